This design comes from an exercise in tuning for a short achievable clock period and few clock cycles on the open sky130 flow, not from production work. At most, simulation tests tie the RTL to the original design; equivalence was not proved. Runs are listed by start time; runs that overlapped did not see each other's results, and the first one shown may already differ from the original design. Not every run is shown, and edits may drop behaviour that the tests do not exercise. Function not checked in run 2: the RTL went through the layout flow alone. Power is estimated from default activity; no workload was simulated.

$ cat flow/config.mk
export PLATFORM = sky130hd
export DESIGN_NAME = RiscV_pipeline
export DESIGN_NICKNAME = RiscV_pipeline
export VERILOG_FILES = /design/flow/design.v
export SDC_FILE = /design/flow/constraint.sdc
export NUM_CORES = 4
export LEC_CHECK = 0
export CAP_MARGIN = 20
export CORE_MARGIN = 2
export CORE_UTILIZATION = 30
export PLACE_DENSITY = 0.45
export SLEW_MARGIN = 20
$ cat flow/constraint.sdc
create_clock -name core_clock -period 8.5 [get_ports {clk}]
set_input_delay 1.7000 -clock core_clock [delete_from_list [all_inputs] [get_ports {clk}]]
set_output_delay 1.7000 -clock core_clock [all_outputs]
set_load 0.01 [all_outputs]
$ cat flow/design.v
module MUX_2_1 (
    input  wire [31:0] I1,
    input  wire [31:0] I2,
    input  wire        S,
    output wire [31:0] out
);
assign out = (S == 1'b0) ? I1 : I2;
endmodule
module MUX_3_1 (
    input  wire [31:0] I1,
    input  wire [31:0] I2,
    input  wire [31:0] I3,
    input  wire [1:0]  S,
    output wire [31:0] out
);
assign out = (S == 2'b00) ? I1 :
             (S == 2'b01) ? I2 : I3;
endmodule
module ALU (
  input   wire [31:0] op_1,
  input   wire [31:0] op_2,
  input   wire [3:0]  alu_op,
  output  reg  [31:0] alu_out
);
  localparam OP_ADD = 4'b0000;
  localparam OP_SUB = 4'b0001;
  localparam OP_SLL = 4'b0010;
  localparam OP_SLT = 4'b0100;
  localparam OP_ULT = 4'b0110;
  localparam OP_XOR = 4'b1000;
  localparam OP_LSR = 4'b1010;
  localparam OP_ASR = 4'b1011;
  localparam OP_OR  = 4'b1100;
  localparam OP_AND = 4'b1110;
  localparam OP_BP  = 4'b0111;
  localparam OP_EQL = 4'b0011;
  localparam OP_UGT = 4'b0101;
  localparam OP_SGT = 4'b1001;
  reg signed [31:0] signed_op_1;
  reg signed [31:0] signed_op_2;
  always@(*) begin
    signed_op_1 = op_1;
    signed_op_2 = op_2;
    case (alu_op)
      OP_ADD : alu_out = op_1 + op_2;
      OP_SUB : alu_out = op_1 - op_2;
      OP_SLL : alu_out = op_1 << op_2[4:0];
      OP_SGT : alu_out = {31'h0, signed_op_1 >= signed_op_2};
      OP_UGT:  alu_out = {31'h0, op_1 >= op_2};
      OP_LSR:  alu_out = op_1>> op_2[4:0];
      OP_ASR:  alu_out = signed_op_1 >>> op_2[4:0];
      OP_OR :  alu_out = op_1 | op_2;
      OP_AND:  alu_out = op_1 & op_2;
      OP_XOR:  alu_out = op_1 ^ op_2;
      OP_EQL:  alu_out = {31'h0, op_1 == op_2};
      OP_ULT:  alu_out = {31'h0, op_1 < op_2};
      OP_SLT:  alu_out = {31'h0, signed_op_1 < signed_op_2};
      OP_BP :  alu_out = op_2;
      default: alu_out = 32'h0;
    endcase
  end
endmodule
module inst_decoder (
  input   wire [31:0]  instr,
  output  wire [4:0]   rs1,
  output  wire [4:0]   rs2,
  output  wire [4:0]   rd,
  output  wire [6:0]   opcode,
  output  wire [2:0]   funct3,
  output  wire [6:0]   funct7,
  output  reg  [31:0]  immediate 
);
  assign rd = instr[11:7];
  assign opcode = instr[6:0];
  assign funct3 = instr[14:12];
  assign funct7 = instr[31:25];
  assign rs1 = instr[19:15];
  assign rs2 = instr[24:20];
  assign rd = instr[11:7];
  always @(instr) begin
    case (opcode)
      7'b011_0011: 
      begin
          immediate = 32'hdeadbeef;
      end 
      7'b110_0111,
      7'b000_0011,
      7'b001_0011:
      begin
          immediate = {{20{instr[31]}},instr[31:20]}; 
      end
      7'b011_0111,
      7'b001_0111:
      begin 
        immediate = {instr[31:12],12'h0}; 
      end
      7'b110_1111:
      begin
        immediate = {{11{instr[31]}},instr[31], instr[19:12],instr[20], instr[30:21],1'b0};
      end	
      7'b110_0011:
      begin
            immediate = {{19{instr[31]}},instr[31],instr[7],instr[30:25],instr[11:8],1'b0};
      end	
      7'b010_0011:
      begin 
            immediate = {{20{instr[31]}},instr[31:25],instr[11:7]};
      end
      default:    immediate = 32'hdeadbeef;   
    endcase
  end
endmodule
module controller(
    input  wire       clk,
    input  wire       rst_n,
    input  wire [6:0] opcode,
    input  wire [2:0] funct3,
    input  wire [6:0] funct7,
    output reg         jump,
    output reg         branch,
    output reg         ALU_OP1_mux,
    output reg         ALU_OP2_mux,
    output reg  [3:0]  ALU_OP,
    output reg  [1:0]  reg_data_mux,
    output reg         reg_wr_en, 
    output reg         mem_wr_en,
    output reg  [2:0]  mem_control,
    output reg         mem_read
);
    localparam OP_ADD = 4'b0000;
    localparam OP_BP  = 4'b0111;
    always @(opcode or funct3 or funct7) begin
        jump         = 0;
        branch       = 0;
        mem_read     = 0;
        ALU_OP1_mux  = 0;
        ALU_OP2_mux  = 0;
        reg_wr_en    = 0;
        mem_wr_en    = 0;
        reg_data_mux = 0;
        ALU_OP       = 4'hf;
        mem_control  = 3'b010;
        case (opcode)
            7'b011_0011:  
            begin
                ALU_OP2_mux  = 1;
                reg_wr_en = 1; 
                reg_data_mux = 2'b01;
                ALU_OP = {funct3,funct7[5]};
            end
            7'b001_0011:  
            begin
                reg_data_mux = 2'b01;
                reg_wr_en = 1; 
                ALU_OP = (funct3 == 3'b101) ? {funct3,funct7[5]}:{funct3,1'b0};
            end
            7'b010_0011:  
            begin
                mem_wr_en = 1;
                reg_data_mux = 2'b01;
                mem_control = funct3;
                ALU_OP = OP_ADD;
            end
            7'b000_0011:  
            begin
                mem_control = funct3;
                reg_wr_en = 1;
                ALU_OP = OP_ADD;
                mem_read = 1;
            end 
            7'b110_0011:  
            begin 
                branch = 1;
                ALU_OP1_mux = 1; 
                ALU_OP = OP_ADD;
            end
            7'b110_0111:  
            begin
                reg_wr_en = 1;
                reg_data_mux = 2'b11;
                ALU_OP = OP_ADD;
                jump = 1;
            end
            7'b110_1111:  
            begin
                jump = 1;
                reg_wr_en = 1;
                ALU_OP1_mux = 1; 
                reg_data_mux = 2'b11;
                ALU_OP = OP_ADD;
            end
            7'b011_0111:  
            begin 
                reg_wr_en = 1;
                reg_data_mux = 2'b01;
                ALU_OP = OP_BP;
            end
            7'b001_0111:  
            begin 
                reg_wr_en = 1;
                ALU_OP1_mux = 1; 
                reg_data_mux = 2'b01;
                ALU_OP = OP_ADD;
            end
        endcase
    end
endmodule
module fwd_unit (
    input  [4:0] rs1_addr,
    input  [4:0] rs2_addr,
    input  [4:0] rd_addr_stg_4,
    input  [4:0] rd_addr_stg_5,
    input         rw_stg_4,
    input         rw_stg_5,
    output [1:0]  fwd_mux_1,
    output [1:0]  fwd_mux_2 
);
assign fwd_mux_1 = (rw_stg_4 && (rd_addr_stg_4 != 5'd0) && (rs1_addr == rd_addr_stg_4)) ? 2'b01 :  
                   (rw_stg_5 && (rd_addr_stg_5 != 5'd0) && (rs1_addr == rd_addr_stg_5)) ? 2'b10 : 
                   2'b00 ;
assign fwd_mux_2 = (rw_stg_4 && (rd_addr_stg_4 != 5'd0) && (rs2_addr == rd_addr_stg_4)) ? 2'b01 :  
                   (rw_stg_5 && (rd_addr_stg_5 != 5'd0) && (rs2_addr == rd_addr_stg_5)) ? 2'b10 : 
                   2'b00 ;
endmodule
module hazard_unit (
    input  [4:0] reg_wr_addr,
    input  [4:0] rs1_addr,
    input  [4:0] rs2_addr,
    input         mem_rd,
    output wire   load_hazard      
);
    assign load_hazard = mem_rd &&((reg_wr_addr == rs1_addr) || (reg_wr_addr == rs2_addr)); 
endmodule
module PC_counter (
    input  wire        clk,
    input  wire        rst_n,
    input  wire        PC_en,
    input  wire [31:0] PC_in,
    input  wire        input_sel,   
    output reg  [31:0] PC,
    output wire [31:0] PC_next
);
    assign PC_next = PC + 4;
    always @(posedge clk or negedge rst_n) 
    begin
        if (~ rst_n)
            PC <= 32'd4294967292; 
        else if(PC_en)
            PC <= input_sel ? PC_in :PC_next ;
    end
endmodule
module IF_reg (
    input         clk,
    input         clear,
    input         rst_n,
    input         wr_en,
    input  [31:0] PC_next_in,
    input  [31:0] instr_in,
    input  [31:0] instr_addr_in,
    output [31:0] PC_next_out,
    output [31:0] instr_out,
    output [31:0] instr_addr_out
);
    reg [95:0] IF_data;
    assign {PC_next_out,instr_out,instr_addr_out} = IF_data;
    always @(posedge clk or negedge rst_n) begin
        if (~rst_n)
            IF_data <= 96'h0;
        else if (clear)
            IF_data <= 96'h0;
        else if (wr_en)
            IF_data <= {PC_next_in,instr_in,instr_addr_in};
    end
endmodule
module ID_reg (
    input         clk,
    input         clear,
    input         rst_n,
    input         wr_en,
    input         jump_in,
    input         branch_in,
    input         mem_read_in,
    input         ALU_OP1_mux_in,
    input         ALU_OP2_mux_in,
    input  [3:0]  ALU_OP_in,
    input  [1:0]  reg_data_mux_in,
    input         reg_wr_en_in, 
    input         mem_wr_en_in,
    input  [2:0]  mem_control_in,
    input  [31:0] PC_next_in,
    input  [31:0] instr_addr_in,
    input  [31:0] rs1_in,
    input  [31:0] rs2_in,
    input  [31:0] immediate_in,
    input  [4:0]  reg_wr_addr_in,
    input  [4:0]  rs1_addr_in,
    input  [4:0]  rs2_addr_in,
    input  [6:0]  OPCODE_in,
    input  [2:0]  funct3_in,
    output         jump_out,
    output         branch_out,
    output         mem_read_out,
    output         ALU_OP1_mux_out,
    output         ALU_OP2_mux_out,
    output  [3:0]  ALU_OP_out,
    output  [1:0]  reg_data_mux_out,
    output         reg_wr_en_out, 
    output         mem_wr_en_out,
    output  [2:0]  mem_control_out,
    output  [31:0] PC_next_out,
    output  [31:0] instr_addr_out,
    output  [31:0] rs1_out,
    output  [31:0] rs2_out,
    output  [31:0] immediate_out,
    output  [4:0]  reg_wr_addr_out,
    output  [4:0]  rs1_addr_out,
    output  [4:0]  rs2_addr_out,
    output  [6:0]  OPCODE_out,
    output  [2:0]  funct3_out
);
    reg [200:0] ID_data;
    assign {jump_out,
            branch_out,
            mem_read_out,
            ALU_OP1_mux_out,
            ALU_OP2_mux_out,
            ALU_OP_out,
            reg_data_mux_out,
            reg_wr_en_out,
            mem_wr_en_out,
            mem_control_out,
            PC_next_out,
            instr_addr_out,
            rs1_out,
            rs2_out,
            immediate_out,
            reg_wr_addr_out,
            rs1_addr_out,
            rs2_addr_out,
            OPCODE_out,
            funct3_out
            } = ID_data;
    always @(posedge clk or negedge rst_n) begin
        if (~rst_n)
            ID_data <= 201'h0;
        else if (clear)
            ID_data <= 201'h0;
        else if (wr_en)
            ID_data <= { jump_in,
                        branch_in,
                        mem_read_in,
                        ALU_OP1_mux_in,
                        ALU_OP2_mux_in,
                        ALU_OP_in,
                        reg_data_mux_in,
                        reg_wr_en_in,
                        mem_wr_en_in,
                        mem_control_in,
                        PC_next_in,
                        instr_addr_in,
                        rs1_in,
                        rs2_in,
                        immediate_in,
                        reg_wr_addr_in,
                        rs1_addr_in,
                        rs2_addr_in,
                        OPCODE_in,
                        funct3_in
                        };
    end
endmodule
module EX_reg (
    input         clk,
    input         clear,
    input         rst_n,
    input         wr_en,
    input  [1:0]  reg_data_mux_in,
    input         reg_wr_en_in, 
    input         mem_wr_en_in,
    input  [2:0]  mem_control_in,
    input  [31:0] PC_next_in,
    input  [31:0] ALU_result_in,
    input  [31:0] rs_OP2_in,
    input  [4:0]  reg_wr_addr_in,
    output [1:0]  reg_data_mux_out,
    output        reg_wr_en_out, 
    output        mem_wr_en_out,
    output [2:0]  mem_control_out,
    output [31:0] PC_next_out,
    output [31:0] ALU_result_out,
    output [31:0] rs_OP2_out,
    output [4:0]  reg_wr_addr_out
);
    reg [107:0] EX_data;
    assign {reg_data_mux_out,
            reg_wr_en_out, 
            mem_wr_en_out,
            mem_control_out,
            PC_next_out,
            ALU_result_out,
            rs_OP2_out,
            reg_wr_addr_out
            } = EX_data;
    always @(posedge clk or negedge rst_n) begin
        if (~rst_n)
            EX_data <= 108'h0;
        else if (clear)
            EX_data <= 108'h0;
        else if (wr_en)
        EX_data <= { reg_data_mux_in,
                    reg_wr_en_in, 
                    mem_wr_en_in,
                    mem_control_in,
                    PC_next_in,
                    ALU_result_in,
                    rs_OP2_in,
                    reg_wr_addr_in
                    };
    end
endmodule
module WB_reg (
    input         clk,
    input         clear,
    input         rst_n,
    input         wr_en, 
    input  [1:0]  reg_data_mux_in,
    input         reg_wr_en_in, 
    input  [31:0] PC_next_in,
    input  [31:0] ALU_result_in,
    input  [4:0]  reg_wr_addr_in,
    input  [31:0] mem_data_read_in,
    output [1:0]  reg_data_mux_out,
    output        reg_wr_en_out, 
    output [31:0] PC_next_out,
    output [31:0] ALU_result_out,
    output [4:0]  reg_wr_addr_out,
    output [31:0] mem_data_read_out
);
reg [103:0] WB_data;
assign           { reg_data_mux_out,
                   reg_wr_en_out, 
                   PC_next_out,
                   ALU_result_out,
                   reg_wr_addr_out,
                   mem_data_read_out
                 } = WB_data;
    always @(posedge clk or negedge rst_n) begin
        if (~rst_n)
            WB_data <= 104'h0;
        else if (clear)
            WB_data <= 104'h0;
        else if (wr_en)
            WB_data <= { reg_data_mux_in,
                        reg_wr_en_in, 
                        PC_next_in,
                        ALU_result_in,
                        reg_wr_addr_in,
                        mem_data_read_in
                      };
    end
endmodule
module branch_comp (
    input wire  [31:0] branch_OP1,
    input wire  [31:0] branch_OP2,
    input wire  [2:0]  branch_OPCODE,
    output wire        branch_taken
);
    localparam OP_EQL = 3'b000;
    localparam OP_NEQ = 3'b001;
    localparam OP_UGT = 3'b111;  
    localparam OP_SGT = 3'b101;  
    localparam OP_SLT = 3'b100;
    localparam OP_ULT = 3'b110;
    reg signed [31:0] signed_op_1;
    reg signed [31:0] signed_op_2;
    always @(*) 
    begin
        signed_op_1 = branch_OP1;
        signed_op_2 = branch_OP2;
    end
    assign branch_taken =  
                          (branch_OPCODE == OP_EQL) ? (branch_OP1 == branch_OP2):
                          (branch_OPCODE == OP_NEQ) ? (branch_OP1 != branch_OP2):
                          (branch_OPCODE == OP_UGT) ? (branch_OP1 >= branch_OP2):
                          (branch_OPCODE == OP_ULT) ? (branch_OP1 <  branch_OP2):
                          (branch_OPCODE == OP_SGT) ? (signed_op_1 >= signed_op_2):
                          (branch_OPCODE == OP_SLT) ? (signed_op_1 < signed_op_2):
                          1'b0; 
endmodule
module reg_file (
  input   wire          clk,
  input   wire          rst_n,
  input   wire [4:0]    rs1_addr,
  input   wire [4:0]    rs2_addr,
  input   wire [4:0]    rd_addr,
  input   wire          wr_en,
  input   wire [31:0]   data_in,
  output  wire [31:0]   rs1_out,
  output  wire [31:0]   rs2_out
);  
  reg [31:0] regfile [31:0];	
  assign rs1_out = rs1_addr ? ((rs1_addr == rd_addr) && wr_en) ? data_in :regfile[rs1_addr] : 32'h0;
  assign rs2_out = rs2_addr ? ((rs2_addr == rd_addr) && wr_en) ? data_in :regfile[rs2_addr] : 32'h0;
  integer i;
  always @(posedge clk or negedge rst_n)
    begin
      if(~rst_n)
        for (i = 0; i < 32; i = i + 1) 
          regfile [i] <= 32'h0; 
      else
        if (wr_en)
            regfile[rd_addr] <=  data_in;
    end
endmodule
module data_mem_if (
    input   wire [2:0]    mem_control,
    input   wire          mem_wr_en,
    input   wire [31:0]   mem_addr,
    input   wire [31:0]   mem_data_in,
    input   wire [31:0]   bus_rdata,
    output  wire [31:0]   bus_addr,
    output  wire          bus_we,
    output  wire [3:0]    bus_wstrb,
    output  wire [31:0]   bus_wdata,
    output  wire [31:0]   mem_data_out
);
    wire [1:0]  ofs   = mem_addr[1:0];
    wire [31:0] shft  = bus_rdata >> {ofs, 3'b000};
    assign bus_addr = mem_addr;
    assign bus_we   = mem_wr_en;
    assign mem_data_out = (mem_control == 3'b010) ? bus_rdata :
                          (mem_control == 3'b001) ? {{16{shft[15]}}, shft[15:0]} :
                          (mem_control == 3'b000) ? {{24{shft[7]}}, shft[7:0]} :
                          (mem_control == 3'b101) ? {16'h0, shft[15:0]} :
                          (mem_control == 3'b100) ? {24'h0, shft[7:0]} : bus_rdata;
    assign bus_wstrb = (mem_control[1:0] == 2'b00) ? (4'b0001 << ofs) :
                       (mem_control[1:0] == 2'b01) ? (ofs[1] ? 4'b1100 : 4'b0011) :
                                                     4'b1111;
    assign bus_wdata = (mem_control[1:0] == 2'b00) ? {4{mem_data_in[7:0]}} :
                       (mem_control[1:0] == 2'b01) ? {2{mem_data_in[15:0]}} :
                                                     mem_data_in;
endmodule
module RiscV_pipeline (
    input  wire        clk,
    input  wire        rst_n,
    output wire [31:0] imem_addr,
    input  wire [31:0] imem_rdata,
    output wire [31:0] dmem_addr,
    output wire        dmem_we,
    output wire [3:0]  dmem_wstrb,
    output wire [31:0] dmem_wdata,
    input  wire [31:0] dmem_rdata
);
    wire [31:0] instr_0, instr_1, rs1_out_0, rs1_out_1, rs2_out_0, rs2_out_1,
                rs1_w_fwd, rs2_w_fwd_0, rs2_w_fwd_1,
                PC_next_0, PC_next_1, PC_next_2, PC_next_3, PC_next_4,
                ALU_OP1, ALU_OP2, immediate_0, immediate_1,
                ALU_result_0, ALU_result_1, ALU_result_2, reg_data_in,
                mem_data_out_0, mem_data_out_1,
                instr_mem_addr_0, instr_mem_addr_1, instr_mem_addr_2;
    wire        PC_mux, branch_0, branch_1, jump_0, jump_1,
                ALU_OP1_mux_0, ALU_OP1_mux_1, ALU_OP2_mux_0, ALU_OP2_mux_1,
                reg_wr_en_0, reg_wr_en_1, reg_wr_en_2, reg_wr_en_3,
                mem_wr_en_0, mem_wr_en_1, mem_wr_en_2,
                branch_taken, if_clear, if_en, id_clear, PC_en;
    wire [4:0]  rs1_addr_0, rs1_addr_1, rs2_addr_0, rs2_addr_1,
                rd_addr_0, rd_addr_1, rd_addr_2, rd_addr_3;
    wire        mem_read_0, mem_read_1, load_hazard;
    wire [6:0]  opcode_0, opcode_1;
    wire [2:0]  funct3_0, funct3_1;
    wire [6:0]  funct7;
    wire [2:0]  mem_control_0, mem_control_1, mem_control_2;
    wire [1:0]  reg_data_mux_0, reg_data_mux_1, reg_data_mux_2, reg_data_mux_3;
    wire [3:0]  ALU_OP_0, ALU_OP_1;
    wire [1:0]  fwd_mux_2_ctrl, fwd_mux_1_ctrl;
    assign imem_addr = instr_mem_addr_0;
    assign instr_0   = imem_rdata;
    assign PC_mux = jump_1 | (branch_1 & branch_taken );
    assign if_en = ~load_hazard;
    assign if_clear = PC_mux; 
    assign PC_en = if_en;
    assign id_clear = load_hazard | PC_mux;
    PC_counter    PC (
                    .clk(clk),
                    .rst_n(rst_n),
                    .PC_en(PC_en),
                    .PC_in({ALU_result_0[31:1], 1'b0}),
                    .input_sel(PC_mux),
                    .PC(instr_mem_addr_0),
                    .PC_next(PC_next_0)
                    );
    IF_reg      IFR ( 
                    .clk(clk),
                    .rst_n(rst_n),
                    .clear(if_clear),
                    .wr_en(if_en),
                    .PC_next_in(PC_next_0),
                    .instr_in(instr_0),    
                    .instr_addr_in(instr_mem_addr_0),
                    .PC_next_out(PC_next_1),
                    .instr_out(instr_1),
                    .instr_addr_out(instr_mem_addr_1)
                    );
    inst_decoder ID ( 
                    .instr(instr_1),
                    .rs1(rs1_addr_0),
                    .rs2(rs2_addr_0),
                    .rd(rd_addr_0),
                    .opcode(opcode_0),
                    .funct3(funct3_0),
                    .funct7(funct7),
                    .immediate(immediate_0)
                    );
    reg_file     RF ( 
                    .clk(clk),
                    .rst_n(rst_n),
                    .rs1_addr(rs1_addr_0),
                    .rs2_addr(rs2_addr_0),
                    .rd_addr(rd_addr_3),
                    .data_in(reg_data_in),
                    .wr_en(reg_wr_en_3),
                    .rs1_out(rs1_out_0),
                    .rs2_out(rs2_out_0)
                    );
    controller   CU ( 
                    .clk(clk),
                    .rst_n(rst_n),
                    .opcode(opcode_0),
                    .funct3(funct3_0),
                    .funct7(funct7),
                    .jump(jump_0),
                    .branch(branch_0),
                    .ALU_OP1_mux(ALU_OP1_mux_0),
                    .ALU_OP2_mux(ALU_OP2_mux_0),
                    .ALU_OP(ALU_OP_0),
                    .reg_data_mux(reg_data_mux_0),
                    .reg_wr_en(reg_wr_en_0),
                    .mem_wr_en(mem_wr_en_0),
                    .mem_control(mem_control_0),
                    .mem_read(mem_read_0)
                    );
    ID_reg      IDR (
                    .clk(clk),
                    .rst_n(rst_n),
                    .clear(id_clear),
                    .wr_en(1'b1),
                    .jump_in(jump_0),
                    .branch_in(branch_0),
                    .mem_read_in(mem_read_0),
                    .ALU_OP1_mux_in(ALU_OP1_mux_0),
                    .ALU_OP2_mux_in(ALU_OP2_mux_0),
                    .ALU_OP_in(ALU_OP_0),
                    .reg_data_mux_in(reg_data_mux_0),
                    .reg_wr_en_in(reg_wr_en_0),
                    .mem_wr_en_in(mem_wr_en_0),
                    .mem_control_in(mem_control_0),
                    .PC_next_in(PC_next_1),
                    .instr_addr_in(instr_mem_addr_1),
                    .rs1_in(rs1_out_0),
                    .rs2_in(rs2_out_0),
                    .immediate_in(immediate_0),
                    .reg_wr_addr_in(rd_addr_0),
                    .rs1_addr_in(rs1_addr_0),
                    .rs2_addr_in(rs2_addr_0),
                    .OPCODE_in(opcode_0),
                    .funct3_in(funct3_0),
                    .jump_out(jump_1),
                    .branch_out(branch_1),
                    .mem_read_out(mem_read_1),
                    .ALU_OP1_mux_out(ALU_OP1_mux_1),
                    .ALU_OP2_mux_out(ALU_OP2_mux_1),
                    .ALU_OP_out(ALU_OP_1),
                    .reg_data_mux_out(reg_data_mux_1),
                    .reg_wr_en_out(reg_wr_en_1),
                    .mem_wr_en_out(mem_wr_en_1),
                    .mem_control_out(mem_control_1),
                    .PC_next_out(PC_next_2),
                    .instr_addr_out(instr_mem_addr_2),
                    .rs1_out(rs1_out_1),
                    .rs2_out(rs2_out_1),
                    .immediate_out(immediate_1),
                    .reg_wr_addr_out(rd_addr_1),
                    .rs1_addr_out(rs1_addr_1),
                    .rs2_addr_out(rs2_addr_1),
                    .OPCODE_out(opcode_1),
                    .funct3_out(funct3_1)
                     ); 
    MUX_3_1      M4 (
                    .I1(rs1_out_1),  
                    .I2(ALU_result_1), 
                    .I3(reg_data_in),  
                    .S(fwd_mux_1_ctrl),
                    .out(rs1_w_fwd)
                    );
    MUX_3_1      M5 (
                    .I1(rs2_out_1), 
                    .I2(ALU_result_1), 
                    .I3(reg_data_in), 
                    .S(fwd_mux_2_ctrl),
                    .out(rs2_w_fwd_0)
                    );
    MUX_2_1      M1 (
                    .I1(rs1_w_fwd),
                    .I2(instr_mem_addr_2),
                    .S(ALU_OP1_mux_1),
                    .out(ALU_OP1)
                    );
    MUX_2_1      M2 (
                    .I1(immediate_1),
                    .I2(rs2_w_fwd_0),
                    .S(ALU_OP2_mux_1),
                    .out(ALU_OP2)
                    );
    ALU          A1 (
                    .op_1(ALU_OP1),
                    .op_2(ALU_OP2),
                    .alu_op(ALU_OP_1),
                    .alu_out(ALU_result_0)
                    );
    fwd_unit     FU (
                    .rs1_addr(rs1_addr_1),
                    .rs2_addr(rs2_addr_1),
                    .rd_addr_stg_4(rd_addr_2),
                    .rd_addr_stg_5(rd_addr_3),
                    .rw_stg_4(reg_wr_en_2),
                    .rw_stg_5(reg_wr_en_3),
                    .fwd_mux_1(fwd_mux_1_ctrl),
                    .fwd_mux_2(fwd_mux_2_ctrl)
                    );
    hazard_unit  HU (
                    .reg_wr_addr(rd_addr_1),
                    .rs1_addr(rs1_addr_0),
                    .rs2_addr(rs2_addr_0),
                    .mem_rd(mem_read_1),
                    .load_hazard(load_hazard)
                    );
    EX_reg      EXR (
                    .clk(clk),
                    .rst_n(rst_n),
                    .clear(1'b0),
                    .wr_en(1'b1),
                    .reg_data_mux_in(reg_data_mux_1),
                    .reg_wr_en_in(reg_wr_en_1), 
                    .mem_wr_en_in(mem_wr_en_1),
                    .mem_control_in(mem_control_1),
                    .PC_next_in(PC_next_2),
                    .ALU_result_in(ALU_result_0),
                    .rs_OP2_in(rs2_w_fwd_0),
                    .reg_wr_addr_in(rd_addr_1),
                    .reg_data_mux_out(reg_data_mux_2),
                    .reg_wr_en_out(reg_wr_en_2), 
                    .mem_wr_en_out(mem_wr_en_2),
                    .mem_control_out(mem_control_2),
                    .PC_next_out(PC_next_3),
                    .ALU_result_out(ALU_result_1),
                    .rs_OP2_out(rs2_w_fwd_1),
                    .reg_wr_addr_out(rd_addr_2)
                    );
    branch_comp  BC (
                    .branch_OP1(rs1_w_fwd),
                    .branch_OP2(rs2_w_fwd_0),
                    .branch_OPCODE(funct3_1),
                    .branch_taken(branch_taken)
    );
    data_mem_if  Mem (
                    .mem_control(mem_control_2),
                    .mem_wr_en(mem_wr_en_2),
                    .mem_addr(ALU_result_1),
                    .mem_data_in(rs2_w_fwd_1),
                    .bus_rdata(dmem_rdata),
                    .bus_addr(dmem_addr),
                    .bus_we(dmem_we),
                    .bus_wstrb(dmem_wstrb),
                    .bus_wdata(dmem_wdata),
                    .mem_data_out(mem_data_out_0)
                    );                      
    WB_reg      WBR (
                    .clk(clk),
                    .rst_n(rst_n),
                    .clear(1'b0),
                    .wr_en(1'b1),
                    .reg_data_mux_in(reg_data_mux_2),
                    .reg_wr_en_in(reg_wr_en_2), 
                    .PC_next_in(PC_next_3),
                    .ALU_result_in(ALU_result_1),
                    .reg_wr_addr_in(rd_addr_2),
                    .mem_data_read_in(mem_data_out_0),
                    .reg_data_mux_out(reg_data_mux_3),
                    .reg_wr_en_out(reg_wr_en_3), 
                    .PC_next_out(PC_next_4),
                    .ALU_result_out(ALU_result_2),
                    .reg_wr_addr_out(rd_addr_3),
                    .mem_data_read_out(mem_data_out_1)
                    );
    MUX_3_1      M3 (
                    .I1(mem_data_out_1),
                    .I2(ALU_result_2),
                    .I3(PC_next_4),
                    .S(reg_data_mux_3),
                    .out(reg_data_in)
                    );
endmodule
$ cat flow/run.sh
#!/bin/bash
# synth_recipe.tcl (not shown) runs the flow's synth.tcl, then flattens the netlist and writes it again
# the make line also repeats each setting of config.mk as NAME=value (left out here)
make -C /OpenROAD-flow-scripts/flow DESIGN_CONFIG=/design/flow/config.mk WORK_HOME=/design/flow/orfs CLKGATE_MAP_FILE= SYNTH_SCRIPT=/design/flow/synth_recipe.tcl finish
==> results of run 1 <==
worst paths after layout:
kind | endpoint | slack, ns | depth (start not counted)
worst max-delay path | PC.PC[26] | 0.85 | 19
worst max register to register | PC.PC[26] | 0.85 | 19
worst min register to register | EXR.EX_data[73] | 0.34 | 0
min in group asynchronous | RF.regfile[9][3] | 0.78 | 1
max in group asynchronous | IFR.IF_data[36] | 5.62 | 3
worst min-delay path | EXR.EX_data[73] | 0.34 | 0
flip-flops by register name (all words and copies together) (netlist names):
signal,count
RF.regfile,992
PC.PC,31
IDR.ID_data,191
IFR.IF_data,94
WBR.WB_data,104
EXR.EX_data,108
per-layer routing:
| layer | global-route usage | up-vias |
|---|---|---|
| li1 | - | 31300 |
| met1 | 0.490 | 39400 |
| met2 | 0.487 | 5897 |
| met3 | 0.103 | 1326 |
| met4 | 0.161 | 42 |
| met5 | 0.000901 | - |
layout make-up:
type	instances	area (sq um)	share of cell area
Sequential cell	1520	38100	0.416
Clock buffer	257	5180	0.0566
Inverter	153	574	0.00627
Timing Repair Buffer	494	4350	0.0475
Multi-Input combinational cell	6080	38000	0.415
Clock inverter	67	992	0.0108
Antenna cell	22	55.1	0.000601
Tap cell	3515	4400	0.0480
layout by cell type (no fill, tap or decap), drive strengths merged, types with 39 or more instances in the layout:
master,count
inv,159
mux2i,142
a222oi,65
mux2,56
clkdlybuf4s50,164
a221oi,401
a21o,44
buf,330
a22oi,305
nor3,162
ha,130
dfrtp,1490
o21ai,1170
and3,130
clkbuf,257
o211ai,39
xnor2,59
nand3,212
a21oi,324
nand4,100
nor2,381
a22o,313
nand2,1440
a211oi,90
logic make-up after synthesis:
group	after synthesis	synth area share
xor+xnor	78	0.00867
simple gates	2603	0.144
flops	1520	0.483
fa+ha+maj	132	0.0211
buf+inv	964	0.0489
compound gates	3035	0.258
other cells	1	0.0000476
mux	231	0.0357
metrics by stage:
stage | area [sq um] | std cells | worst slack (ns)
finish | 91600 | 12100 | 0.852
global route | 91600 | 12100 | 0.499
CTS | 91600 | 12100 | 1.07
detailed placement | 85400 | 11800 | 1.08
global placement | 85300 | 11800 | 0.820
floorplan | 78800 | 8564 | 2.21
power groups by stage:
stage                     clock [mW]  combinational [mW]  sequential [mW]
after floorplan                    0                1.54             8.56
after global placement             0                2.91             9.20
after detailed placement           0                2.92             9.20
after CTS                       8.24                2.93             9.07
after global routing            8.51                3.17             9.15
final                           8.18                3.02             9.11
worst max-delay path, stage by stage, from the launching register on:
cell	delay, ns
dfrtp_1	0.54
or4_4	0.63
o211a_2	0.30
nand2_2	0.55
buf_4	0.37
nor2_1	0.08
a211oi_1	0.26
a21oi_1	0.18
mux2i_1	0.95
inv_1	0.13
ha_1	0.50
inv_1	0.20
or3_1	0.43
nor3_1	0.19
a21oi_1	0.16
a311o_1	0.47
a221o_1	0.37
o21a_1	0.20
or4_1	0.70
o221a_2	0.34
==> run_results.csv, run 1 <==
group,metric,value,unit
outcome,run_status,"no timing/DRC/antenna violations",
synth,most_frequent_cell_after_synthesis,"dfrtp_1",
die,dieHeight,517,um
place,io_buffers,165,
setup_path,worst-setup-path-type,"flop to flop",
synth,post_synth_instance_area,78800,sq um
power,vdd_drop_max,0.237,mV
sta,final.setup_skew,0.0662,ns
cells_and_area,layout-drive-gt1-share,0.111,
synth,postSynth.asyncResetShare,1.00,
setup_path,cp-start-kind,"flop",
setup_path,setup.worst_path.end_class,"flop",
synth,synthFlopType,"dfrtp_1",
sta,achievable-frequency,0.131,GHz
clock_tree,cts-root-buf,"clkbuf_16",
grt,grt_start_max_net_pins,221,
synth,yosys.area.top_type,"dfrtp_1",
detailed_routing,drtIter0Drc,13300,
die,floorplan.core_area,262000,sq um
sta,final-max-slew-violation-count,0,
clock_tree,cts_tree,"yes",
power,power.total,20.3,mW
power,p_seq_frac,0.449,
clock_tree,path_clk_slew,0.07,ns
sta,timing.slew.headroom,0.164,
power,p_leak,38.7,nW
synth,synthesis.area_per_instance,9.21,sq um
detailed_routing,dr_wl_met2,193000,um
synth,synth.top_cells.by_area,"dfrtp_1, o21ai_0, nand2_1",
detailed_routing,met3_length,58000,um
die,design.die.area,267000,sq um
synth,synth_enable_flop_cells,0,
setup_path,cp_data_required_time,9.26,ns
sta,hold_viol,0,
place,gp_congestion,1.02,
power,p_clk_frac,0.403,
sta,timing.setup.tns,0,ns
setup_path,crit_arrival,8.41,ns
setup_path,crit_path_max_fanout,29,
power,comb_power_share,0.149,
sta,final.min_clock_period,7.65,ns
detailed_routing,avgRoutedWirePerCell,39.4,um
sta,fin_crit_sh,0.900,
synth,ys_top_cells_by_count,"dfrtp_1, nand2_1, o21ai_0",
cells_and_area,area_growth_syn_to_layout,16.2,%
power,power.density,222,nW/um^2
detailed_routing,drtPass1Iterations,9,
synth,synth_top_cell_area_share,0.473,
detailed_routing,drcViolationCount,0,
detailed_routing,route.layer.met1.wl,200000,um
synth,postSynthCellCount,8564,
place,dp_hpwl,308000,um
cells_and_area,post_layout_nets,8623,
clock_tree,post_cts_hold_buffer_count,0,
sta,grt_setup_unrepaired,"no",
clock_tree,max-clock-path-buffers,3,
sta,tightest_hold_margin,0.345,ns
die,width_of_the_die,517,um
grt,grt_first_pass_wirelength,642000,um
cells_and_area,n_fill_cell,26600,
grt,gr-usage-all-layers,0.348,
cells_and_area,final_core_utilization,0.350,
run,cap_viol_max_count,0,
grt,initial_antenna_violation_count,44,
clock_tree,cts_sinks,1520,
synth,yosys_register_bits,1520,
synth,yosysUniqueCellTypes,93,
detailed_routing,via_per_inst,6.44,
grt,grt_overflow_total,0,
synth,post_synthesis_sequential_area_ratio,0.483,
worst_hold_path,timing.hold.worst.class,"flop to flop",
clock_tree,cts_inserted_buffers,176,
synth,synth.yosys.warnings,11,
detailed_routing,ant_nets,0,
clock_tree,skew_pair_late_insertion_delay,0.90,ns
clock_tree,setup_bufs_post_cts,0,
setup_path,regToRegStartpoint,"WBR.WB_data[33]",
detailed_routing,route.top_layer_used,"met5",
sta,setup_violations,0,
die,number_of_cell_rows,188,
synth,syn-num-nets,8762,
clock_tree,post_cts_resize_count,0,
setup_path,critical_path.startpoint,"WBR.WB_data[33]",
worst_hold_path,hold_path.startpoint,"IDR.ID_data[157]",
sta,worst-slew-pin-transition,1.22,ns
die,design.portCount,167,
clock_tree,cts_max_level,4,
die,initial_utilization,0.301,
detailed_routing,totalWireLength,477000,um
power,internal_power,13.8,mW
power,switching_share,0.320,
grt,grt_pass1_vias,72300,
power,switchingPower,6.50,mW
detailed_routing,vias,78000,
Testbench counts, summed over its fixed seeds: cycles 124,407.
==> run 2, diff against run 1 <==
==> flow/design.v (replaced) <==
module RiscV_pipeline (
    input  wire        clk,
    input  wire        rst_n,
    output wire [31:0] imem_addr,
    input  wire [31:0] imem_rdata,
    output wire [31:0] dmem_addr,
    output wire        dmem_we,
    output wire [3:0]  dmem_wstrb,
    output wire [31:0] dmem_wdata,
    input  wire [31:0] dmem_rdata
);
    parameter LDFWD    = 2;
    parameter BTB_BITS = 5;
    parameter TAG_BITS = 8;
    parameter RAS_BITS = 4;
    localparam NBTB = 1 << BTB_BITS;
    localparam NRAS = 1 << RAS_BITS;
    reg  [31:0] pc_f;
    reg         v_d;
    reg  [31:0] ir_d, pc_d, ptgt_d;
    reg         pt_d, hit_d;
    reg  [1:0]  ctr_d;
    reg         v_e;
    reg  [31:0] a_e, b_e, s_e, pc_e, pc4_e, tgt_e, cres_e, jd0_e, jd1_e;
    reg  [3:0]  sa_e, sb_e, ss_e;           
    reg  [4:0]  rd_e;
    reg         we_e, ld_e, st_e, br_e, jal_e, jalr_e, sub_e, pt_e, mst_e;
    reg  [2:0]  f3_e;
    reg  [9:0]  rsel_e;                     
    reg         hit_e, ret_e;
    reg  [1:0]  ctr_e;
    reg  [31:0] res_m, addr_m, wdata_m;
    reg  [3:0]  wstrb_m;
    reg         st_m, ld_m, we_m;
    reg  [4:0]  rd_m;
    reg  [2:0]  f3_m;
    reg  [31:0] res_w;
    reg         we_w;
    reg  [4:0]  rd_w;
    reg         bu_v, bu_inv, bu_alloc, bu_taken, bu_unc, bu_ret;
    reg  [31:0] bu_pc, bu_tgt;
    reg  [1:0]  bu_ctr;
    wire        mis_e;
    wire [31:0] redir_pc;
    wire        stall;
    reg                 btb_v   [0:NBTB-1];
    reg  [TAG_BITS-1:0] btb_tag [0:NBTB-1];
    reg  [31:0]         btb_tgt [0:NBTB-1];
    reg  [1:0]          btb_ctr [0:NBTB-1];
    reg                 btb_ret [0:NBTB-1];
    reg  [31:0]         ras     [0:NRAS-1];
    reg  [RAS_BITS-1:0] ras_sp;
    wire [BTB_BITS-1:0] bidx_f = pc_f[BTB_BITS+1:2];
    wire [TAG_BITS-1:0] btag_f = pc_f[BTB_BITS+TAG_BITS+1:BTB_BITS+2];
    wire                hit_f  = btb_v[bidx_f] && (btb_tag[bidx_f] == btag_f);
    wire [1:0]          ctr_f  = btb_ctr[bidx_f];
    wire                pt_f   = hit_f && ctr_f[1];
    wire [31:0]         ptgt_f = btb_ret[bidx_f] ? ras[ras_sp] : btb_tgt[bidx_f];
    wire [31:0]         pc4_f  = pc_f + 32'd4;
    assign imem_addr = pc_f;
    always @(posedge clk or negedge rst_n) begin
        if (!rst_n)
            pc_f <= 32'd0;
        else if (mis_e)
            pc_f <= redir_pc;
        else if (!stall)
            pc_f <= pt_f ? ptgt_f : pc4_f;
    end
    always @(posedge clk or negedge rst_n) begin
        if (!rst_n)
            v_d <= 1'b0;
        else if (mis_e)
            v_d <= 1'b0;
        else if (!stall)
            v_d <= 1'b1;
    end
    always @(posedge clk) begin
        if (!stall) begin
            ir_d   <= imem_rdata;
            pc_d   <= pc_f;
            pt_d   <= pt_f;
            ptgt_d <= ptgt_f;
            hit_d  <= hit_f;
            ctr_d  <= ctr_f;
        end
    end
    integer i;
    wire [BTB_BITS-1:0] bidx_u = bu_pc[BTB_BITS+1:2];
    always @(posedge clk or negedge rst_n) begin
        if (!rst_n) begin
            for (i = 0; i < NBTB; i = i + 1)
                btb_v[i] <= 1'b0;
        end else if (bu_v) begin
            if (bu_inv)
                btb_v[bidx_u] <= 1'b0;
            else if (bu_alloc)
                btb_v[bidx_u] <= 1'b1;
        end
    end
    always @(posedge clk) begin
        if (bu_v && !bu_inv) begin
            if (bu_alloc) begin
                btb_tag[bidx_u] <= bu_pc[BTB_BITS+TAG_BITS+1:BTB_BITS+2];
                btb_ret[bidx_u] <= bu_ret;
                btb_tgt[bidx_u] <= bu_tgt;
                btb_ctr[bidx_u] <= bu_unc ? 2'b11 : 2'b10;
            end else begin
                if (bu_taken)
                    btb_tgt[bidx_u] <= bu_tgt;
                btb_ctr[bidx_u] <= bu_unc ? 2'b11 :
                                   bu_taken ? ((bu_ctr == 2'b11) ? 2'b11 : bu_ctr + 2'b01)
                                            : ((bu_ctr == 2'b00) ? 2'b00 : bu_ctr - 2'b01);
            end
        end
    end
    wire [6:0] op_d  = ir_d[6:0];
    wire [4:0] rd_d  = ir_d[11:7];
    wire [2:0] f3_d  = ir_d[14:12];
    wire [4:0] rs1_d = ir_d[19:15];
    wire [4:0] rs2_d = ir_d[24:20];
    wire       f7_d  = ir_d[30];
    wire i_lui   = (op_d == 7'b0110111);
    wire i_auipc = (op_d == 7'b0010111);
    wire i_jal   = (op_d == 7'b1101111);
    wire i_jalr  = (op_d == 7'b1100111);
    wire i_br    = (op_d == 7'b1100011);
    wire i_ld    = (op_d == 7'b0000011);
    wire i_st    = (op_d == 7'b0100011);
    wire i_opi   = (op_d == 7'b0010011);
    wire i_op    = (op_d == 7'b0110011);
    wire i_alu   = i_opi | i_op;
    wire [31:0] imm_i = {{20{ir_d[31]}}, ir_d[31:20]};
    wire [31:0] imm_s = {{20{ir_d[31]}}, ir_d[31:25], ir_d[11:7]};
    wire [31:0] imm_b = {{19{ir_d[31]}}, ir_d[31], ir_d[7], ir_d[30:25], ir_d[11:8], 1'b0};
    wire [31:0] imm_u = {ir_d[31:12], 12'h000};
    wire [31:0] imm_j = {{11{ir_d[31]}}, ir_d[31], ir_d[19:12], ir_d[20], ir_d[30:21], 1'b0};
    wire        use_imm = ~(i_op | i_br);
    wire [31:0] imm_d   = i_st ? imm_s : imm_i;
    wire [31:0] tgt_d   = pc_d + (i_jal ? imm_j : i_auipc ? imm_u : imm_b);
    wire [31:0] pc4_d   = pc_d + 32'd4;
    wire [31:0] cres_d  = i_lui ? imm_u : i_auipc ? tgt_d : pc4_d;
    wire        tok_d   = (ptgt_d == tgt_d);
    wire [31:0] jd0_d   = ptgt_d - imm_i;
    wire [31:0] jd1_d   = ptgt_d - imm_i + 32'd1;
    wire        wr_d    = (rd_d != 5'd0) & (i_lui | i_auipc | i_jal | i_jalr | i_ld | i_alu);
    wire        u1_d    = ~(i_lui | i_auipc | i_jal);
    wire        u2_d    = i_op | i_br | i_st;
    reg  [31:0] rf [1:31];
    wire [31:0] rf1 = (rs1_d == 5'd0) ? 32'd0 : (we_w && rd_w == rs1_d) ? res_w : rf[rs1_d];
    wire [31:0] rf2 = (rs2_d == 5'd0) ? 32'd0 : (we_w && rd_w == rs2_d) ? res_w : rf[rs2_d];
    always @(posedge clk or negedge rst_n) begin
        if (!rst_n) begin
            for (i = 1; i < 32; i = i + 1)
                rf[i] <= 32'd0;
        end else if (we_w)
            rf[rd_w] <= res_w;
    end
    wire m1 = v_e & we_e & (rd_e == rs1_d);
    wire m2 = v_e & we_e & (rd_e == rs2_d);
    wire w1 = we_m & (rd_m == rs1_d);
    wire w2 = we_m & (rd_m == rs2_d);
    wire [3:0] sel1 = m1 ? (ld_e ? 4'b1000 : 4'b0010) : w1 ? 4'b0100 : 4'b0001;
    wire [3:0] sel2 = m2 ? (ld_e ? 4'b1000 : 4'b0010) : w2 ? 4'b0100 : 4'b0001;
    wire       ldok = (LDFWD != 0);
    wire hz1 = m1 & ld_e & u1_d;
    wire hz2 = m2 & ld_e & u2_d & ~i_st;      
    generate
        if (LDFWD == 0)
            assign stall = v_d & (hz1 | hz2);
        else if (LDFWD == 1)
            assign stall = v_d & (hz1 | hz2) & (i_br | i_jalr);
        else
            assign stall = 1'b0;
    endgenerate
    wire mst_d = (pt_d & ~(i_br | i_jal | i_jalr)) |
                 (i_br & pt_d & ~tok_d) |
                 (i_jal & ~(pt_d & tok_d)) |
                 (i_jalr & ~pt_d);
    wire [9:0] rsel_d;
    assign rsel_d[0] = (i_alu & f3_d == 3'd0) | i_ld | i_st;
    assign rsel_d[1] = i_alu & f3_d == 3'd1;
    assign rsel_d[2] = i_alu & f3_d == 3'd2;
    assign rsel_d[3] = i_alu & f3_d == 3'd3;
    assign rsel_d[4] = i_alu & f3_d == 3'd4;
    assign rsel_d[5] = i_alu & f3_d == 3'd5 & ~f7_d;
    assign rsel_d[6] = i_alu & f3_d == 3'd5 & f7_d;
    assign rsel_d[7] = i_alu & f3_d == 3'd6;
    assign rsel_d[8] = i_alu & f3_d == 3'd7;
    assign rsel_d[9] = i_lui | i_auipc | i_jal | i_jalr;
    wire go_e = v_d & ~stall & ~mis_e;
    always @(posedge clk or negedge rst_n) begin
        if (!rst_n)
            v_e <= 1'b0;
        else
            v_e <= go_e;
    end
    always @(posedge clk) begin
        a_e    <= rf1;
        b_e    <= use_imm ? imm_d : rf2;
        s_e    <= rf2;
        sa_e   <= {sel1[3] & ldok, sel1[2:0]};
        sb_e   <= use_imm ? 4'b0001 : {sel2[3] & ldok, sel2[2:0]};
        ss_e   <= sel2;
        pc_e   <= pc_d;
        pc4_e  <= pc4_d;
        tgt_e  <= tgt_d;
        cres_e <= cres_d;
        jd0_e  <= jd0_d;
        jd1_e  <= jd1_d;
        rd_e   <= rd_d;
        we_e   <= wr_d;
        ld_e   <= i_ld;
        st_e   <= i_st;
        br_e   <= i_br;
        jal_e  <= i_jal;
        jalr_e <= i_jalr;
        sub_e  <= i_op & (f3_d == 3'd0) & f7_d;
        f3_e   <= f3_d;
        rsel_e <= rsel_d;
        pt_e   <= pt_d;
        mst_e  <= mst_d;
        hit_e  <= hit_d;
        ctr_e  <= ctr_d;
        ret_e  <= i_jalr & (rd_d == 5'd0) & (rs1_d == 5'd1);
    end
    wire call_d = (i_jal | i_jalr) & (rd_d == 5'd1);
    wire ret_d  = i_jalr & (rd_d == 5'd0) & (rs1_d == 5'd1);
    wire [RAS_BITS-1:0] sp_up = ras_sp + 1'b1;
    always @(posedge clk or negedge rst_n) begin
        if (!rst_n) begin
            for (i = 0; i < NRAS; i = i + 1)
                ras[i] <= 32'd0;
        end else if (v_d & ~stall & call_d)
            ras[sp_up] <= pc4_d;
    end
    always @(posedge clk or negedge rst_n) begin
        if (!rst_n)
            ras_sp <= {RAS_BITS{1'b0}};
        else if (go_e) begin
            if (call_d)
                ras_sp <= sp_up;
            else if (ret_d)
                ras_sp <= ras_sp - 1'b1;
        end
    end
    wire [31:0] ldata;      
    wire [31:0] A = ({32{sa_e[0]}} & a_e) | ({32{sa_e[1]}} & res_m) |
                    ({32{sa_e[2]}} & res_w) | ({32{sa_e[3]}} & ldata);
    wire [31:0] B = ({32{sb_e[0]}} & b_e) | ({32{sb_e[1]}} & res_m) |
                    ({32{sb_e[2]}} & res_w) | ({32{sb_e[3]}} & ldata);
    wire [31:0] S = ({32{ss_e[0]}} & s_e) | ({32{ss_e[1]}} & res_m) |
                    ({32{ss_e[2]}} & res_w) | ({32{ss_e[3]}} & ldata);
    wire [31:0] Ac, Bc;
    generate
        if (LDFWD == 2) begin : g_cf
            assign Ac = A;
            assign Bc = B;
        end else begin : g_cs
            assign Ac = ({32{sa_e[0]}} & a_e) | ({32{sa_e[1]}} & res_m) |
                        ({32{sa_e[2]}} & res_w);
            assign Bc = ({32{sb_e[0]}} & b_e) | ({32{sb_e[1]}} & res_m) |
                        ({32{sb_e[2]}} & res_w);
        end
    endgenerate
    wire [31:0] sum  = A + (B ^ {32{sub_e}}) + {31'd0, sub_e};
    wire [31:0] jsum = Ac + b_e;
    wire        eq   = (Ac == Bc);
    wire        lt   = ($signed(Ac) < $signed(Bc));
    wire        ltu  = (Ac < Bc);
    wire        slt  = ($signed(A) < $signed(B));
    wire        sltu = (A < B);
    wire [31:0] r_sll = A << B[4:0];
    wire [31:0] r_srl = A >> B[4:0];
    wire [31:0] r_sra = $signed(A) >>> B[4:0];
    wire [31:0] res_e = ({32{rsel_e[0]}} & sum) |
                        ({32{rsel_e[1]}} & r_sll) |
                        ({32{rsel_e[2]}} & {31'd0, slt}) |
                        ({32{rsel_e[3]}} & {31'd0, sltu}) |
                        ({32{rsel_e[4]}} & (A ^ B)) |
                        ({32{rsel_e[5]}} & r_srl) |
                        ({32{rsel_e[6]}} & r_sra) |
                        ({32{rsel_e[7]}} & (A | B)) |
                        ({32{rsel_e[8]}} & (A & B)) |
                        ({32{rsel_e[9]}} & cres_e);
    wire cmp   = f3_e[2] ? (f3_e[1] ? ltu : lt) : eq;
    wire taken = cmp ^ f3_e[0];
    wire jok   = (Ac == jd0_e) | (Ac == jd1_e);
    assign mis_e = v_e & (mst_e | (br_e & (taken ^ pt_e)) | (jalr_e & ~jok));
    assign redir_pc = jalr_e ? {jsum[31:1], 1'b0} :
                      (jal_e | (br_e & taken)) ? tgt_e : pc4_e;
    wire [3:0]  wstrb_e = (f3_e[1:0] == 2'b00) ? (4'b0001 << sum[1:0]) :
                          (f3_e[1:0] == 2'b01) ? (sum[1] ? 4'b1100 : 4'b0011) : 4'b1111;
    wire [31:0] wdata_e = (f3_e[1:0] == 2'b00) ? {4{S[7:0]}} :
                          (f3_e[1:0] == 2'b01) ? {2{S[15:0]}} : S;
    always @(posedge clk or negedge rst_n) begin
        if (!rst_n) begin
            st_m <= 1'b0;
            ld_m <= 1'b0;
            we_m <= 1'b0;
            bu_v <= 1'b0;
        end else begin
            st_m <= v_e & st_e;
            ld_m <= v_e & ld_e;
            we_m <= v_e & we_e;
            bu_v <= v_e & (br_e | jal_e | jalr_e | (hit_e & ~(br_e | jal_e | jalr_e)));
        end
    end
    always @(posedge clk) begin
        res_m    <= res_e;
        addr_m   <= sum;
        wdata_m  <= wdata_e;
        wstrb_m  <= wstrb_e;
        rd_m     <= rd_e;
        f3_m     <= f3_e;
        bu_pc    <= pc_e;
        bu_tgt   <= jalr_e ? {jsum[31:1], 1'b0} : tgt_e;
        bu_inv   <= hit_e & ~(br_e | jal_e | jalr_e);
        bu_taken <= jal_e | jalr_e | (br_e & taken);
        bu_alloc <= ~hit_e & (jal_e | jalr_e | (br_e & taken));
        bu_unc   <= jal_e | jalr_e;
        bu_ret   <= ret_e;
        bu_ctr   <= ctr_e;
    end
    assign dmem_addr  = addr_m;
    assign dmem_we    = st_m;
    assign dmem_wstrb = wstrb_m;
    assign dmem_wdata = wdata_m;
    wire [31:0] sh  = dmem_rdata >> {addr_m[1:0], 3'b000};
    assign ldata = (f3_m[1:0] == 2'b00) ? {{24{sh[7]  & ~f3_m[2]}}, sh[7:0]} :
                   (f3_m[1:0] == 2'b01) ? {{16{sh[15] & ~f3_m[2]}}, sh[15:0]} :
                                          dmem_rdata;
    always @(posedge clk or negedge rst_n) begin
        if (!rst_n)
            we_w <= 1'b0;
        else
            we_w <= we_m;
    end
    always @(posedge clk) begin
        res_w <= ld_m ? ldata : res_m;
        rd_w  <= rd_m;
    end
endmodule
==> run_results.csv, run 2 <==
group,metric,value,unit
detailed_routing,via_per_inst,5.88,
die,number_of_cell_rows,269,
sta,timing.setup.tns,0,ns
setup_path,worst-setup-path-type,"flop to flop",
clock_tree,skew_pair_late_insertion_delay,1.06,ns
sta,final.min_clock_period,7.67,ns
setup_path,ff2ff_path_depth,19,
sta,setup_violations,0,
die,width_of_the_die,738,um
detailed_routing,drtIter0Drc,17400,
clock_tree,post_cts_hold_buffer_count,0,
clock_tree,cts_tree,"yes",
grt,grt_first_pass_wirelength,982000,um
setup_path,crit_path_max_fanout,19,
clock_tree,cts-root-buf,"clkbuf_16",
power,vdd_drop_max,0.192,mV
synth,postSynth.asyncResetShare,0.443,
synth,synth.top_cells.by_area,"edfxtp_1, dfrtp_1, mux2_2",
synth,syn-num-nets,13000,
sta,timing.slew.headroom,0.0932,
synth,synthFlopType,"dfrtp_1",
setup_path,setup_slack_of_the_worst_register_to_register_path,0.83,ns
place,gp_congestion,0.967,
cells_and_area,layout-drive-gt1-share,0.226,
synth,synthesis.area_per_instance,12.7,sq um
sta,grt_setup_unrepaired,"no",
synth,most_frequent_cell_after_synthesis,"dfrtp_1",
die,floorplan.core_area,536000,sq um
synth,synth_top_cell_area_share,0.256,
grt,grt_start_max_net_pins,165,
synth,post_synth_instance_area,162000,sq um
clock_tree,cts_max_level,5,
detailed_routing,avgRoutedWirePerCell,35.4,um
setup_path,setup.worst_path.end_class,"flop",
cells_and_area,area_growth_syn_to_layout,16.0,%
clock_tree,setup_bufs_post_cts,0,
cells_and_area,top_register,"btb_tgt",
grt,initial_antenna_violation_count,49,
detailed_routing,ant_nets,0,
cells_and_area,most-common-layout-cells,"dfrtp_1, edfxtp_1, mux2_2",
power,power.density,262,nW/um^2
worst_hold_path,hold_path_end,"ctr_e[0]",
cells_and_area,final_common_cell,"dfrtp_1",
grt,gr-usage-all-layers,0.256,
synth,synth_enable_flop_cells,1376,
detailed_routing,vias,119000,
power,power.total,49.1,mW
clock_tree,cts_inserted_buffers,402,
synth,yosysUniqueCellTypes,97,
clock_tree,cts_sinks,3563,
sta,final_worst_setup_slack,0.833,ns
die,design.die.area,544000,sq um
cells_and_area,stdcell_count,20300,
sta,fin_crit_sh,0.902,
die,initial_utilization,0.301,
cells_and_area,post_layout_nets,13100,
place,postPlaceCellArea,174000,sq um
clock_tree,path_clk_slew,0.06,ns
cells_and_area,final_cell_area,187000,sq um
synth,yosys.area.top_type,"edfxtp_1",
sta,final.setup_skew,0.160,ns
detailed_routing,totalWireLength,718000,um
setup_path,cp-start-kind,"flop",
clock_tree,max-clock-path-buffers,4,
detailed_routing,drcViolationCount,0,
setup_path,timing.rr.end,"pc_f[29]",
sta,achievable-frequency,0.130,GHz
place,io_buffers,166,
synth,synth.yosys.warnings,4,
setup_path,cp_data_required_time,9.36,ns
place,dpl.cell_count,19500,
cells_and_area,n_fill_cell,52700,
die,dieHeight,738,um
place,dp_hpwl,452000,um
cells_and_area,number_of_flip_flops_in_the_largest_register,1024,
place,place_ws,0.350,ns
sta,final-max-slew-violation-count,0,
outcome,run_status,"no timing/DRC/antenna violations",
synth,post_synthesis_sequential_area_ratio,0.576,
grt,grt_pass1_vias,115000,
die,design.portCount,167,
grt,grt_overflow_total,0,
power,p_leak,74.8,nW
clock_tree,post_cts_resize_count,0,
worst_hold_path,timing.hold.worst.class,"flop to flop",
sta,hold_viol,0,
detailed_routing,drtPass1Iterations,14,
sta,worst-slew-pin-transition,1.35,ns
synth,postSynthCellCount,12700,
synth,yosys_register_bits,3563,
synth,ys_top_cells_by_count,"dfrtp_1, edfxtp_1, mux2_2",
worst_hold_path,hold_path.startpoint,"ctr_d[0]",
run,cap_viol_max_count,0,
cells_and_area,top_regs,"btb_tgt x1024, rf x992, ras x512",
setup_path,crit_arrival,8.52,ns
worst_hold_path,worstHoldPathCells,0,
setup_path,regToRegStartpoint,"addr_m[0]",
==> run 2: routing by layer <==
layer  GRT usage  vias up  part of all wire
met4       0.116       12             0.056
met5           0        -           0.00012
met1       0.358    62300              0.43
met2       0.378     6527              0.43
met3      0.0545     1658             0.088
li1            -    49000                 -
==> run 2: logic make-up after synthesis <==
family | share of synthesized area
DFF | 0.576
AOI/OAI and AO/OA | 0.138
and+or+nand+nor | 0.0703
muxes | 0.149
adders and majority gates | 0.0186
buffers and inverters | 0.0297
xor gates and xnor gates | 0.0190
==> run 2: through the flow <==
step	hold slack, ns	util
after floorplan	0.310	-
after global placement	0.310	0.323
after detailed placement	0.312	0.323
after CTS	0.310	0.349
after global routing	0.312	0.349
final	0.307	0.349
==> run 2: final cells by class <==
cell class                      instances  area (sq um)  share of cell area
Clock buffer                          541         11100              0.0595
Sequential cell                      3563         93100               0.497
Tap cell                             7181          8980              0.0480
Clock inverter                        199          2450              0.0131
Inverter                              230           865             0.00462
Multi-Input combinational cell       7935         65300               0.349
Timing Repair Buffer                  626          5460              0.0291
Antenna cell                           35          87.6            0.000468
==> run 2: worst max path at each step <==
stage                     slack [ns]       end  depth (start not counted)            from
after floorplan                 1.83  pc_f[25]                         17  dmem_rdata[31]
final                           0.83  pc_f[29]                         19       addr_m[0]
after CTS                       1.20  pc_f[29]                         19       addr_m[0]
after detailed placement        0.35  pc_f[29]                         19  dmem_rdata[17]
after global placement          0.38  pc_f[29]                         19  dmem_rdata[25]
after global routing            0.64  pc_f[29]                         19       addr_m[0]
==> run 2: critical path: stages, from the launching register on <==
cell	delay, ns
dfxtp_1	0.89
buf_4	0.34
nor2b_1	0.49
a221oi_1	0.20
buf_4	0.23
a21boi_1	0.89
inv_1	0.47
ha_1	0.44
nand3_1	0.15
a311oi_1	0.77
o31ai_1	0.20
a2111oi_0	0.52
buf_4	0.20
o2111a_1	0.26
o21ai_0	0.21
o21ai_0	0.45
a31oi_1	0.17
xor2_1	0.24
mux2i_1	0.11
mux2_2	0.29
==> run 2: power breakdown <==
group	total [mW]	switching (mW)	leakage (nW)	internal (mW)
Clock	18.1	7.63	6.61	10.5
Sequential	21.1	1.65	39.3	19.5
Combinational	9.87	6.24	28.9	3.63
==> run 3, diff against run 2 <==
==> flow/design.v (replaced) <==
module RiscV_pipeline (
    input  wire        clk,
    input  wire        rst_n,
    output wire [31:0] imem_addr,
    input  wire [31:0] imem_rdata,
    output wire [31:0] dmem_addr,
    output wire        dmem_we,
    output wire [3:0]  dmem_wstrb,
    output wire [31:0] dmem_wdata,
    input  wire [31:0] dmem_rdata
);
    parameter BTB_BITS = 5;      
    parameter TAG_BITS = 8;      
    parameter TGT_HI   = 15;     
    parameter RAS_BITS = 3;      
    parameter GH_BITS  = 4;      
    parameter PH_PC    = 2;      
    localparam NBTB = 1 << BTB_BITS;
    localparam NRAS = 1 << RAS_BITS;
    localparam TW   = TGT_HI - 1;           
    localparam PW   = GH_BITS + PH_PC;      
    integer i;
    reg  [31:0] pc_f;
    reg         v_d;
    reg  [31:0] ir_d, pc_d, ptgt_d;
    reg         pt_d, hit_d;
    reg  [1:0]  ctr_d;
    reg  [PW-1:0] pidx_d;
    reg         v_e;
    reg  [31:0] a_e, b_e, s_e, pc_e, pc4_e, pcb_e, pcj_e, pcu_e, luiv_e, ptgt_e, jd0_e, jd1_e;
    reg  [2:0]  sa_e, sb_e, ss_e;           
    reg  [4:0]  rd_e;
    reg         we_e, ld_e, lw_e, st_e, br_e, jal_e, jalr_e, oth_e, pt_e;
    reg  [2:0]  f3_e;
    reg  [2:0]  bsel_e;                     
    reg         binv_e;
    reg  [10:0] rsel_e;                     
    reg         hit_e, ret_e, call_e, brl_e, sub_e, sra_e;
    reg         call_m, ras_m, sfb_e, sfb_m, lal_m, sub_m, sra_m;
    reg  [10:0] rsel_m;
    reg  [1:0]  ctr_e;
    reg  [PW-1:0] pidx_e;
    reg  [31:0] res_m, addr_m, wdata_m;
    reg  [3:0]  wstrb_m;
    reg         st_m, ld_m, we_m;
    reg  [4:0]  rd_m;
    reg  [2:0]  f3_m;
    reg  [1:0]  ofs_m;
    reg         brl_m, cu_m, xt_m, hit_m, ret_m, unc_m, oth_m, pt_m, tok_m;
    reg  [31:0] al_m, bl_m, pc_m, tgt_m, pc4_m, jtgt_m;
    reg         cb_m, cj_m, cjr_m, co_m, jok_m;
    reg  [TW-1:0] btgt_m;
    reg  [1:0]  ctr_m;
    reg  [PW-1:0] pidx_m;
    reg  [2:0]  bsel_m;
    reg         binv_m;
    reg  [31:0] res_w;
    reg         we_w;
    reg  [4:0]  rd_w;
    reg         bu_v, bu_inv, bu_alloc, bu_taken, bu_unc, bu_ret;
    reg  [31:0] bu_pc;
    reg  [TW-1:0] bu_tgt;
    reg  [1:0]  bu_ctr;
    wire        stall;
    wire [31:0] pnext;      
    wire [31:0] npc;        
    wire        mis_e;
    wire        mis_m;      
    wire        mis_w;      
    wire        kill_x;     
    wire        nul;        
    wire [31:0] ldata;      
    wire [31:0] mval;       
    wire [31:0] alu2;       
    reg                 btb_v   [0:NBTB-1];
    reg  [TAG_BITS-1:0] btb_tag [0:NBTB-1];
    reg  [TW-1:0]       btb_tgt [0:NBTB-1];
    reg  [1:0]          btb_ctr [0:NBTB-1];
    reg                 btb_ret [0:NBTB-1];
    reg  [TW-1:0]       ras     [0:NRAS-1];
    reg  [RAS_BITS-1:0] ras_sp;
    wire [BTB_BITS-1:0] bidx_f = pc_f[BTB_BITS+1:2];
    wire [TAG_BITS-1:0] btag_f = pc_f[BTB_BITS+TAG_BITS+1:BTB_BITS+2];
    wire                hit_f  = btb_v[bidx_f] && (btb_tag[bidx_f] == btag_f);
    wire [1:0]          ctr_f  = btb_ctr[bidx_f];
    reg  [1:0]          pht [0:(1<<PW)-1];
    reg  [GH_BITS-1:0]  ghr;
    wire [PW-1:0]       pidx_f = {pc_f[PH_PC+1:2], ghr};
    wire                pt_f   = hit_f && (ctr_f[1] | pht[pidx_f][1]);
    wire [TW-1:0]       plo_f  = btb_ret[bidx_f] ? ras[ras_sp] : btb_tgt[bidx_f];
    wire [31:0]         ptgt_f = {pc_f[31:TGT_HI+1], plo_f, 2'b00};
    wire [31:0]         pc4_f  = pc_f + 32'd4;
    assign pnext     = stall ? pc_f : pt_f ? ptgt_f : pc4_f;
    assign imem_addr = pc_f;
    always @(posedge clk or negedge rst_n) begin
        if (!rst_n)
            pc_f <= 32'd0;
        else
            pc_f <= npc;
    end
    always @(posedge clk or negedge rst_n) begin
        if (!rst_n)
            v_d <= 1'b0;
        else if (kill_x)
            v_d <= 1'b0;
        else if (!stall)
            v_d <= 1'b1;
    end
    always @(posedge clk) begin
        if (!stall) begin
            ir_d   <= imem_rdata;
            pc_d   <= pc_f;
            pt_d   <= pt_f;
            ptgt_d <= ptgt_f;
            hit_d  <= hit_f;
            ctr_d  <= ctr_f;
            pidx_d <= pidx_f;
        end
    end
    wire [BTB_BITS-1:0] bidx_u = bu_pc[BTB_BITS+1:2];
    always @(posedge clk or negedge rst_n) begin
        if (!rst_n) begin
            for (i = 0; i < NBTB; i = i + 1)
                btb_v[i] <= 1'b0;
        end else if (bu_v) begin
            if (bu_inv)
                btb_v[bidx_u] <= 1'b0;
            else if (bu_alloc)
                btb_v[bidx_u] <= 1'b1;
        end
    end
    always @(posedge clk) begin
        if (bu_v && !bu_inv) begin
            if (bu_alloc) begin
                btb_tag[bidx_u] <= bu_pc[BTB_BITS+TAG_BITS+1:BTB_BITS+2];
                btb_ret[bidx_u] <= bu_ret;
                btb_tgt[bidx_u] <= bu_tgt;
                btb_ctr[bidx_u] <= bu_unc ? 2'b11 : 2'b00;
            end else begin
                if (bu_taken)
                    btb_tgt[bidx_u] <= bu_tgt;
                btb_ctr[bidx_u] <= bu_unc ? 2'b11 : 2'b00;
            end
        end
    end
    wire [6:0] op_d  = ir_d[6:0];
    wire [4:0] rd_d  = ir_d[11:7];
    wire [2:0] f3_d  = ir_d[14:12];
    wire [4:0] rs1_d = ir_d[19:15];
    wire [4:0] rs2_d = ir_d[24:20];
    wire       f7_d  = ir_d[30];
    wire i_lui   = (op_d == 7'b0110111);
    wire i_auipc = (op_d == 7'b0010111);
    wire i_jal   = (op_d == 7'b1101111);
    wire i_jalr  = (op_d == 7'b1100111);
    wire i_br    = (op_d == 7'b1100011);
    wire i_ld    = (op_d == 7'b0000011);
    wire i_st    = (op_d == 7'b0100011);
    wire i_opi   = (op_d == 7'b0010011);
    wire i_op    = (op_d == 7'b0110011);
    wire i_alu   = i_opi | i_op;
    wire [31:0] imm_i = {{20{ir_d[31]}}, ir_d[31:20]};
    wire [31:0] imm_s = {{20{ir_d[31]}}, ir_d[31:25], ir_d[11:7]};
    wire [31:0] imm_b = {{19{ir_d[31]}}, ir_d[31], ir_d[7], ir_d[30:25], ir_d[11:8], 1'b0};
    wire [31:0] imm_u = {ir_d[31:12], 12'h000};
    wire [31:0] imm_j = {{11{ir_d[31]}}, ir_d[31], ir_d[19:12], ir_d[20], ir_d[30:21], 1'b0};
    wire [31:0] pcb_d = pc_d + imm_b;
    wire [31:0] pcj_d = pc_d + imm_j;
    wire [31:0] pcu_d = pc_d + imm_u;
    wire [31:0] jd0_d = ptgt_d - imm_i;
    wire [31:0] jd1_d = ptgt_d - imm_i + 32'd1;
    wire [31:0] pc4_d  = pc_d + 32'd4;
    wire        use_imm = ~(i_op | i_br);
    wire [31:0] imm_d   = i_st ? imm_s : imm_i;
    wire        wr_d    = (rd_d != 5'd0) & (i_lui | i_auipc | i_jal | i_jalr | i_ld | i_alu);
    wire        u1_d    = ~(i_lui | i_auipc | i_jal);
    wire        u2_d    = i_op | i_br | i_st;
    reg  [31:0] rf [1:31];
    wire [31:0] rf1 = (rs1_d == 5'd0) ? 32'd0 : (we_w && rd_w == rs1_d) ? res_w : rf[rs1_d];
    wire [31:0] rf2 = (rs2_d == 5'd0) ? 32'd0 : (we_w && rd_w == rs2_d) ? res_w : rf[rs2_d];
    always @(posedge clk or negedge rst_n) begin
        if (!rst_n) begin
            for (i = 1; i < 32; i = i + 1)
                rf[i] <= 32'd0;
        end else if (we_w)
            rf[rd_w] <= res_w;
    end
    wire m1 = v_e & we_e & ~nul & (rd_e == rs1_d);
    wire m2 = v_e & we_e & ~nul & (rd_e == rs2_d);
    wire w1 = we_m & (rd_m == rs1_d);
    wire w2 = we_m & (rd_m == rs2_d);
    wire [31:0] op1_d = w1 ? mval : rf1;
    wire [31:0] op2_d = w2 ? mval : rf2;
    wire        lx_e  = ld_e | brl_e;
    wire [2:0]  sel1  = m1 ? (lx_e ? 3'b100 : 3'b010) : 3'b001;
    wire [2:0]  sel2  = m2 ? (lx_e ? 3'b100 : 3'b010) : 3'b001;
    wire hz1 = m1 & lx_e & u1_d & ~(i_br | i_alu);
    wire hz2 = m2 & u2_d & ((lx_e & ~(i_br | i_alu) & ~i_st) | (brl_e & i_st));
    wire brl_d = (i_br | i_alu) & lx_e & ((m1 & u1_d) | (m2 & u2_d));
    wire stall_c = v_d & (hz1 | hz2);
    wire [6:0] op_n  = imem_rdata[6:0];
    wire [4:0] rs1_n = imem_rdata[19:15];
    wire [4:0] rs2_n = imem_rdata[24:20];
    wire n_lui = (op_n == 7'b0110111), n_auipc = (op_n == 7'b0010111), n_jal = (op_n == 7'b1101111);
    wire n_br  = (op_n == 7'b1100011), n_st = (op_n == 7'b0100011), n_op = (op_n == 7'b0110011);
    wire n_alu = n_op | (op_n == 7'b0010011);
    wire u1_n  = ~(n_lui | n_auipc | n_jal);
    wire u2_n  = n_op | n_br | n_st;
    wire hzn   = wr_d & (((i_ld | brl_d) & (((rs1_n == rd_d) & u1_n & ~(n_br | n_alu)) |
                                             ((rs2_n == rd_d) & u2_n & ~(n_br | n_alu) & ~n_st))) |
                         (brl_d & (rs2_n == rd_d) & n_st));
    reg  stall_q;
    always @(posedge clk or negedge rst_n) begin
        if (!rst_n)
            stall_q <= 1'b0;
        else
            stall_q <= v_d & ~stall_q & ~kill_x & hzn;
    end
    assign stall = stall_q;
    wire        is_sub = i_op & f7_d;
    wire [10:0] rsel_d;
    assign rsel_d[0]  = (i_alu & f3_d == 3'd0) | i_ld | i_st;
    assign rsel_d[1]  = i_auipc;
    assign rsel_d[2]  = i_alu & f3_d == 3'd1;
    assign rsel_d[3]  = i_alu & f3_d == 3'd2;
    assign rsel_d[4]  = i_alu & f3_d == 3'd3;
    assign rsel_d[5]  = i_alu & f3_d == 3'd4;
    assign rsel_d[6]  = i_alu & f3_d == 3'd5;
    assign rsel_d[7]  = i_lui;
    assign rsel_d[8]  = i_alu & f3_d == 3'd6;
    assign rsel_d[9]  = i_alu & f3_d == 3'd7;
    assign rsel_d[10] = i_jal | i_jalr;
    wire go_e = v_d & ~stall & ~kill_x;
    always @(posedge clk or negedge rst_n) begin
        if (!rst_n)
            v_e <= 1'b0;
        else
            v_e <= go_e;
    end
    always @(posedge clk) begin
        a_e    <= op1_d;
        b_e    <= use_imm ? imm_d : op2_d;
        s_e    <= op2_d;
        sa_e   <= sel1;
        sb_e   <= use_imm ? 3'b001 : sel2;
        ss_e   <= sel2;
        pc_e   <= pc_d;
        pc4_e  <= pc4_d;
        pcb_e  <= pcb_d;
        pcj_e  <= pcj_d;
        pcu_e  <= pcu_d;
        luiv_e <= imm_u;
        ptgt_e <= ptgt_d;
        jd0_e  <= jd0_d;
        jd1_e  <= jd1_d;
        rd_e   <= rd_d;
        we_e   <= wr_d;
        ld_e   <= i_ld;
        lw_e   <= i_ld & (f3_d == 3'b010);
        st_e   <= i_st;
        br_e   <= i_br;
        jal_e  <= i_jal;
        jalr_e <= i_jalr;
        oth_e  <= ~(i_br | i_jal | i_jalr);
        f3_e   <= f3_d;
        bsel_e <= {f3_d[2] & f3_d[1], f3_d[2] & ~f3_d[1], ~f3_d[2]};
        binv_e <= f3_d[0];
        rsel_e <= rsel_d;
        pt_e   <= pt_d;
        hit_e  <= hit_d;
        ctr_e  <= ctr_d;
        pidx_e <= pidx_d;
        ret_e  <= i_jalr & (rd_d == 5'd0) & (rs1_d == 5'd1);
        call_e <= (i_jal | i_jalr) & (rd_d == 5'd1);
        sfb_e  <= i_br & ~pt_d & (imm_b == 32'd8);
        brl_e  <= brl_d;
        sub_e  <= is_sub & (f3_d == 3'd0);
        sra_e  <= f7_d;
    end
    wire call_d = (i_jal | i_jalr) & (rd_d == 5'd1);
    wire ret_d  = i_jalr & (rd_d == 5'd0) & (rs1_d == 5'd1);
    wire [RAS_BITS-1:0] sp_up = ras_sp + 1'b1;
    always @(posedge clk or negedge rst_n) begin
        if (!rst_n) begin
            for (i = 0; i < NRAS; i = i + 1)
                ras[i] <= {TW{1'b0}};
        end else if (v_d & ~stall & call_d)
            ras[sp_up] <= pc4_d[TGT_HI:2];
    end
    reg  [RAS_BITS-1:0] ras_cp;
    wire [RAS_BITS-1:0] cp_n = ~ras_m ? ras_cp : call_m ? ras_cp + 1'b1 : ret_m ? ras_cp - 1'b1 : ras_cp;
    always @(posedge clk or negedge rst_n) begin
        if (!rst_n) begin
            ras_sp <= {RAS_BITS{1'b0}};
            ras_cp <= {RAS_BITS{1'b0}};
        end else begin
            ras_cp <= mis_w ? ras_cp : cp_n;
            if (mis_w)
                ras_sp <= ras_cp;
            else if (mis_m)
                ras_sp <= cp_n;
            else if (go_e) begin
                if (call_d)
                    ras_sp <= sp_up;
                else if (ret_d)
                    ras_sp <= ras_sp - 1'b1;
            end
        end
    end
    wire [31:0] A  = ({32{sa_e[0]}} & a_e) | ({32{sa_e[1]}} & res_m);
    wire [31:0] B  = ({32{sb_e[0]}} & b_e) | ({32{sb_e[1]}} & res_m);
    wire [31:0] S  = ({32{ss_e[0]}} & s_e) | ({32{ss_e[1]}} & res_m) | ({32{ss_e[2]}} & ldata);
    wire [31:0] Aj = A;
    wire [31:0] Al = A | ({32{sa_e[2]}} & mval);
    wire [31:0] Bl = B | ({32{sb_e[2]}} & mval);
    wire [31:0] sum   = A + (B ^ {32{sub_e}}) + {31'd0, sub_e};
    wire        ltu   = (A < B);
    wire        lt    = ltu ^ A[31] ^ B[31];
    wire        eq    = (A == B);
    wire [31:0] jsum  = Aj + b_e;
    wire [31:0] r_sll = A << B[4:0];
    wire [63:0] r_sx  = {{32{sra_e & A[31]}}, A} >> B[4:0];
    wire [31:0] r_sr  = r_sx[31:0];
    wire [31:0] tgt_e = jal_e ? pcj_e : pcb_e;
    wire [31:0] res_e = ({32{rsel_e[0]}}  & sum) |
                        ({32{rsel_e[1]}}  & pcu_e) |
                        ({32{rsel_e[7]}}  & luiv_e) |
                        ({32{rsel_e[2]}}  & r_sll) |
                        ({32{rsel_e[3]}}  & {31'd0, lt}) |
                        ({32{rsel_e[4]}}  & {31'd0, ltu}) |
                        ({32{rsel_e[5]}}  & (A ^ B)) |
                        ({32{rsel_e[6]}}  & r_sr) |
                        ({32{rsel_e[8]}}  & (A | B)) |
                        ({32{rsel_e[9]}}  & (A & B)) |
                        ({32{rsel_e[10]}} & pc4_e);
    wire        taken = ((bsel_e[0] & eq) | (bsel_e[1] & lt) | (bsel_e[2] & ltu)) ^ binv_e;
    wire        jok   = (Aj == jd0_e) | (Aj == jd1_e);
    wire        tok   = (tgt_e == ptgt_e);
    wire [31:0] jtgt  = {jsum[31:1], 1'b0};
    wire        eq_l  = (al_m == bl_m);
    wire        ltu_l = (al_m < bl_m);
    wire        lt_l  = ltu_l ^ al_m[31] ^ bl_m[31];
    wire        tk_l  = ((bsel_m[0] & eq_l) | (bsel_m[1] & lt_l) | (bsel_m[2] & ltu_l)) ^ binv_m;
    wire        tk_m  = brl_m ? tk_l : xt_m;
    assign nul   = cb_m & ~brl_m & sfb_m & xt_m & v_e & oth_e & ~pt_e;
    wire   mis_m0 = (cb_m & ~brl_m & ~nul & (xt_m ? ~(pt_m & tok_m) : pt_m)) |
                   (cjr_m & ~(pt_m & jok_m)) |
                   (cj_m & ~(pt_m & tok_m)) |
                   (co_m & pt_m);
    assign mis_m  = mis_m0 & ~mis_w;
    assign kill_x = mis_m | mis_w;
    reg         lb_w, tk_w, pt_w, tok_w, misw_q;
    reg  [31:0] tgt_w, pc4_w;
    always @(posedge clk or negedge rst_n) begin
        if (!rst_n) begin
            lb_w   <= 1'b0;
            misw_q <= 1'b0;
        end else begin
            lb_w   <= cb_m & brl_m & ~mis_w;
            misw_q <= cb_m & brl_m & ~mis_w & (tk_l ? ~(pt_m & tok_m) : pt_m);
        end
    end
    always @(posedge clk) begin
        tk_w  <= tk_l;
        pt_w  <= pt_m;
        tok_w <= tok_m;
        tgt_w <= tgt_m;
        pc4_w <= pc4_m;
    end
    assign mis_w = misw_q;
    assign npc = mis_w ? (tk_w ? tgt_w : pc4_w) :
                 mis_m ? (cjr_m ? jtgt_m : (cj_m | (cb_m & xt_m)) ? tgt_m : pc4_m) : pnext;
    assign mis_e = 1'b0;
    wire [3:0]  wstrb_e = (f3_e[1:0] == 2'b00) ? (4'b0001 << sum[1:0]) :
                          (f3_e[1:0] == 2'b01) ? (sum[1] ? 4'b1100 : 4'b0011) : 4'b1111;
    wire [31:0] wdata_e = (f3_e[1:0] == 2'b00) ? {4{S[7:0]}} :
                          (f3_e[1:0] == 2'b01) ? {2{S[15:0]}} : S;
    always @(posedge clk or negedge rst_n) begin
        if (!rst_n) begin
            st_m <= 1'b0;
            ld_m <= 1'b0;
            we_m <= 1'b0;
            bu_v <= 1'b0;
            brl_m <= 1'b0;
            lal_m <= 1'b0;
            cu_m <= 1'b0;
            cb_m  <= 1'b0;
            ras_m <= 1'b0;
            cj_m  <= 1'b0;
            cjr_m <= 1'b0;
            co_m  <= 1'b0;
        end else begin
            st_m <= v_e & st_e & ~kill_x & ~nul;
            ld_m <= v_e & ld_e & ~kill_x & ~nul;
            we_m <= v_e & we_e & ~kill_x & ~nul;
            brl_m <= v_e & brl_e & ~kill_x & ~nul;
            lal_m <= v_e & brl_e & ~br_e & ~kill_x & ~nul;
            cu_m <= v_e & (~oth_e | hit_e) & ~kill_x & ~nul;
            cb_m  <= v_e & br_e & ~kill_x & ~nul;
            ras_m <= v_e & (call_e | ret_e) & ~kill_x & ~nul;
            cj_m  <= v_e & jal_e & ~kill_x & ~nul;
            cjr_m <= v_e & jalr_e & ~kill_x & ~nul;
            co_m  <= v_e & oth_e & ~kill_x & ~nul;
            bu_v <= cu_m & ~mis_w;
        end
    end
    always @(posedge clk) begin
        res_m    <= res_e;
        addr_m   <= sum;
        ofs_m    <= sum[1:0];
        wdata_m  <= wdata_e;
        wstrb_m  <= wstrb_e;
        rd_m     <= rd_e;
        f3_m     <= f3_e;
        al_m     <= Al;
        rsel_m   <= rsel_e;
        sub_m    <= sub_e;
        sra_m    <= sra_e;
        bl_m     <= Bl;
        bsel_m   <= bsel_e;
        binv_m   <= binv_e;
        pt_m     <= pt_e;
        tok_m    <= tok;
        pc_m     <= pc_e;
        tgt_m    <= tgt_e;
        pc4_m    <= pc4_e;
        btgt_m   <= jalr_e ? jtgt[TGT_HI:2] : tgt_e[TGT_HI:2];
        xt_m     <= jal_e | jalr_e | (br_e & taken);
        jok_m    <= jok;
        jtgt_m   <= jtgt;
        hit_m    <= hit_e;
        oth_m    <= oth_e;
        unc_m    <= jal_e | jalr_e;
        ret_m    <= ret_e;
        call_m   <= call_e;
        sfb_m    <= sfb_e;
        ctr_m    <= ctr_e;
        pidx_m   <= pidx_e;
        bu_pc    <= pc_m;
        bu_tgt   <= btgt_m;
        bu_inv   <= hit_m & oth_m;
        bu_taken <= tk_m;
        bu_alloc <= ~hit_m & tk_m & ~sfb_m;
        bu_unc   <= unc_m;
        bu_ret   <= ret_m;
        bu_ctr   <= ctr_m;
    end
    reg           pu_v, pu_tk;
    reg  [PW-1:0] pu_idx;
    always @(posedge clk or negedge rst_n) begin
        if (!rst_n)
            pu_v <= 1'b0;
        else
            pu_v <= cb_m & ~mis_w;
    end
    always @(posedge clk) begin
        pu_tk  <= tk_m;
        pu_idx <= pidx_m;
    end
    always @(posedge clk or negedge rst_n) begin
        if (!rst_n) begin
            for (i = 0; i < (1 << PW); i = i + 1)
                pht[i] <= 2'b10;
            ghr <= {GH_BITS{1'b0}};
        end else if (pu_v) begin
            pht[pu_idx] <= pu_tk ? ((pht[pu_idx] == 2'b11) ? 2'b11 : pht[pu_idx] + 2'b01)
                                 : ((pht[pu_idx] == 2'b00) ? 2'b00 : pht[pu_idx] - 2'b01);
            ghr <= {ghr[GH_BITS-2:0], pu_tk};
        end
    end
    assign dmem_addr  = addr_m;
    assign dmem_we    = st_m & ~mis_w;
    assign dmem_wstrb = wstrb_m;
    assign dmem_wdata = wdata_m;
    wire [31:0] sh = dmem_rdata >> {ofs_m, 3'b000};
    assign ldata = (f3_m[1:0] == 2'b00) ? {{24{sh[7]  & ~f3_m[2]}}, sh[7:0]} :
                   (f3_m[1:0] == 2'b01) ? {{16{sh[15] & ~f3_m[2]}}, sh[15:0]} :
                                          dmem_rdata;
    assign mval = ld_m ? ldata : lal_m ? alu2 : res_m;
    wire [31:0] sum2  = al_m + (bl_m ^ {32{sub_m}}) + {31'd0, sub_m};
    wire        ltu2  = (al_m < bl_m);
    wire        lt2   = ltu2 ^ al_m[31] ^ bl_m[31];
    wire [31:0] sll2  = al_m << bl_m[4:0];
    wire [63:0] sx2   = {{32{sra_m & al_m[31]}}, al_m} >> bl_m[4:0];
    assign alu2 = ({32{rsel_m[0]}} & sum2) |
                  ({32{rsel_m[2]}} & sll2) |
                  ({32{rsel_m[3]}} & {31'd0, lt2}) |
                  ({32{rsel_m[4]}} & {31'd0, ltu2}) |
                  ({32{rsel_m[5]}} & (al_m ^ bl_m)) |
                  ({32{rsel_m[6]}} & sx2[31:0]) |
                  ({32{rsel_m[8]}} & (al_m | bl_m)) |
                  ({32{rsel_m[9]}} & (al_m & bl_m));
    always @(posedge clk or negedge rst_n) begin
        if (!rst_n)
            we_w <= 1'b0;
        else
            we_w <= we_m & ~mis_w;
    end
    always @(posedge clk) begin
        res_w <= mval;
        rd_w  <= rd_m;
    end
endmodule
--- a/flow/config.mk
+++ b/flow/config.mk
@@ -7,6 +7,7 @@
 export LEC_CHECK = 0
 export CAP_MARGIN = 20
 export CORE_MARGIN = 2
-export CORE_UTILIZATION = 30
-export PLACE_DENSITY = 0.45
+export CORE_UTILIZATION = 50
+export PLACE_DENSITY = 0.65
+export SETUP_SLACK_MARGIN = 5
 export SLEW_MARGIN = 20
==> run_results.csv, run 3 <==
group,metric,value,unit
outcome,run_status,"no timing/DRC/antenna violations",
synth,ys_top_cells_by_count,"dfrtp_1, mux2_2, nand2_1",
clock_tree,skew_pair_late_insertion_delay,0.96,ns
clock_tree,cts_tree,"yes",
synth,synth.yosys.warnings,5,
cells_and_area,area_growth_syn_to_layout,21.0,%
synth,synth_top_cell_area_share,0.218,
sta,final.min_clock_period,3.89,ns
grt,grt_overflow_total,0,
grt,grt_pass1_vias,116000,
power,p_seq_frac,0.408,
place,place_ws,3.02,ns
synth,synthFlopType,"dfrtp_1",
clock_tree,cts_max_level,5,
sta,achievable-frequency,0.257,GHz
synth,postSynth.asyncResetShare,0.439,
clock_tree,max-clock-path-buffers,4,
place,dp_hpwl,402000,um
run,cap_viol_max_count,0,
sta,final_worst_setup_slack,4.61,ns
cells_and_area,multiInputGateArea,70400,sq um
clock_tree,cts_inserted_buffers,326,
worst_hold_path,timing.hold.worst.class,"flop to flop",
cells_and_area,final_common_cell,"dfrtp_1",
cells_and_area,stdcell_count,17200,
grt,gr-usage-all-layers,0.424,
detailed_routing,drcViolationCount,0,
power,p_clk_frac,0.343,
sta,worst-slew-pin-transition,1.29,ns
setup_path,worst-setup-path-type,"flop to flop",
sta,hold_viol,0,
sta,timing.setup.tns,0,ns
sta,fin_crit_sh,0.457,
cells_and_area,layout-drive-gt1-share,0.301,
cells_and_area,number_of_flip_flops_in_the_largest_register,992,
detailed_routing,ant_nets,0,
place,gp_congestion,1.03,
setup_path,setup.worst_path.end_class,"flop",
cells_and_area,register_area,75900,sq um
die,design.portCount,167,
power,switching_share,0.322,
die,floorplan.core_area,288000,sq um
sta,final.setup_skew,0.0812,ns
power,p_leak,72.6,nW
setup_path,path_delay_family,"multiplexers",
setup_path,crit_path_max_fanout,9,
clock_tree,path_clk_slew,0.06,ns
synth,synthesis.area_per_instance,11.5,sq um
synth,post_synth_instance_area,145000,sq um
sta,tightest_hold_margin,0.326,ns
cells_and_area,n_fill_cell,22600,
detailed_routing,drtPass1Iterations,17,
synth,postSynthCellCount,12600,
place,dpl.cell_count,15900,
setup_path,critical-path-max-stage-delay,0.64,ns
setup_path,crit_path_frequent_cell,"buf_12",
grt,grt_first_pass_wirelength,890000,um
setup_path,cp-start-kind,"flop",
detailed_routing,vias,122000,
cells_and_area,final_cell_area,175000,sq um
synth,most_frequent_cell_after_synthesis,"dfrtp_1",
cells_and_area,most-common-layout-cells,"dfrtp_1, mux2_2, nand2_1",
power,internal_power,29.4,mW
power,switchingPower,14.0,mW
synth,syn-num-nets,13000,
setup_path,crit_buf_inv,5,
die,initial_utilization,0.503,
synth,yosysUniqueCellTypes,98,
power,comb_power_share,0.248,
die,number_of_cell_rows,197,
die,dieHeight,542,um
synth,yosys_register_bits,3017,
cells_and_area,top_regs,"rf x992, btb_tgt x448, btb_tag x256",
die,design.die.area,294000,sq um
sta,final-max-slew-violation-count,0,
sta,setup_violations,0,
detailed_routing,totalWireLength,651000,um
clock_tree,cts_sinks,3017,
grt,grt_start_max_net_pins,175,
cells_and_area,post_layout_nets,13500,
power,power.density,248,nW/um^2
synth,synth_enable_flop_cells,852,
detailed_routing,drtIter0Drc,21200,
grt,initial_antenna_violation_count,45,
synth,synth.top_cells.by_area,"dfrtp_1, edfxtp_1, dfxtp_1",
sta,grt_setup_unrepaired,"yes",
synth,post_synthesis_sequential_area_ratio,0.523,
setup_path,cp_data_required_time,9.37,ns
die,width_of_the_die,542,um
detailed_routing,avgRoutedWirePerCell,37.9,um
sta,timing.slew.headroom,0.138,
setup_path,critical-path-slowest-cell,"mux4_2",
power,vdd_drop_max,0.212,mV
place,postPlaceCellArea,151000,sq um
place,io_buffers,166,
detailed_routing,via_per_inst,7.11,
setup_path,path_cells,"buf_12, buf_12, buf_12, clkbuf_16, mux4_2, mux4_2, mux2i_4, buf_12, nor2_1, a31oi_1, mux2i_4, a31o_1, a21oi_2",
setup_path,crit_arrival,4.76,ns
cells_and_area,top_register,"rf",
clock_tree,cts-root-buf,"clkbuf_16",
synth,yosys.area.top_type,"dfrtp_1",
-- run 3: cell families (layout without fill, tap and decap cells) --
logic type                 count (synthesis)  in the layout  share of synthesized area
and+or+nand+nor                         2700           2704                     0.0872
other                                      0             26                          0
DFF                                     3017           3017                      0.523
xor gates and xnor gates                 452            452                     0.0276
muxes                                   1598           1599                      0.144
adders and majority gates                393            400                     0.0343
buffers and inverters                   1212           2001                     0.0324
AOI/OAI and AO/OA                       3184           3185                      0.151
-- run 3: repair_timing --
| item | 4_1_cts | 5_1_grt |
|---|---|---|
| gates cloned | 33 | 23 |
| resized for setup | 947 | 612 |
| hold buffers | 0 | 0 |
| endpoints found under the setup margin | 612 | 515 |
| pin swaps | 218 | 344 |
| buffers inserted | 297 | 242 |
-- run 3: final timing paths --
path,end,from,cells after the start,slack [ns]
max,pc_f[3],pc_f[2],13,4.61
min,bu_pc[11],pc_m[11],0,0.33
max reg2reg,pc_f[3],pc_f[2],13,4.61
min reg2reg,bu_pc[11],pc_m[11],0,0.33
max in group asynchronous,rf[1][9],rst_n,3,5.79
min in group asynchronous,pht[0][0],rst_n,1,0.67
-- run 3: layout make-up --
cell class,instances,share of cell area
Antenna cell,26,0.000372
Timing Repair Buffer,1107,0.0665
Timing Repair inverter,1,0.0000429
Clock inverter,136,0.00987
Tap cell,3781,0.0270
Multi-Input combinational cell,8340,0.402
Clock buffer,458,0.0533
Inverter,299,0.00702
Sequential cell,3017,0.434
-- run 3: worst reg2reg max path: stages (launching register included) --
cell and delay, ns:
dfrtp_4 0.53, buf_12 0.15, buf_12 0.14, buf_12 0.14, clkbuf_16 0.17, mux4_2 0.46, mux4_2 0.64, mux2i_4 0.22
buf_12 0.18, nor2_1 0.08, a31oi_1 0.56, mux2i_4 0.14, a31o_1 0.26, a21oi_2 0.13
-- run 3: through the flow --
stage | util | power [mW]
2_1_floorplan | - | 22.5
3_3_place_gp | 0.526 | 25.9
3_5_place_dp | 0.526 | 26.0
4_1_cts | 0.589 | 42.0
5_1_grt | 0.608 | 44.3
6_report | 0.608 | 43.4
-- run 3: per-layer routing --
layer  wire length, um  GRT usage  up-vias
li1                  -          -    48500
met1            238000      0.548    60500
met2            265000      0.594    10000
met3             92900      0.161     2985
met4             53600      0.274       50
met5               763    0.00625        -
-- run 3: power groups by stage --
stage                     Clock [mW]  Combinational [mW]  Sequential (mW)
after global routing            15.5                11.1             17.8
after detailed placement           0                7.76             18.2
after floorplan                    0                5.29             17.2
after CTS                       14.9                9.47             17.7
final                           14.9                10.8             17.7
after global placement             0                7.71             18.1
Testbench counts for the RTL of run 3, summed over its fixed seeds: cycles 90,445.
==> run 4, diff against run 3 <==
--- a/flow/design.v
+++ b/flow/design.v
@@ -27,7 +27,8 @@
     reg  [1:0]  ctr_d;
     reg  [PW-1:0] pidx_d;
     reg         v_e;
-    reg  [31:0] a_e, b_e, s_e, pc_e, pc4_e, pcb_e, pcj_e, pcu_e, luiv_e, ptgt_e, jd0_e, jd1_e;
+    reg  [31:0] a_e, b_e, s_e, pc_e, pc4_e, pcb_e, pcj_e, pcu_e, luiv_e, ptgt_e, jd0_e;
+    reg         jodd_e;
     reg  [2:0]  sa_e, sb_e, ss_e;           
     reg  [4:0]  rd_e;
     reg         we_e, ld_e, lw_e, st_e, br_e, jal_e, jalr_e, oth_e, pt_e;
@@ -81,7 +82,14 @@
     reg  [RAS_BITS-1:0] ras_sp;
     wire [BTB_BITS-1:0] bidx_f = pc_f[BTB_BITS+1:2];
     wire [TAG_BITS-1:0] btag_f = pc_f[BTB_BITS+TAG_BITS+1:BTB_BITS+2];
-    wire                hit_f  = btb_v[bidx_f] && (btb_tag[bidx_f] == btag_f);
+    wire [NBTB-1:0]     bm_f;
+    genvar g;
+    generate
+        for (g = 0; g < NBTB; g = g + 1) begin : g_bm
+            assign bm_f[g] = btb_v[g] & (btb_tag[g] == btag_f);
+        end
+    endgenerate
+    wire                hit_f  = bm_f[bidx_f];
     wire [1:0]          ctr_f  = btb_ctr[bidx_f];
     reg  [1:0]          pht [0:(1<<PW)-1];
     reg  [GH_BITS-1:0]  ghr;
@@ -91,12 +99,16 @@
     wire [31:0]         ptgt_f = {pc_f[31:TGT_HI+1], plo_f, 2'b00};
     wire [31:0]         pc4_f  = pc_f + 32'd4;
     assign pnext     = stall ? pc_f : pt_f ? ptgt_f : pc4_f;
-    assign imem_addr = pc_f;
+    reg  [31:0] pcq_n;
+    assign imem_addr = ~pcq_n;
     always @(posedge clk or negedge rst_n) begin
-        if (!rst_n)
-            pc_f <= 32'd0;
-        else
-            pc_f <= npc;
+        if (!rst_n) begin
+            pc_f  <= 32'd0;
+            pcq_n <= 32'hffffffff;
+        end else begin
+            pc_f  <= npc;
+            pcq_n <= ~npc;
+        end
     end
     always @(posedge clk or negedge rst_n) begin
         if (!rst_n)
@@ -168,7 +180,6 @@
     wire [31:0] pcj_d = pc_d + imm_j;
     wire [31:0] pcu_d = pc_d + imm_u;
     wire [31:0] jd0_d = ptgt_d - imm_i;
-    wire [31:0] jd1_d = ptgt_d - imm_i + 32'd1;
     wire [31:0] pc4_d  = pc_d + 32'd4;
     wire        use_imm = ~(i_op | i_br);
     wire [31:0] imm_d   = i_st ? imm_s : imm_i;
@@ -252,7 +263,7 @@
         luiv_e <= imm_u;
         ptgt_e <= ptgt_d;
         jd0_e  <= jd0_d;
-        jd1_e  <= jd1_d;
+        jodd_e <= ir_d[20];
         rd_e   <= rd_d;
         we_e   <= wr_d;
         ld_e   <= i_ld;
@@ -334,7 +345,7 @@
                         ({32{rsel_e[9]}}  & (A & B)) |
                         ({32{rsel_e[10]}} & pc4_e);
     wire        taken = ((bsel_e[0] & eq) | (bsel_e[1] & lt) | (bsel_e[2] & ltu)) ^ binv_e;
-    wire        jok   = (Aj == jd0_e) | (Aj == jd1_e);
+    wire        jok   = ~jodd_e & (Aj[31:1] == jd0_e[31:1]);
     wire        tok   = (tgt_e == ptgt_e);
     wire [31:0] jtgt  = {jsum[31:1], 1'b0};
     wire        eq_l  = (al_m == bl_m);
==> run_results.csv, run 4 <==
group,metric,value,unit
cells_and_area,final_common_cell,"dfrtp_1",
power,vdd_drop_max,0.236,mV
setup_path,worst-setup-path-type,"flop to flop",
synth,syn-num-nets,13100,
synth,ys_top_cells_by_count,"dfrtp_1, mux2_2, edfxtp_1",
detailed_routing,drtPass1Iterations,17,
sta,worst-slew-pin-transition,1.36,ns
grt,initial_antenna_violation_count,49,
setup_path,crit_path_max_fanout,14,
clock_tree,cts_tree,"yes",
setup_path,critical-path-slowest-cell,"nor3_4",
synth,synth.yosys.warnings,5,
detailed_routing,vias,123000,
die,initial_utilization,0.502,
clock_tree,cts-root-buf,"clkbuf_16",
power,power.density,247,nW/um^2
detailed_routing,avgRoutedWirePerCell,38.4,um
cells_and_area,top_regs,"rf x992, btb_tgt x448, btb_tag x256",
synth,synth_enable_flop_cells,852,
detailed_routing,drtIter0Drc,22600,
setup_path,crit_path_frequent_cell,"buf_4",
die,design.portCount,167,
synth,post_synthesis_sequential_area_ratio,0.519,
sta,final.setup_skew,0.0578,ns
synth,most_frequent_cell_after_synthesis,"dfrtp_1",
cells_and_area,most-common-layout-cells,"dfrtp_1, mux2_2, edfxtp_1",
clock_tree,path_clk_slew,0.06,ns
clock_tree,max-clock-path-buffers,4,
synth,synth_top_cell_area_share,0.216,
grt,gr-usage-all-layers,0.432,
sta,fin_crit_sh,0.454,
synth,post_synth_instance_area,146000,sq um
place,dp_hpwl,405000,um
sta,final.min_clock_period,3.86,ns
sta,setup_violations,0,
sta,final_worst_setup_slack,4.64,ns
die,floorplan.core_area,291000,sq um
setup_path,path_cells,"buf_12, buf_16, clkinvlp_4, buf_4, and3_2, buf_4, a22o_1, a221oi_1, nand4_1, nor3_4, a211oi_1, a21oi_1, o21ai_0, a21o_1",
grt,grt_pass1_vias,118000,
outcome,run_status,"no timing/DRC/antenna violations",
die,width_of_the_die,545,um
sta,grt_setup_unrepaired,"yes",
synth,synthFlopType,"dfrtp_1",
cells_and_area,area_growth_syn_to_layout,20.6,%
grt,grt_overflow_total,0,
synth,postSynthCellCount,12600,
cells_and_area,number_of_flip_flops_in_the_largest_register,992,
synth,yosys_register_bits,3017,
die,dieHeight,545,um
power,power.total,43.6,mW
cells_and_area,post_layout_nets,13600,
setup_path,path_delay_family,"compound AO/OA/AOI/OAI gates",
synth,yosys.area.top_type,"dfrtp_1",
clock_tree,cts_max_level,5,
place,io_buffers,166,
worst_hold_path,timing.hold.worst.class,"flop to flop",
synth,postSynth.asyncResetShare,0.449,
setup_path,cp_data_required_time,9.32,ns
die,number_of_cell_rows,198,
grt,grt_first_pass_wirelength,908000,um
sta,final-max-slew-violation-count,0,
clock_tree,cts_sinks,3017,
sta,timing.slew.headroom,0.0852,
synth,synth.top_cells.by_area,"dfrtp_1, edfxtp_1, dfxtp_1",
setup_path,critical-path-max-stage-delay,0.40,ns
synth,synthesis.area_per_instance,11.6,sq um
detailed_routing,via_per_inst,7.13,
power,p_leak,72.8,nW
detailed_routing,drcViolationCount,0,
place,place_ws,3.41,ns
clock_tree,skew_pair_late_insertion_delay,0.96,ns
setup_path,cp-start-kind,"flop",
setup_path,setup.worst_path.end_class,"flop",
sta,timing.setup.tns,0,ns
sta,hold_viol,0,
sta,achievable-frequency,0.259,GHz
cells_and_area,layout-drive-gt1-share,0.303,
detailed_routing,totalWireLength,665000,um
cells_and_area,top_register,"rf",
grt,grt_start_max_net_pins,167,
place,gp_congestion,1.04,
run,cap_viol_max_count,0,
clock_tree,cts_inserted_buffers,324,
die,design.die.area,297000,sq um
synth,yosysUniqueCellTypes,107,
detailed_routing,ant_nets,0,
setup_path,crit_arrival,4.68,ns
setup_path,crit_buf_inv,5,
## run 4: area by class of cell
class | instances | area (sq um)
sequential | 3017 | 76100
timing repair inverter | 1 | 7.51
inverter | 351 | 1480
tap | 3900 | 4880
clock buffer | 443 | 9130
antenna | 32 | 80.1
timing repair buffer | 1104 | 11600
fill | 23000 | 115000
clock inverter | 152 | 1760
multi-input combinational | 8309 | 71200
## run 4: path summary, 6_finish.rpt
path,cells past startpoint,to,startpoint,slack (ns)
worst max-delay path,14,b_e[28],ir_d[24],4.64
worst min-delay path,0,tgt_w[29],tgt_m[29],0.32
worst max register to register,14,b_e[28],ir_d[24],4.64
worst min register to register,0,tgt_w[29],tgt_m[29],0.32
max in group asynchronous,3,rf[6][31],rst_n,5.91
min in group asynchronous,1,rf[22][2],rst_n,0.67
## run 4: cell families (layout without fill, tap and decap cells)
logic type,after synthesis,count (layout),share of synthesized area
DFF,3017,3017,0.519
buffers and inverters,1287,2051,0.0353
muxes,1651,1651,0.142
AOI/OAI and AO/OA,3064,3070,0.148
adders and majority gates,390,401,0.0337
other,0,32,0
and+or+nand+nor,2550,2550,0.0835
xor gates and xnor gates,637,637,0.0382
## run 4: stage by stage
| step | instances | instance area (sq um) | hold WS (ns) | utilization |
|---|---|---|---|---|
| after CTS | 17100 | 171000 | 0.323 | 0.590 |
| after global placement | 16100 | 153000 | 0.313 | 0.526 |
| final | 17300 | 176000 | 0.321 | 0.606 |
| after floorplan | 12600 | 146000 | 0.310 | - |
| after detailed placement | 16100 | 153000 | 0.313 | 0.526 |
| after global routing | 17300 | 176000 | 0.324 | 0.606 |
## run 4: repair_timing
item / in CTS / in global routing
gates resized for setup: 1071 / 573
cloned: 43 / 11
pin swaps: 224 / 291
setup buffers: 306 / 202
hold buffers: 0 / 0
setup endpoints to repair: 692 / 546
## run 4: routing by layer
layer	wire length [um]	vias to the layer above	global-route usage
met3	89500	3087	0.149
met2	276000	10200	0.620
li1	-	48500	-
met4	62100	34	0.314
met1	237000	61500	0.541
met5	443	-	0.00260
## run 4: power by group
group	internal [mW]	total (mW)	switching, mW	leakage, nW
sequential	16.6	18.1	1.45	33.1
clock	8.41	14.7	6.27	5.31
combinational	4.10	10.8	6.71	34.3
Testbench counts for the RTL of run 4, summed over its fixed seeds: cycles 90,445.

-- port drivers added, routing unchanged --
No port has a modelled driver above. Below, the same layouts with a new extraction and two added sets of constraints. Step 1 (the two cells are an assumption about what drives the block):
set clk [get_ports {clk}]
set_driving_cell -lib_cell sky130_fd_sc_hd__clkbuf_16 $clk
set_driving_cell -lib_cell sky130_fd_sc_hd__buf_2 [delete_from_list [all_inputs] $clk]
Step 2 adds t to the input delays and takes it off the output delays; t is the mean of the earliest and latest rising clock arrival at the registers after step 1. Input paths then give back, and output paths get back, about the clock's delay inside the block. a / b / c = ideal ports / drivers / drivers and shift; a / b = the first two.
run	t, ns	setup slack, ns	worst setup path after step 2	slew at the worst register clock pin (ns)
run 1	0.965	0.852 / 0.852 / 0.852	register to register	0.07 / 0.07
run 2	1.122	0.833 / 0.833 / -0.049	input to register	0.07 / 0.07
run 3	1.026	4.614 / 4.614 / 3.988	input to register	0.07 / 0.07
run 4	1.038	4.637 / 4.637 / 3.923	input to register	0.07 / 0.07
With both steps, setup timing fails in run 2, where it was met with ideal ports. The setup slack of run 2, which loses most, moves by 0.000 ns with the drivers and by -0.882 ns with both steps.
